This design comes from an exercise in tuning for small area, a short achievable clock period and few clock cycles per item on the open sky130 flow, not from production work. The RTL was checked by simulation tests, not by an equivalence proof against the original design. The runs stand in the order in which they began. Some may have run side by side, so a run need not build on the results above it, and the first need not be the original design. Not every run is shown, and edits may drop behaviour that the tests do not exercise. The clock port is modelled as an ideal driver; clocking choices that lean on that would not hold on a real chip.

**design/flow/run.sh**
```bash
#!/bin/bash
# synth_recipe.tcl (not shown) runs the flow's synth.tcl, then flattens the netlist and writes it again
# the make line also repeats each setting of config.mk as NAME=value (left out here)
make -C /OpenROAD-flow-scripts/flow DESIGN_CONFIG=/design/flow/config.mk WORK_HOME=/design/flow/orfs CLKGATE_MAP_FILE= SYNTH_SCRIPT=/design/flow/synth_recipe.tcl finish
```
**design/flow/config.mk**
```make
export PLATFORM = sky130hd
export DESIGN_NAME = idct8x8
export DESIGN_NICKNAME = idct8x8
export VERILOG_FILES = /design/flow/design.v
export SDC_FILE = /design/flow/constraint.sdc
export NUM_CORES = 8
export LEC_CHECK = 0
export CAP_MARGIN = 20
export CORE_MARGIN = 2
export CORE_UTILIZATION = 40
export SLEW_MARGIN = 20
```
**design/flow/constraint.sdc**
```tcl
create_clock -name core_clock -period 10.0 [get_ports {clk}]
set_input_delay 2.0000 -clock core_clock [delete_from_list [all_inputs] [get_ports {clk}]]
set_output_delay 2.0000 -clock core_clock [all_outputs]
set_load 0.01 [all_outputs]
```
**design/flow/design.v**
```verilog
`timescale 1ns/1ps
module idct1d_mac #(
    parameter IN_W   = 16,
    parameter SCALE  = 14,
    parameter ACC_W  = 38,
    parameter OUT_W  = 20
)(
    input  wire                   clk,
    input  wire                   rst,
    input  wire                   start,
    input  wire signed [8*IN_W-1:0] vec_in_flat,
    output reg                     done,
    output reg signed [8*OUT_W-1:0] vec_out_flat
);
    wire signed [IN_W-1:0] x [0:7];
    generate
      genvar gi; 
      for (gi = 0; gi < 8; gi = gi + 1) begin : UNFLAT_IN
        assign x[gi] = vec_in_flat[gi*IN_W +: IN_W];
      end
    endgenerate
    reg signed [IN_W-1:0] x_s0 [0:7];
    reg signed [IN_W+1:0] x_s1 [0:7];
    reg signed [IN_W+2:0] x_s2 [0:7];
    reg signed [IN_W+3:0] x_s3 [0:7];
    reg signed [OUT_W-1:0] y [0:7];
    reg [2:0] state;
    localparam S_IDLE = 3'd0;
    localparam S_S0_LOAD = 3'd1;
    localparam S_S1_BUTTERFLY = 3'd2;
    localparam S_S2_BUTTERFLY = 3'd3;
    localparam S_S3_BUTTERFLY = 3'd4;
    localparam S_S4_OUT = 3'd5;
    localparam S_FINISHED = 3'd6;  
    reg busy;
    integer oi; 
    integer li;
    always @(*) begin
      for (oi = 0; oi < 8; oi = oi + 1) begin
        vec_out_flat[oi*OUT_W +: OUT_W] = y[oi];
      end
    end
    function signed [IN_W+1:0] a_mul (input signed [IN_W+1:0] val);
        begin
            a_mul = (val <<< 1) + (val);  
        end
    endfunction
    function signed [IN_W+2:0] b_mul (input signed [IN_W+2:0] val);
        begin
            b_mul = (val <<< 2) - (val <<< 1) - (val);  
        end
    endfunction
    always @(posedge clk or posedge rst) begin
        if (rst) begin
            state <= S_IDLE;
            done <= 1'b0;
            busy <= 1'b0;
            for (li = 0; li < 8; li = li + 1) begin
                x_s0[li] <= 0;
            end
        end else begin
            done <= 1'b0;
            case (state)
                S_IDLE: begin
                    if (start && !busy) begin
                        busy <= 1'b1;
                        for (li = 0; li < 8; li = li + 1) begin
                            x_s0[li] <= x[li];
                        end
                        state <= S_S1_BUTTERFLY;
                    end
                end
                S_S1_BUTTERFLY: begin
                    x_s1[0] <= x_s0[0] + x_s0[4];
                    x_s1[1] <= x_s0[1] + x_s0[5];
                    x_s1[2] <= x_s0[2] + x_s0[6];
                    x_s1[3] <= x_s0[3] + x_s0[7];
                    x_s1[4] <= x_s0[0] - x_s0[4];
                    x_s1[5] <= x_s0[1] - x_s0[5];
                    x_s1[6] <= x_s0[2] - x_s0[6];
                    x_s1[7] <= x_s0[3] - x_s0[7];
                    state <= S_S2_BUTTERFLY;
                end
                S_S2_BUTTERFLY: begin
                    x_s2[0] <= x_s1[0] + x_s1[2];
                    x_s2[1] <= x_s1[1] + x_s1[3];
                    x_s2[2] <= x_s1[0] - x_s1[2];
                    x_s2[3] <= x_s1[1] - x_s1[3];
                    x_s2[4] <= a_mul(x_s1[4]) + b_mul(x_s1[5]);
                    x_s2[5] <= b_mul(x_s1[4]) - a_mul(x_s1[5]);
                    x_s2[6] <= a_mul(x_s1[6]) + b_mul(x_s1[7]);
                    x_s2[7] <= b_mul(x_s1[6]) - a_mul(x_s1[7]);
                    state <= S_S3_BUTTERFLY;
                end
                S_S3_BUTTERFLY: begin
                    x_s3[0] <= x_s2[0] + x_s2[1];
                    x_s3[1] <= x_s2[0] - x_s2[1];
                    x_s3[2] <= x_s2[2] + x_s2[3];
                    x_s3[3] <= x_s2[2] - x_s2[3];
                    x_s3[4] <= x_s2[4] + x_s2[5];
                    x_s3[5] <= x_s2[4] - x_s2[5];
                    x_s3[6] <= x_s2[6] + x_s2[7];
                    x_s3[7] <= x_s2[6] - x_s2[7];
                    state <= S_S4_OUT;
                end
                S_S4_OUT: begin
                    y[0] <= x_s3[0];
                    y[1] <= x_s3[1];
                    y[2] <= x_s3[2];
                    y[3] <= x_s3[3];
                    y[4] <= x_s3[4];
                    y[5] <= x_s3[5];
                    y[6] <= x_s3[6];
                    y[7] <= x_s3[7];
                    state <= S_FINISHED;
                end
                S_FINISHED: begin
                    busy <= 1'b0;
                    done <= 1'b1;
                    state <= S_IDLE;
                end
            endcase
        end
    end
endmodule
module idct8x8 (
    input  wire clk,
    input  wire rst,
    input  wire in_we,
    input  wire [5:0] in_addr,
    input  wire signed [15:0] in_data,
    input  wire start,
    output reg  done,
    input  wire [5:0] out_addr,
    output wire [7:0] out_data
);
    reg signed [15:0] in_ram [0:63];
    reg signed [19:0] mid_ram [0:63];
    reg [7:0] out_ram [0:63];
    always @(posedge clk) if (in_we) in_ram[in_addr] <= in_data;
    assign out_data = out_ram[out_addr];
    reg signed [8*16-1:0] vec_row_flat;
    wire signed [8*20-1:0] row_vec_out_flat;
    reg row_start;
    wire row_done;
    idct1d_mac #(.IN_W(16), .SCALE(14), .ACC_W(38), .OUT_W(20)) U_ROW (
      .clk(clk), .rst(rst), .start(row_start),
      .vec_in_flat(vec_row_flat),
      .done(row_done),
      .vec_out_flat(row_vec_out_flat)
    );
    reg signed [8*20-1:0] vec_col_flat_in;
    wire signed [8*24-1:0] col_vec_out_flat;
    reg col_start;
    wire col_done;
    idct1d_mac #(.IN_W(20), .SCALE(14), .ACC_W(42), .OUT_W(24)) U_COL (
      .clk(clk), .rst(rst), .start(col_start),
      .vec_in_flat(vec_col_flat_in),
      .done(col_done),
      .vec_out_flat(col_vec_out_flat)
    );
    reg [2:0] state;
    reg [2:0] row, col;
    localparam S_IDLE=0, S_ROW_IN=1, S_ROW_RUN=2, S_COL_IN=3, S_COL_RUN=4, S_DONE=5;
    task pack_row;
      input [2:0] r;
      integer u, addr;
      begin
        for (u=0; u<8; u=u+1) begin
          addr = r*8 + u;
          vec_row_flat[u*16 +: 16] = in_ram[addr];
        end
      end
    endtask
    task unpack_row_to_mid;
      input [2:0] r;
      integer u, addr;
      reg signed [19:0] tmp;
      begin
        for (u=0; u<8; u=u+1) begin
          tmp = row_vec_out_flat[u*20 +: 20];
          addr = r*8 + u;
          mid_ram[addr] = tmp;
        end
      end
    endtask
    task pack_col_from_mid;
      input [2:0] c;
      integer r2, addr;
      begin
        for (r2=0; r2<8; r2=r2+1) begin
          addr = r2*8 + c;
          vec_col_flat_in[r2*20 +: 20] = mid_ram[addr];
        end
      end
    endtask
    function [7:0] clamp8;
      input signed [23:0] v;
      begin
        if (v < 0) clamp8 = 0;
        else if (v > 255) clamp8 = 255;
        else clamp8 = v[7:0];
      end
    endfunction
    task store_col_to_out;
      input [2:0] c;
      integer r2, addr;
      reg signed [23:0] yval, scaled;
      begin
        for (r2=0; r2<8; r2=r2+1) begin
          yval = col_vec_out_flat[r2*24 +: 24];
             scaled = (yval + 4) >>> 3;
          addr = r2*8 + c;
          out_ram[addr] = clamp8(scaled + 128);  
        end
      end
    endtask
    always @(posedge clk or posedge rst) begin
      if (rst) begin
        state <= S_IDLE;
        done <= 0;
        row_start <= 0;
        col_start <= 0;
        row <= 0;
        col <= 0;
        vec_row_flat <= 0;
        vec_col_flat_in <= 0;
      end else begin
        row_start <= 0;
        col_start <= 0;
        done <= 0;
        case (state)
          S_IDLE: if (start) begin row<=0; state<=S_ROW_IN; end
          S_ROW_IN: begin pack_row(row); row_start<=1; state<=S_ROW_RUN; end
          S_ROW_RUN: if (row_done) begin
              unpack_row_to_mid(row);
              if (row!=7) begin row<=row+1; state<=S_ROW_IN; end
              else begin col<=0; state<=S_COL_IN; end
            end
          S_COL_IN: begin pack_col_from_mid(col); col_start<=1; state<=S_COL_RUN; end
          S_COL_RUN: if (col_done) begin
              store_col_to_out(col);
              if (col!=7) begin col<=col+1; state<=S_COL_IN; end
              else state<=S_DONE;
            end
          S_DONE: begin done<=1; state<=S_IDLE; end
        endcase
      end
    end
endmodule
```
==> results of run 1 <==
cells by family (layout without fill, tap and decap cells):
group / count (synthesis) / count (layout) / share of synthesized area
xor+xnor: 1007 / 1007 / 0.0368
buf+inv: 2449 / 2645 / 0.0390
flops: 4674 / 4674 / 0.571
simple gates: 5030 / 5030 / 0.0951
compound gates: 4646 / 4646 / 0.125
mux: 644 / 644 / 0.0410
fa+ha+maj: 1576 / 1576 / 0.0923
other cells: 1 / 44 / 0.0000156
how the worst max path moves through the flow:
stage           startpoint          end  cells past startpoint
2_1_floorplan          rst     register                      5
3_3_place_gp   out_addr[5]  out_data[5]                     10
3_5_place_dp   out_addr[4]  out_data[5]                      9
4_1_cts        out_addr[5]  out_data[5]                     10
5_1_grt        out_addr[5]  out_data[1]                      9
6_report       out_addr[3]  out_data[7]                     10
layer usage:
layer  wire length, um  vias up  global-route usage
met3             52600     1349              0.0323
met2            362000     6465               0.405
met1            293000    79700               0.302
met5               238        -                   0
met4             41300       12               0.114
li1                  -    73000                   -
registers in the layout, summed over array words and instances (netlist names), 128 cells and up, named ones only:
register,flops
U_ROW.x_s2,148
mid_ram,1244
U_COL.x_s0,160
U_COL.y,176
U_ROW.x_s1,132
vec_col_flat_in,160
U_COL.x_s2,180
U_ROW.x_s0,128
U_ROW.y,153
U_ROW.x_s3,153
out_ram,512
U_COL.x_s3,176
vec_row_flat,128
in_ram,1024
U_COL.x_s1,164
synthesized netlist by cell type, drive strengths merged, types with 200 or more instances:
| master | number |
|---|---|
| a21o | 200 |
| inv | 1370 |
| mux2i | 206 |
| xnor2 | 739 |
| ha | 1244 |
| nor3 | 320 |
| o21ai | 826 |
| nand3 | 270 |
| mux4 | 256 |
| dfrtp | 598 |
| nand2 | 2280 |
| clkbuf | 864 |
| fa | 332 |
| a21oi | 1698 |
| a31oi | 249 |
| a222oi | 293 |
| xor2 | 265 |
| nor2 | 1055 |
| edfxtp | 4076 |
| buf | 214 |
| a22oi | 235 |
final cells by class:
class,count,share of cell area
Inverter,1371,0.0193
Tap cell,8008,0.0376
Antenna cell,42,0.000394
Multi-Input combinational cell,12900,0.356
Sequential cell,4674,0.515
Timing Repair Buffer,372,0.0117
Clock inverter,296,0.0116
Clock buffer,606,0.0484
metrics by stage:
stage / util / cells / setup slack [ns] / cell area, um2
floorplan: - / 20000 / -5.54 / 241000
global placement: 0.418 / 27300 / 2.01 / 250000
detailed placement: 0.418 / 27300 / 2.06 / 250000
CTS: 0.445 / 28200 / 2.06 / 266000
global route: 0.445 / 28300 / 1.94 / 267000
finish: 0.445 / 28300 / 1.99 / 267000
==> reports/metrics.yaml, run 1 <==
clk_pin_slew_ns: 0.06
h-tree-depth: 5
rsz0062_at_grt: "no"
crit_slowest_cell: "nor2_1"
grt_pass1_vias: 156000
ctsLongestPathBuffers: 4
outcome: "timing/DRC/antenna clean"
ys_seq_area_frac: 0.571
die_h_um: 780
gp_congestion: 0.943
r2r_end: "U_COL.x_s2[5][22]$_DFFE_PP_"
fill_cells: 54400
path_class: "input port to output pin"
grt_max_degree: 169
ys_types: 116
min_period_ns: 8.01
hold_path.class: "register to register"
wl_per_cell_um: 26.5
multi_input_area_um2: 94900
root_buffer: "clkbuf_16"
numClockSinks: 4674
tightest_slew_ns: 1.29
cpPeakStageDelay_ns: 1.03
rr_worst_depth: 19
start_util: 0.402
port_buffers: 40
layout_worst_path_cycle_share: 0.801
grt_pass1_wl_um: 1080000
syn_to_final_growth_pct: 10.8
path_max_fanout: 8
grt_util_all_layers: 0.238
regArea_um2: 137000
crit_top_cell: "clkdlybuf4s50_1"
num_rows: 284
cts_tree: "done"
final_nets: 21400
slew_headroom: 0.129
synth.avg_cell_area_um2: 12.0
worst_setup_path_end_kind: "output pin"
fmax_ghz: 0.125
drv_cap: 0
routed_via_density: 5.68
start_kind: "input port"
layout_commonest_cell: "edfxtp_1"
finalClockSkew_ns: 0.141
critPathBufInv: 3
cts_setup_buffers: 0
synth_top_area_frac: 0.509
grt_overflow: 0
crit_path_cell_trace: "clkdlybuf4s50_1, nor2b_1, nand3_1, nor2_1, a22oi_1, nand4_1, nor4_1, buf_4, a21oi_1, clkdlybuf4s50_1"
hold_path_end: "U_ROW.y[2][11]$_DFFE_PP_"
setup-tns-final_ns: 0
drc: 0
whs_ns: 0.348
clk_latency_ns: 1.11
crit_family: "simple AND/OR/NAND/NOR gates"
dr.pass1.iters: 12
ant_nets: 0
io_pins: 41
crit_arrival_ns: 6.01
wirelength_um: 749000
slew_violations: 0
cts_buffers: 480
synthTopCellsByArea: "edfxtp_1 (51%), ha_1 (6.5%), dfrtp_1 (6.2%)"
antenna_found_initial: 53
cts_hold_buf: 0
regToRegSetupSlack_ns: 3.24
die_w_um: 780
cts_resized: 0
core_area_um2: 599000
setup_viol_count_final: 0
ys_warn_count: 15
hold_violations: 0
synth-seq-cells: 4674
yosys.area.top_type: "edfxtp_1"
final_cell_mix: "edfxtp_1 (4,076), nand2_1 (2,252), a21oi_1 (1,677)"
async_flop_share: 0.128
holdPathStages: 0
cp_data_required_time_ns: 8.00
synth_cells: 20000
worstReg2RegStart: "U_COL.x_s1[5][0]$_DFFE_PP_"
synth_area_um2: 241000
hp-start: "U_ROW.x_s3[2][11]$_DFFE_PP_"
place_hpwl_um: 521000
synthFlopType: "edfxtp_1"
drive_above_1_share: 0.0938
num_vias: 160000
dr.first_iter.drc_count: 18000
synth_edf_count: 4076
die_area_um2: 608000
Testbench counts, summed over its fixed seeds: cycles 33,024, blocks 128.
Power of run 1 is not shown: the default activity estimate is doubtful for this run.
==> inputs of run 2 (changes only) <==
==> design/flow/design.v (replaced) <==
`timescale 1ns/1ps
module idct8x8 (
    input  wire clk,
    input  wire rst,
    input  wire in_we,
    input  wire [5:0] in_addr,
    input  wire signed [15:0] in_data,
    input  wire start,
    output reg  done,
    input  wire [5:0] out_addr,
    output wire [7:0] out_data
);
    localparam WW = 19;                
    reg [64*WW-1:0] w;                 
    reg rowph, colph;
    reg [3:0] cnt;
    wire idle = ~rowph & ~colph;
    wire dov  = rowph | (start & idle);
    wire doh  = colph;
    reg s_row, s_odd, s_even;
    always @(posedge clk or posedge rst) begin
        if (rst) begin
            s_row <= 1'b1; s_odd <= 1'b0; s_even <= 1'b0;
        end else begin
            s_row  <= ~(colph | (dov & cnt == 4'd8)) | (colph & cnt == 4'd8);
            s_odd  <= (dov & cnt == 4'd8) | (colph & cnt <= 4'd2);
            s_even <= colph & cnt >= 4'd3 & cnt <= 4'd7;
        end
    end
    reg [159:0] v;
    integer i;
    always @(*) begin
        for (i = 0; i < 8; i = i + 1)
            v[i*20 +: 20] = ({20{s_row}}  & {{4{w[((i+4)%8)*WW+15]}}, w[((i+4)%8)*WW +: 16]})
                          | ({20{s_odd}}  & {w[(i*8)*WW +: WW], 1'b0})
                          | ({20{s_even}} & {w[(i*8)*WW+WW-1], w[(i*8)*WW +: WW]});
    end
    reg [87:0] g;
    reg [83:0] d;
    reg [7:0] f;
    function signed [1:0] wrapf;
        input signed [20:0] dd;
        input rm;
        begin
            if (rm) wrapf = (dd >= 21'sd43691) ? 2'sd1 : (dd <= -21'sd43691) ? -2'sd1 : 2'sd0;
            else    wrapf = (dd >= 21'sd699051) ? 2'sd1 : (dd <= -21'sd699051) ? -2'sd1 : 2'sd0;
        end
    endfunction
    function [21:0] add4;
        input signed [19:0] a0, b0, c0, d0;
        input neg;
        reg [21:0] a, b, c, dd, s1, c1, s2, c2;
        begin
            a = {{2{a0[19]}}, a0};
            b = {{2{b0[19]}}, b0};
            c = {{2{c0[19]}}, c0} ^ {22{neg}};
            dd = {{2{d0[19]}}, d0} ^ {22{neg}};
            s1 = a ^ b ^ c;
            c1 = {(a[20:0] & b[20:0]) | (a[20:0] & c[20:0]) | (b[20:0] & c[20:0]), neg};
            s2 = s1 ^ c1 ^ dd;
            c2 = {(s1[20:0] & c1[20:0]) | (s1[20:0] & dd[20:0]) | (c1[20:0] & dd[20:0]), neg};
            add4 = s2 + c2;
        end
    endfunction
    wire signed [19:0] x0 = v[0 +: 20], x1 = v[20 +: 20], x2 = v[40 +: 20], x3 = v[60 +: 20];
    wire signed [19:0] x4 = v[80 +: 20], x5 = v[100 +: 20], x6 = v[120 +: 20], x7 = v[140 +: 20];
    reg signed [20:0] dd [0:3];
    always @(*) begin
        g[0 +: 22]  = add4(x0, x4, x2, x6, 1'b0);
        g[22 +: 22] = add4(x1, x5, x3, x7, 1'b0);
        g[44 +: 22] = add4(x0, x4, x2, x6, 1'b1);
        g[66 +: 22] = add4(x1, x5, x3, x7, 1'b1);
        dd[0] = x0 - x4;
        dd[1] = x1 - x5;
        dd[2] = x2 - x6;
        dd[3] = x3 - x7;
        for (i = 0; i < 4; i = i + 1) begin
            d[i*21 +: 21] = dd[i];
            f[i*2 +: 2] = wrapf(dd[i], ~colph);
        end
    end
    reg [87:0] pg;
    reg [83:0] pd;
    reg [7:0] pf;
    reg rm2;
    always @(posedge clk) begin
        pg <= g;
        pd <= d;
        pf <= f;
        rm2 <= ~colph;
    end
    reg [91:0] y;
    reg [91:0] h;
    reg [63:0] px;
    function [7:0] pixel;
        input [23:0] yy;
        reg same, hi;
        reg [7:0] q;
        begin
            same = (yy[23:10] == 14'd0) | (yy[23:10] == 14'h3fff);
            q = yy[10:3] + {7'd0, yy[2]};
            hi = ~yy[23] & yy[2] & (yy[9:3] == 7'h7f);
            pixel = (~same | hi) ? {8{~yy[23]}} : {~q[7], q[6:0]};
        end
    endfunction
    function [22:0] addcorr;
        input [22:0] b;
        input signed [2:0] t;
        input rm;
        reg [5:0] a;
        begin
            a = rm ? {{3{t[2]}}, t} : {t[1:0], 4'd0};
            addcorr = {b[22:17] + a, b[16:0]};
        end
    endfunction
    wire signed [21:0] g0 = pg[0 +: 22], g1 = pg[22 +: 22], g2 = pg[44 +: 22], g3 = pg[66 +: 22];
    wire signed [20:0] d0 = pd[0 +: 21], d1 = pd[21 +: 21], d2 = pd[42 +: 21], d3 = pd[63 +: 21];
    wire signed [1:0] f0 = pf[0 +: 2], f1 = pf[2 +: 2], f2 = pf[4 +: 2], f3 = pf[6 +: 2];
    function [22:0] addbk;
        input [22:0] a, b;
        input ci;
        reg [22:0] p, g, p0;
        integer ii, jj;
        begin
            p = a ^ b; g = a & b; p0 = p;
            g[0] = g[0] | (p[0] & ci);
            for (ii = 1; ii <= 5; ii = ii + 1)
                for (jj = 2**ii - 1; jj < 23; jj = jj + 2**ii) begin
                    g[jj] = g[jj] | p[jj] & g[jj - 2**(ii-1)];
                    p[jj] = p[jj] & p[jj - 2**(ii-1)];
                end
            for (ii = 5; ii > 0; ii = ii - 1)
                for (jj = 2**ii + 2**(ii-1) - 1; jj < 23; jj = jj + 2**ii) begin
                    g[jj] = g[jj] | p[jj] & g[jj - 2**(ii-1)];
                    p[jj] = p[jj] & p[jj - 2**(ii-1)];
                end
            addbk = p0 ^ {g[21:0], ci};
        end
    endfunction
    reg signed [22:0] yy [0:3];
    reg signed [22:0] hh [0:3];
    always @(*) begin
        yy[0] = addbk({g0[21], g0}, {g1[21], g1}, 1'b0);
        yy[1] = addbk({g0[21], g0}, ~{g1[21], g1}, 1'b1);
        yy[2] = addbk({g2[21], g2}, {g3[21], g3}, 1'b0);
        yy[3] = addbk({g2[21], g2}, ~{g3[21], g3}, 1'b1);
        hh[0] = addcorr(addbk({d0[20], d0, 1'b0}, ~{{2{d1[20]}}, d1}, 1'b1), f1 - f0, rm2);
        hh[1] = addcorr(addbk({{2{d0[20]}}, d0}, {d1[20], d1, 1'b0}, 1'b0), -f0 - f1, rm2);
        hh[2] = addcorr(addbk({d2[20], d2, 1'b0}, ~{{2{d3[20]}}, d3}, 1'b1), f3 - f2, rm2);
        hh[3] = addcorr(addbk({{2{d2[20]}}, d2}, {d3[20], d3, 1'b0}, 1'b0), -f2 - f3, rm2);
        for (i = 0; i < 4; i = i + 1) begin
            y[i*23 +: 23] = yy[i];
            h[i*23 +: 23] = hh[i];
            px[i*8 +: 8] = pixel({yy[i][22], yy[i]});
            px[(i+4)*8 +: 8] = pixel({hh[i], 1'b0});
        end
    end
    function [5:0] phys;
        input [5:0] a;
        phys = {a[5:3], a[2:0] + 3'd4};
    endfunction
    wire [5:0] pin = phys(in_addr);
    reg [63:0] wsel, hsel;
    always @(*) begin
        for (i = 0; i < 64; i = i + 1) begin
            wsel[i] = ~dov & ~doh & in_we & (pin == i);
            hsel[i] = ~dov & ~doh & ~(in_we & (pin == i));
        end
    end
    wire [64*WW-1:0] wn;
    genvar gr, gc;
    generate
        for (gr = 0; gr < 8; gr = gr + 1) begin : R
            for (gc = 0; gc < 8; gc = gc + 1) begin : C
                localparam integer K = (gr*8 + gc)*WW;
                wire [WW-1:0] vs, hs;
                if (gr == 7) begin
                    if (gc >= 4) assign vs = y[(gc-4)*23 +: WW];
                    else         assign vs = h[gc*23 +: WW];
                end else         assign vs = w[K+8*WW +: WW];
                if (gc == 7) assign hs = {w[K+8 +: WW-8], px[gr*8 +: 8]};
                else         assign hs = w[K+WW +: WW];
                assign wn[K +: 16] = ({16{dov}} & vs[15:0]) | ({16{doh}} & hs[15:0])
                                   | ({16{wsel[gr*8+gc]}} & in_data) | ({16{hsel[gr*8+gc]}} & w[K +: 16]);
                assign wn[K+16 +: WW-16] = dov ? vs[WW-1:16] : hs[WW-1:16];
            end
        end
    endgenerate
    always @(posedge clk) w <= wn;
    always @(posedge clk or posedge rst) begin
        if (rst) begin
            rowph <= 1'b0;
            colph <= 1'b0;
            cnt <= 4'd0;
            done <= 1'b0;
        end else begin
            done <= 1'b0;
            if (dov) begin
                if (cnt == 4'd8) begin rowph <= 1'b0; colph <= 1'b1; cnt <= 4'd0; end
                else begin rowph <= 1'b1; cnt <= cnt + 4'd1; end
            end else if (doh) begin
                if (cnt == 4'd8) begin colph <= 1'b0; done <= 1'b1; cnt <= 4'd0; end
                else cnt <= cnt + 4'd1;
            end
        end
    end
    wire [511:0] pix;
    generate
        for (gr = 0; gr < 64; gr = gr + 1) begin : P
            assign pix[gr*8 +: 8] = w[phys(gr)*WW +: 8];
        end
    endgenerate
    idct_rdmux u_rd (.d(pix), .a(out_addr), .q(out_data));
endmodule
module idct_rdmux (
    input  wire [511:0] d,
    input  wire [5:0] a,
    output reg  [7:0] q
);
    reg [7:0] lo, hi;
    reg [7:0] part [0:7];
    integer i, j;
    always @(*) begin
        for (i = 0; i < 8; i = i + 1) begin
            lo[i] = (a[2:0] == i);
            hi[i] = (a[5:3] == i);
        end
        for (j = 0; j < 8; j = j + 1) begin
            part[j] = 8'd0;
            for (i = 0; i < 8; i = i + 1) part[j] = part[j] | ({8{lo[i]}} & d[(j*8+i)*8 +: 8]);
        end
        q = 8'd0;
        for (j = 0; j < 8; j = j + 1) q = q | ({8{hi[j]}} & part[j]);
    end
endmodule
--- a/design/flow/config.mk
+++ b/design/flow/config.mk
@@ -6,6 +6,12 @@
 export NUM_CORES = 8
 export LEC_CHECK = 0
 export CAP_MARGIN = 20
+export CELL_PAD_IN_SITES_DETAIL_PLACEMENT = 1
 export CORE_MARGIN = 2
-export CORE_UTILIZATION = 40
+export CORE_UTILIZATION = 35
+export CTS_CLUSTER_DIAMETER = 80
+export CTS_CLUSTER_SIZE = 24
+export PLACE_DENSITY = 0.5
+export SETUP_SLACK_MARGIN = 4.2
 export SLEW_MARGIN = 20
+export SYNTH_HIERARCHICAL = 1
==> reports/metrics.yaml, run 2 <==
synth_xor_area_frac: 0.0310
synth_edf_count: 24
layout_commonest_cell: "nand2_1"
synth-seq-cells: 1407
cts_tree: "done"
synth-compound-area-share: 0.245
drc: 0
synth.avg_cell_area_um2: 8.61
port_buffers: 40
die_w_um: 482
ys_types: 97
grt_max_degree: 190
hold_path.class: "register to register"
crit_arrival_ns: 4.21
setup-tns-final_ns: 0
final_nets: 9967
ys_seq_area_frac: 0.356
fill_cells: 26000
dr.first_iter.drc_count: 18300
gp_congestion: 1.04
cp_data_required_time_ns: 8.00
finalClockSkew_ns: 0.0350
async_flop_share: 0.00711
die_area_um2: 232000
io_pins: 41
wl_per_cell_um: 39.5
place_hpwl_um: 369000
grt_util_all_layers: 0.405
wirelength_um: 490000
grt_overflow: 0
h-tree-depth: 3
synth_top_area_frac: 0.344
yosys.area_share.adder: 0.131
grt_pass1_wl_um: 660000
hold_violations: 0
worst_setup_path_end_kind: "output pin"
synth_top_family_by_area: "compound AO/OA/AOI/OAI gates"
syn_to_final_growth_pct: 15.4
start_util: 0.352
ys_top_cells_by_count: "nand2_1 (2,398), dfxtp_1 (1,373), a222oi_1 (1,077)"
yosys.area.top_type: "dfxtp_1"
ant_nets: 0
ctsLongestPathBuffers: 3
synth.area.mux_share: 0.00732
ys_warn_count: 12
core_area_um2: 227000
synth_area_um2: 80000
min_period_ns: 6.21
largest_register_ffs: 1216
yosys.cell_count.top_type: "nand2_1"
cts_buffers: 109
final_cell_mix: "nand2_1 (2,390), dfxtp_1 (1,369), a222oi_1 (1,077)"
slew_headroom: 0.0904
rsz0062_at_grt: "yes"
start_kind: "input port"
synth_cells: 9289
num_vias: 83400
outcome: "timing/DRC/antenna clean"
num_rows: 175
tightest_slew_ns: 1.36
die_h_um: 482
synthFlopType: "dfxtp_1"
grt_pass1_vias: 79200
clk_pin_slew_ns: 0.09
layout_worst_path_cycle_share: 0.621
synth-simple-area-share: 0.168
setup_viol_count_final: 0
synthTopCellsByArea: "dfxtp_1 (34%), a222oi_1 (13%), nand2_1 (11%)"
drive_above_1_share: 0.116
slew_violations: 0
cts_hold_buf: 0
routed_via_density: 6.72
fmax_ghz: 0.161
root_buffer: "clkbuf_16"
drv_cap: 0
dr.pass1.iters: 17
path_class: "input port to output pin"
clk_latency_ns: 0.84
numClockSinks: 1407
antenna_found_initial: 79
path_max_fanout: 8
==> run 2: layer usage <==
metal / vias up / global-route usage / share of wire
met4: 38 / 0.195 / 0.055
met1: 42500 / 0.539 / 0.40
li1: 34300 / - / -
met2: 5513 / 0.577 / 0.41
met3: 1056 / 0.145 / 0.13
met5: - / 0 / 0.00092
==> run 2: cells by family after synthesis <==
| kind of cell | Yosys count |
|---|---|
| xor gates and xnor gates | 283 |
| muxes | 44 |
| adders and majority gates | 678 |
| buffers and inverters | 1301 |
| DFF | 1407 |
| AOI/OAI and AO/OA | 2333 |
| and+or+nand+nor | 3243 |
==> run 2: final cells by class <==
type	count	area, um2	share of cell area
well taps	3009	3760	0.0408
multi-input cells	6581	48400	0.525
flip-flops and latches	1407	28500	0.308
repair buffers	516	5080	0.0550
inverters	642	2430	0.0264
diodes	48	120	0.00130
clock inverters	82	1200	0.0130
clock buffers	121	2820	0.0306
==> run 2: what timing repair did <==
action                                  4_1_cts  5_1_grt
buffers inserted                             90       25
cloned                                       23        6
pin swaps                                    90       74
endpoints found under the setup margin      257      241
resized for setup                           323       99
==> run 2: worst max-delay path: stages <==
cell	delay, ns
buf_16	0.13
buf_16	0.16
nor2b_4	0.16
bufbuf_16	0.29
a221oi_1	0.31
o22ai_1	0.15
o211ai_1	0.46
nand4_1	0.29
buf_2	0.22
==> run 2: path summary, 6_finish.rpt <==
kind	from	to	slack, ns	cells after the start
max	out_addr[1]	out_data[4]	3.79	9
min	w[73]$_DFF_P_	w[54]$_DFF_P_	0.42	2
max reg2reg	pd[21]$_DFF_P_	w[747]$_DFF_P_	4.16	27
min reg2reg	w[73]$_DFF_P_	w[54]$_DFF_P_	0.42	2
max in group asynchronous	rst	s_odd$_DFF_PP0_	8.01	2
min in group asynchronous	rst	rowph$_DFFE_PP0N_	1.53	2
==> run 2: per-module statistics from Yosys, one instance, submodules excluded <==
module | flops+latches | cells | area (um2)
idct_rdmux | 0 | 577 | 4240
idct8x8 | 1407 | 8712 | 75800
==> run 2: metrics by stage <==
| stage | utilization | hold slack, ns | setup slack, ns | std cells | cell area, um2 |
|---|---|---|---|---|---|
| after floorplan | - | 0.392 | 4.36 | 9289 | 80000 |
| after global placement | 0.371 | 0.401 | 2.42 | 12000 | 84400 |
| after detailed placement | 0.371 | 0.407 | 2.58 | 12000 | 84400 |
| after CTS | 0.402 | 0.426 | 3.99 | 12300 | 91300 |
| after global routing | 0.406 | 0.445 | 3.95 | 12400 | 92300 |
| final | 0.406 | 0.421 | 3.79 | 12400 | 92300 |
Testbench counts for the RTL of run 2, summed over its fixed seeds: cycles 18,688, blocks 128.
Power of run 2 is not shown: default switching activity piles up to over one toggle a cycle in this logic, so the estimate is an artifact.
==> inputs of run 3 (changes only) <==
--- a/design/flow/design.v
+++ b/design/flow/design.v
@@ -17,105 +17,25 @@
     wire idle = ~rowph & ~colph;
     wire dov  = rowph | (start & idle);
     wire doh  = colph;
-    reg s_row, s_odd, s_even;
+    reg s_row, s_odd;
     always @(posedge clk or posedge rst) begin
         if (rst) begin
-            s_row <= 1'b1; s_odd <= 1'b0; s_even <= 1'b0;
+            s_row <= 1'b1; s_odd <= 1'b0;
         end else begin
             s_row  <= ~(colph | (dov & cnt == 4'd8)) | (colph & cnt == 4'd8);
             s_odd  <= (dov & cnt == 4'd8) | (colph & cnt <= 4'd2);
-            s_even <= colph & cnt >= 4'd3 & cnt <= 4'd7;
         end
     end
     reg [159:0] v;
     integer i;
     always @(*) begin
         for (i = 0; i < 8; i = i + 1)
-            v[i*20 +: 20] = ({20{s_row}}  & {{4{w[((i+4)%8)*WW+15]}}, w[((i+4)%8)*WW +: 16]})
-                          | ({20{s_odd}}  & {w[(i*8)*WW +: WW], 1'b0})
-                          | ({20{s_even}} & {w[(i*8)*WW+WW-1], w[(i*8)*WW +: WW]});
+            v[i*20 +: 20] = s_row ? {{4{w[((i+4)%8)*WW+15]}}, w[((i+4)%8)*WW +: 16]}
+                          : s_odd ? {w[(i*8)*WW +: WW], 1'b0}
+                          : {w[(i*8)*WW+WW-1], w[(i*8)*WW +: WW]};
     end
     reg [87:0] g;
     reg [83:0] d;
-    reg [7:0] f;
-    function signed [1:0] wrapf;
-        input signed [20:0] dd;
-        input rm;
-        begin
-            if (rm) wrapf = (dd >= 21'sd43691) ? 2'sd1 : (dd <= -21'sd43691) ? -2'sd1 : 2'sd0;
-            else    wrapf = (dd >= 21'sd699051) ? 2'sd1 : (dd <= -21'sd699051) ? -2'sd1 : 2'sd0;
-        end
-    endfunction
-    function [21:0] add4;
-        input signed [19:0] a0, b0, c0, d0;
-        input neg;
-        reg [21:0] a, b, c, dd, s1, c1, s2, c2;
-        begin
-            a = {{2{a0[19]}}, a0};
-            b = {{2{b0[19]}}, b0};
-            c = {{2{c0[19]}}, c0} ^ {22{neg}};
-            dd = {{2{d0[19]}}, d0} ^ {22{neg}};
-            s1 = a ^ b ^ c;
-            c1 = {(a[20:0] & b[20:0]) | (a[20:0] & c[20:0]) | (b[20:0] & c[20:0]), neg};
-            s2 = s1 ^ c1 ^ dd;
-            c2 = {(s1[20:0] & c1[20:0]) | (s1[20:0] & dd[20:0]) | (c1[20:0] & dd[20:0]), neg};
-            add4 = s2 + c2;
-        end
-    endfunction
-    wire signed [19:0] x0 = v[0 +: 20], x1 = v[20 +: 20], x2 = v[40 +: 20], x3 = v[60 +: 20];
-    wire signed [19:0] x4 = v[80 +: 20], x5 = v[100 +: 20], x6 = v[120 +: 20], x7 = v[140 +: 20];
-    reg signed [20:0] dd [0:3];
-    always @(*) begin
-        g[0 +: 22]  = add4(x0, x4, x2, x6, 1'b0);
-        g[22 +: 22] = add4(x1, x5, x3, x7, 1'b0);
-        g[44 +: 22] = add4(x0, x4, x2, x6, 1'b1);
-        g[66 +: 22] = add4(x1, x5, x3, x7, 1'b1);
-        dd[0] = x0 - x4;
-        dd[1] = x1 - x5;
-        dd[2] = x2 - x6;
-        dd[3] = x3 - x7;
-        for (i = 0; i < 4; i = i + 1) begin
-            d[i*21 +: 21] = dd[i];
-            f[i*2 +: 2] = wrapf(dd[i], ~colph);
-        end
-    end
-    reg [87:0] pg;
-    reg [83:0] pd;
-    reg [7:0] pf;
-    reg rm2;
-    always @(posedge clk) begin
-        pg <= g;
-        pd <= d;
-        pf <= f;
-        rm2 <= ~colph;
-    end
-    reg [91:0] y;
-    reg [91:0] h;
-    reg [63:0] px;
-    function [7:0] pixel;
-        input [23:0] yy;
-        reg same, hi;
-        reg [7:0] q;
-        begin
-            same = (yy[23:10] == 14'd0) | (yy[23:10] == 14'h3fff);
-            q = yy[10:3] + {7'd0, yy[2]};
-            hi = ~yy[23] & yy[2] & (yy[9:3] == 7'h7f);
-            pixel = (~same | hi) ? {8{~yy[23]}} : {~q[7], q[6:0]};
-        end
-    endfunction
-    function [22:0] addcorr;
-        input [22:0] b;
-        input signed [2:0] t;
-        input rm;
-        reg [5:0] a;
-        begin
-            a = rm ? {{3{t[2]}}, t} : {t[1:0], 4'd0};
-            addcorr = {b[22:17] + a, b[16:0]};
-        end
-    endfunction
-    wire signed [21:0] g0 = pg[0 +: 22], g1 = pg[22 +: 22], g2 = pg[44 +: 22], g3 = pg[66 +: 22];
-    wire signed [20:0] d0 = pd[0 +: 21], d1 = pd[21 +: 21], d2 = pd[42 +: 21], d3 = pd[63 +: 21];
-    wire signed [1:0] f0 = pf[0 +: 2], f1 = pf[2 +: 2], f2 = pf[4 +: 2], f3 = pf[6 +: 2];
     function [22:0] addbk;
         input [22:0] a, b;
         input ci;
@@ -137,6 +57,81 @@
             addbk = p0 ^ {g[21:0], ci};
         end
     endfunction
+    function [21:0] add4;
+        input signed [19:0] a0, b0, c0, d0;
+        input neg;
+        reg [21:0] a, b, c, dd, s1, c1, s2, c2;
+        begin
+            a = {{2{a0[19]}}, a0};
+            b = {{2{b0[19]}}, b0};
+            c = {{2{c0[19]}}, c0} ^ {22{neg}};
+            dd = {{2{d0[19]}}, d0} ^ {22{neg}};
+            s1 = a ^ b ^ c;
+            c1 = {(a[20:0] & b[20:0]) | (a[20:0] & c[20:0]) | (b[20:0] & c[20:0]), neg};
+            s2 = s1 ^ c1 ^ dd;
+            c2 = {(s1[20:0] & c1[20:0]) | (s1[20:0] & dd[20:0]) | (c1[20:0] & dd[20:0]), neg};
+            add4 = addbk({s2[21], s2}, {c2[21], c2}, 1'b0);
+        end
+    endfunction
+    wire signed [19:0] x0 = v[0 +: 20], x1 = v[20 +: 20], x2 = v[40 +: 20], x3 = v[60 +: 20];
+    wire signed [19:0] x4 = v[80 +: 20], x5 = v[100 +: 20], x6 = v[120 +: 20], x7 = v[140 +: 20];
+    reg signed [20:0] dd [0:3];
+    always @(*) begin
+        g[0 +: 22]  = add4(x0, x4, x2, x6, 1'b0);
+        g[22 +: 22] = add4(x1, x5, x3, x7, 1'b0);
+        g[44 +: 22] = add4(x0, x4, x2, x6, 1'b1);
+        g[66 +: 22] = add4(x1, x5, x3, x7, 1'b1);
+        dd[0] = addbk({{3{x0[19]}}, x0}, ~{{3{x4[19]}}, x4}, 1'b1);
+        dd[1] = addbk({{3{x1[19]}}, x1}, ~{{3{x5[19]}}, x5}, 1'b1);
+        dd[2] = addbk({{3{x2[19]}}, x2}, ~{{3{x6[19]}}, x6}, 1'b1);
+        dd[3] = addbk({{3{x3[19]}}, x3}, ~{{3{x7[19]}}, x7}, 1'b1);
+        for (i = 0; i < 4; i = i + 1) begin
+            d[i*21 +: 21] = dd[i];
+        end
+    end
+    reg [87:0] pg;
+    reg [83:0] pd;
+    reg rm2;
+    always @(posedge clk) begin
+        pg <= g;
+        pd <= d;
+        rm2 <= ~colph;
+    end
+    reg [91:0] y;
+    reg [91:0] h;
+    reg [63:0] px;
+    function [7:0] pixel;
+        input [23:0] yy;
+        reg same, hi;
+        reg [7:0] q;
+        begin
+            same = (yy[23:10] == 14'd0) | (yy[23:10] == 14'h3fff);
+            q = yy[10:3] + {7'd0, yy[2]};
+            hi = ~yy[23] & yy[2] & (yy[9:3] == 7'h7f);
+            pixel = (~same | hi) ? {8{~yy[23]}} : {~q[7], q[6:0]};
+        end
+    endfunction
+    function [22:0] addcorr;
+        input [22:0] b;
+        input signed [2:0] t;
+        input rm;
+        reg [5:0] a;
+        begin
+            a = rm ? {{3{t[2]}}, t} : {t[1:0], 4'd0};
+            addcorr = {b[22:17] + a, b[16:0]};
+        end
+    endfunction
+    wire signed [21:0] g0 = pg[0 +: 22], g1 = pg[22 +: 22], g2 = pg[44 +: 22], g3 = pg[66 +: 22];
+    wire signed [20:0] d0 = pd[0 +: 21], d1 = pd[21 +: 21], d2 = pd[42 +: 21], d3 = pd[63 +: 21];
+    function signed [1:0] wrapf;
+        input signed [20:0] dd;
+        input rm;
+        begin
+            if (rm) wrapf = (dd >= 21'sd43691) ? 2'sd1 : (dd <= -21'sd43691) ? -2'sd1 : 2'sd0;
+            else    wrapf = (dd >= 21'sd699051) ? 2'sd1 : (dd <= -21'sd699051) ? -2'sd1 : 2'sd0;
+        end
+    endfunction
+    wire signed [1:0] f0 = wrapf(d0, rm2), f1 = wrapf(d1, rm2), f2 = wrapf(d2, rm2), f3 = wrapf(d3, rm2);
     reg signed [22:0] yy [0:3];
     reg signed [22:0] hh [0:3];
     always @(*) begin
==> design/flow/config.mk (replaced) <==
export PLATFORM = sky130hd
export DESIGN_NAME = idct8x8
export DESIGN_NICKNAME = idct8x8
export VERILOG_FILES = /design/flow/design.v
export SDC_FILE = /design/flow/constraint.sdc
export NUM_CORES = 8
export LEC_CHECK = 0
export CAP_MARGIN = 20
export CORE_MARGIN = 2
export CORE_UTILIZATION = 45
export CTS_BUF_LIST = sky130_fd_sc_hd__clkbuf_8
export CTS_CLUSTER_DIAMETER = 60
export CTS_CLUSTER_SIZE = 16
export MIN_ROUTING_LAYER = met2
export SETUP_SLACK_MARGIN = 4.0
export SLEW_MARGIN = 20
export SYNTH_HIERARCHICAL = 1
==> reports/metrics.yaml, run 3 <==
outcome: "did not finish"
failing_step: "global routing"
error: "[ERROR GRT-0116] Global routing finished with congestion. Check the congestion regions in the DRC Viewer."
synth.area.mux_share: 0.0264
place_hpwl_um: 336000
synth_top_family_by_area: "compound AO/OA/AOI/OAI gates"
synthFlopType: "dfxtp_1"
synth.avg_cell_area_um2: 8.77
root_buffer: "clkbuf_8"
cts_buffers: 141
grt_overflow: 3547
grt_pass1_wl_um: 799000
pre_cts_ws_ns: 2.41
port_buffers: 40
synth_xor_area_frac: 0.0254
grt_max_degree: 231
start_util: 0.453
async_flop_share: 0.00644
io_pins: 41
die_h_um: 425
yosys.area_share.adder: 0.142
synth-seq-cells: 1398
synth_area_um2: 79900
numClockSinks: 1398
h-tree-depth: 4
synth_top_area_frac: 0.342
ys_top_cells_by_count: "nand2_1 (2,459), dfxtp_1 (1,365), a222oi_1 (980)"
die_w_um: 425
synth-simple-area-share: 0.163
synth-compound-area-share: 0.230
ys_seq_area_frac: 0.354
gp_congestion: 1.31
synth_edf_count: 24
synth_cells: 9112
synthTopCellsByArea: "dfxtp_1 (34%), a222oi_1 (12%), nand2_1 (12%)"
grt_pass1_vias: 126000
ys_warn_count: 12
yosys.cell_count.top_type: "nand2_1"
yosys.area.top_type: "dfxtp_1"
num_rows: 154
ctsLongestPathBuffers: 3
grt_util_all_layers: 0.899
ys_types: 110
run 3: worst max-delay path by stage:
stage               startpoint              to  slack, ns  depth (start not counted)
2_1_floorplan  s_odd$_DFF_PP0_  pg[65]$_DFF_P_       4.15                         22
3_3_place_gp       out_addr[4]     out_data[6]       2.39                          8
3_5_place_dp       out_addr[4]     out_data[6]       2.41                          8
4_1_cts            out_addr[1]     out_data[3]       3.92                         11
run 3: repair_timing:
item	CTS
buffers inserted	56
pin swaps	37
hold buffers	0
cloned	18
endpoints found under the hold margin	0
setup endpoints to repair	36
resized for setup	166
run 3: cell families after synthesis:
family | count (synthesis)
AO/OA/AOI/OAI | 2201
AND/OR/NAND/NOR | 3179
XOR/XNOR | 229
adder cells (fa/ha/maj) | 703
flip-flops | 1398
buffers and inverters | 1208
multiplexers | 194
run 3: per-layer routing:
metal / overflow / global-route usage
met1: - / -
met2: 189 / 0.890
met3: 2884 / 1.03
met4: 154 / 0.713
met5: 320 / 0.874
run 3: stage by stage:
stage | hold slack [ns] | cell area [um2] | cells
after CTS | 0.426 | 87400 | 11400
after detailed placement | 0.397 | 82600 | 11100
after global placement | 0.404 | 82600 | 11100
after floorplan | 0.392 | 79900 | 9112
run 3: per-module statistics from Yosys (local to each module, per instance):
module	cell area, um2	flops+latches	copies in the design	cells
idct_rdmux	4240	0	1	577
idct8x8	75600	1398	1	8535
Testbench counts for the RTL of run 3, summed over its fixed seeds: cycles 18,688, blocks 128.
==> inputs of run 4 (changes only) <==
--- a/design/flow/config.mk
+++ b/design/flow/config.mk
@@ -11,7 +11,6 @@
 export CTS_BUF_LIST = sky130_fd_sc_hd__clkbuf_8
 export CTS_CLUSTER_DIAMETER = 60
 export CTS_CLUSTER_SIZE = 16
-export MIN_ROUTING_LAYER = met2
 export SETUP_SLACK_MARGIN = 4.0
 export SLEW_MARGIN = 20
 export SYNTH_HIERARCHICAL = 1
==> reports/metrics.yaml, run 4 <==
synth_area_um2: 79900
ys_types: 110
start_util: 0.453
start_kind: "input port"
root_buffer: "clkbuf_8"
die_w_um: 425
ys_seq_area_frac: 0.354
ys_warn_count: 12
cts_buffers: 143
synth.avg_cell_area_um2: 8.77
grt_pass1_wl_um: 594000
grt_max_degree: 194
die_h_um: 425
outcome: "timing/DRC/antenna clean"
hold_path.class: "register to register"
yosys.area.top_type: "dfxtp_1"
whs_ns: 0.425
wirelength_um: 441000
async_flop_share: 0.00644
layout_commonest_cell: "nand2_1"
h-tree-depth: 4
slew_violations: 0
drc: 0
synth_top_area_frac: 0.342
path_class: "input port to output pin"
syn_to_final_growth_pct: 9.58
dr.first_iter.drc_count: 21300
ctsLongestPathBuffers: 3
setup_viol_count_final: 0
clk_pin_slew_ns: 0.10
final_nets: 9657
yosys.cell_count.top_type: "nand2_1"
num_vias: 79900
gp_congestion: 1.09
cts_hold_buf: 0
crit_arrival_ns: 4.14
grt_util_all_layers: 0.469
drv_cap: 0
dp.cells: 11100
rr_worst_depth: 19
numClockSinks: 1398
hold_violations: 0
worst_setup_path_end_kind: "output pin"
rsz0062_at_grt: "yes"
drive_above_1_share: 0.101
pre_cts_ws_ns: 2.32
cts_tree: "done"
setup-tns-final_ns: 0
port_buffers: 40
io_pins: 41
tightest_slew_ns: 1.30
routed_via_density: 7.01
synth_edf_count: 24
grt_overflow: 0
num_rows: 154
layout_worst_path_cycle_share: 0.614
final_cell_mix: "nand2_1 (2,451), dfxtp_1 (1,355), a222oi_1 (980)"
core_area_um2: 176000
path_max_fanout: 19
finalClockSkew_ns: 0.0715
fin_cells: 11400
fin_ws_ns: 3.86
place_hpwl_um: 331000
wl_per_cell_um: 38.7
ant_nets: 0
grt_pass1_vias: 71400
holdPathStages: 2
largest_register_ffs: 1216
synth-seq-cells: 1398
regArea_um2: 28300
synthFlopType: "dfxtp_1"
clk_latency_ns: 1.04
synthTopCellsByArea: "dfxtp_1 (34%), a222oi_1 (12%), nand2_1 (12%)"
fill_cells: 16800
antenna_found_initial: 52
die_area_um2: 181000
multi_input_area_um2: 47800
ys_top_cells_by_count: "nand2_1 (2,459), dfxtp_1 (1,365), a222oi_1 (980)"
cp_data_required_time_ns: 8.00
min_period_ns: 6.14
synth_cells: 9112
fmax_ghz: 0.163
slew_headroom: 0.131
dr.pass1.iters: 17
==> run 4: worst max-delay path, cell delays in order <==
cell and delay (ns):
buf_12 0.19, and2_2 0.63, a221oi_1 0.20, nor2_1 0.42, a32oi_2 0.26, nand4_1 0.24
buf_2 0.17
==> run 4: path summary, 6_finish.rpt <==
path / from / endpoint / slack, ns
setup / recovery: out_addr[1] / out_data[4] / 3.86
hold / removal: w[113]$_DFF_P_ / w[94]$_DFF_P_ / 0.42
setup reg to reg: s_row$_DFF_PP1_ / pg[21]$_DFF_P_ / 4.07
hold reg to reg: w[113]$_DFF_P_ / w[94]$_DFF_P_ / 0.42
max in group asynchronous: rst / s_odd$_DFF_PP0_ / 8.29
min in group asynchronous: rst / colph$_DFFE_PP0P_ / 1.28
==> run 4: stage by stage <==
stage | util | cell area, um2
6_report | 0.496 | 87500
5_1_grt | 0.496 | 87500
2_1_floorplan | - | 79900
3_3_place_gp | 0.468 | 82500
3_5_place_dp | 0.468 | 82600
4_1_cts | 0.493 | 86900
==> run 4: what timing repair did <==
item,4_1_cts,5_1_grt
buffers inserted,24,14
gates resized for setup,165,81
gates cloned,15,5
endpoints found under the setup margin,43,38
pin swaps,35,26
==> run 4: Yosys stat by module (local to each module, per instance) <==
| module | cell area (um2) | flops+latches | times used |
|---|---|---|---|
| idct8x8 | 75600 | 1398 | 1 |
| idct_rdmux | 4240 | 0 | 1 |
==> run 4: per-layer routing <==
layer	part of all wire	track usage	vias to the layer above
met3	0.17	0.219	974
met4	0.047	0.182	28
li1	-	-	33000
met5	0.00076	0	-
met1	0.40	0.656	39100
met2	0.38	0.614	6771
==> run 4: logic make-up after synthesis <==
group,Yosys count,synth area share
AOI/OAI and AO/OA,2201,0.230
xor gates and xnor gates,229,0.0254
adders and majority gates,703,0.142
buffers and inverters,1208,0.0591
DFF,1398,0.354
muxes,194,0.0264
and+or+nand+nor,3179,0.163
==> run 4: layout make-up <==
class / instances / area share
antenna: 23 / 0.000658
clock buffer: 154 / 0.0242
clock inverter: 101 / 0.0125
inverter: 543 / 0.0236
multi-input combinational: 6510 / 0.547
sequential: 1398 / 0.323
tap: 2340 / 0.0335
timing repair buffer: 326 / 0.0357
Power of run 4 is left out for the same reason.
==> inputs of run 5 (changes only) <==
--- a/design/flow/design.v
+++ b/design/flow/design.v
@@ -15,22 +15,24 @@
     reg rowph, colph;
     reg [3:0] cnt;
     wire idle = ~rowph & ~colph;
-    wire dov  = rowph | (start & idle);
+    wire dov  = rowph;                 
     wire doh  = colph;
-    reg s_row, s_odd;
+    reg s_row0, s_row1, s_odd;
     always @(posedge clk or posedge rst) begin
         if (rst) begin
-            s_row <= 1'b1; s_odd <= 1'b0;
+            s_row0 <= 1'b1; s_row1 <= 1'b0; s_odd <= 1'b0;
         end else begin
-            s_row  <= ~(colph | (dov & cnt == 4'd8)) | (colph & cnt == 4'd8);
-            s_odd  <= (dov & cnt == 4'd8) | (colph & cnt <= 4'd2);
+            s_row0 <= (idle & ~start) | (colph & cnt == 4'd8);
+            s_row1 <= (idle & start) | (rowph & cnt != 4'd7);
+            s_odd  <= (rowph & cnt == 4'd7) | (colph & cnt <= 4'd2);
         end
     end
     reg [159:0] v;
     integer i;
     always @(*) begin
         for (i = 0; i < 8; i = i + 1)
-            v[i*20 +: 20] = s_row ? {{4{w[((i+4)%8)*WW+15]}}, w[((i+4)%8)*WW +: 16]}
+            v[i*20 +: 20] = s_row0 ? {{4{w[((i+4)%8)*WW+15]}}, w[((i+4)%8)*WW +: 16]}
+                          : s_row1 ? {{4{w[(8+(i+4)%8)*WW+15]}}, w[(8+(i+4)%8)*WW +: 16]}
                           : s_odd ? {w[(i*8)*WW +: WW], 1'b0}
                           : {w[(i*8)*WW+WW-1], w[(i*8)*WW +: WW]};
     end
@@ -190,9 +192,11 @@
             done <= 1'b0;
         end else begin
             done <= 1'b0;
-            if (dov) begin
-                if (cnt == 4'd8) begin rowph <= 1'b0; colph <= 1'b1; cnt <= 4'd0; end
-                else begin rowph <= 1'b1; cnt <= cnt + 4'd1; end
+            if (idle) begin
+                if (start) begin rowph <= 1'b1; cnt <= 4'd0; end
+            end else if (dov) begin
+                if (cnt == 4'd7) begin rowph <= 1'b0; colph <= 1'b1; cnt <= 4'd0; end
+                else cnt <= cnt + 4'd1;
             end else if (doh) begin
                 if (cnt == 4'd8) begin colph <= 1'b0; done <= 1'b1; cnt <= 4'd0; end
                 else cnt <= cnt + 4'd1;
==> design/flow/flow/run.sh (new file) <==
#!/bin/bash
# The standard layout, with an extra gate-sizing pass after clock tree synthesis:
# flow/size.tcl upsizes cells on near-critical paths (their footprint may change)
# and legalizes the placement; the standard flow then routes and finishes.
set -eo pipefail
R="$PWD/orfs/results/sky130hd/idct8x8/base"
bash standard.sh cts 2>&1 | tee flow_make_cts.log
ODB_IN="$R/4_cts.odb" ODB_OUT="$R/4_cts_sized.odb" SDC="$R/4_cts.sdc" \
  SIZE_WINDOW=0.15 SIZE_PASSES=4 SIZE_PATHS=60 \
  openroad -no_init -exit flow/size.tcl 2>&1 | tee flow_size.log
cp "$R/4_cts_sized.odb" "$R/4_cts.odb"
touch "$R/4_cts.odb" "$R/4_cts.sdc"
bash standard.sh finish 2>&1 | tee flow_make_finish.log
==> design/flow/flow/size.tcl (new file) <==
# Upsizes combinational cells on near-critical paths after clock tree synthesis, one
# cell at a time, keeping a change only when its path gets faster and the worst slack does not drop.
read_liberty /OpenROAD-flow-scripts/flow/platforms/sky130hd/lib/sky130_fd_sc_hd__tt_025C_1v80.lib
read_db $::env(ODB_IN)
read_sdc $::env(SDC)
source /OpenROAD-flow-scripts/flow/platforms/sky130hd/setRC.tcl
set_propagated_clock [all_clocks]
estimate_parasitics -placement
set block [ord::get_db_block]
proc wns {} { return [expr {[sta::worst_slack_cmd max]*1e9}] }
proc eslack {vtx} { return [expr {[sta::vertex_worst_slack $vtx max]*1e9}] }
proc bigger {m} {
  if {![regexp {^(sky130_fd_sc_hd__[a-z0-9]+)_([0-9]+)$} $m -> base n]} { return "" }
  set best ""; set bk 1000
  foreach lib [[ord::get_db] getLibs] { foreach mm [$lib getMasters] { set nm [$mm getName]; if {[regexp "^${base}_(\[0-9\]+)\$" $nm -> k] && $k > $n && $k < $bk} { set best $nm; set bk $k } } }
  return $best
}
set t0 [clock seconds]
puts "start wns [format %.4f [wns]]"
set tried {}
for {set pass 0} {$pass < $::env(SIZE_PASSES)} {incr pass} {
  set w0 [wns]
  set kept 0; set trials 0
  set work {}
  foreach pe [find_timing_paths -path_group core_clock -sort_by_slack -group_path_count $::env(SIZE_PATHS) -endpoint_path_count 1] {
    set ps [expr {[$pe slack]*1e9}]
    if {$ps > $w0 + $::env(SIZE_WINDOW)} break
    set en [get_full_name [$pe pin]]
    set insts {}
    foreach pin [[$pe path] pins] {
      set pn [get_full_name $pin]
      set k [string last "/" $pn]
      if {$k < 0} continue
      set port [string range $pn [expr {$k+1}] end]
      if {$port ni {X Y}} continue
      lappend insts [string range $pn 0 [expr {$k-1}]]
    }
    lappend work [list $en $insts]
  }
  foreach wk $work {
    lassign $wk en insts
    if {[string first / $en] >= 0} { set endpin [get_pins [string map {[ \\[ ] \\]} $en]] } else { set endpin [get_ports $en] }
    foreach iname $insts {
      set inst [$block findInst $iname]
      if {$inst eq "NULL"} continue
      set m [[$inst getMaster] getName]
      if {[string match "*clkbuf*" $m] || [string match "*dly*" $m]} continue
      set b [bigger $m]
      if {$b eq ""} continue
      if {[dict exists $tried "$iname $b"]} continue
      dict set tried "$iname $b" 1
      set wb [wns]
      set sb [get_property $endpin slack_max]
      replace_cell $iname $b
      estimate_parasitics -placement
      incr trials
      set sa [get_property $endpin slack_max]
      if {[wns] >= $wb - 0.0005 && $sa > $sb + 0.003} { incr kept } else { replace_cell $iname $m; estimate_parasitics -placement }
    }
  }
  puts "pass $pass: trials $trials kept $kept wns [format %.4f [wns]] ([expr {[clock seconds]-$t0}] s)"
  if {$kept == 0} break
}
if {[info exists ::env(ODB_OUT)]} {
  detailed_placement
  estimate_parasitics -placement
  puts "after dpl wns [format %.4f [wns]]"
  write_db $::env(ODB_OUT)
}
==> design/flow/standard.sh (new file) <==
#!/bin/bash
# synth_recipe.tcl (not shown) runs the flow's synth.tcl, then flattens the netlist and writes it again
# the make line also repeats each setting of config.mk as NAME=value (left out here)
make -C /OpenROAD-flow-scripts/flow DESIGN_CONFIG=/design/flow/config.mk WORK_HOME=/design/flow/orfs CLKGATE_MAP_FILE= SYNTH_SCRIPT=/design/flow/synth_recipe.tcl "${@:-finish}"
removed: design/flow/run.sh
==> reports/metrics.yaml, run 5 <==
clk_latency_ns: 1.05
async_flop_share: 0.00715
start_util: 0.452
setup_viol_count_final: 0
routed-wl-met2_um: 166000
synthFlopType: "dfxtp_1"
synth_edf_count: 24
final_util: 0.501
place_hpwl_um: 325000
yosys.area.top_type: "dfxtp_1"
outcome: "timing/DRC/antenna clean"
core_area_um2: 180000
antenna_found_initial: 81
routed_via_density: 7.08
synth_top_area_frac: 0.336
crit_arrival_ns: 4.07
synth_area_um2: 81400
final_nets: 9702
root_buffer: "clkbuf_8"
cp_data_required_time_ns: 8.00
die_w_um: 429
layout_worst_path_cycle_share: 0.607
drv_cap: 0
synth-seq-cells: 1399
largest_register_ffs: 1216
dr.first_iter.drc_count: 20800
crit_path_cell_trace: "buf_8, buf_12, and2_4, buf_12, a221oi_4, o22ai_2, o211ai_1, nand4_2, buf_2"
h-tree-depth: 4
dr.pass1.iters: 17
ys_top_cells_by_count: "nand2_1 (2,032), dfxtp_1 (1,365), a222oi_1 (1,002)"
crit_top_cell: "buf_12"
io_pins: 41
fill_cells: 17000
min_period_ns: 6.07
grt_util_all_layers: 0.458
port_buffers: 40
syn_to_final_growth_pct: 10.9
cts_buffers: 148
finalClockSkew_ns: 0.0737
synth_cells: 9158
setup-tns-final_ns: 0
ys_warn_count: 12
crit_family: "compound AO/OA/AOI/OAI gates"
path_max_fanout: 23
clk_pin_slew_ns: 0.10
drt-met1-wl_um: 174000
grt_pass1_vias: 73700
num_vias: 81500
slew_headroom: 0.0786
cts_hold_buf: 0
synthTopCellsByArea: "dfxtp_1 (34%), a222oi_1 (12%), nand2_1 (9.4%)"
regArea_um2: 28400
die_area_um2: 184000
final_cell_mix: "nand2_1 (2,024), dfxtp_1 (1,346), a222oi_1 (1,002)"
slew_violations: 0
wirelength_um: 442000
rsz0062_at_grt: "yes"
hold_violations: 0
gp_congestion: 1.07
multi_input_area_um2: 50100
die_h_um: 429
worst_setup_path_end_kind: "output pin"
grt_overflow: 0
ys_types: 103
cpPeakStageDelay_ns: 0.55
wl_per_cell_um: 38.4
start_kind: "input port"
crit_slowest_cell: "o211ai_1"
path_class: "input port to output pin"
num_rows: 156
fmax_ghz: 0.165
numClockSinks: 1399
ys_seq_area_frac: 0.347
drc: 0
hold_path.class: "register to register"
critPathBufInv: 4
ant_nets: 0
drive_above_1_share: 0.123
wl_met3_um: 75300
layout_commonest_cell: "nand2_1"
cts_tree: "done"
ctsLongestPathBuffers: 3
top_layer_used: "met5"
synth.avg_cell_area_um2: 8.89
grt_max_degree: 216
tightest_slew_ns: 1.37
grt_pass1_wl_um: 596000
yosys.cell_count.top_type: "nand2_1"
-- run 5: cell types whose count changed after synthesis, sizes merged, moves of 71 or more --
| cell | before | now |
|---|---|---|
| nor2b | 38 | 209 |
| o31a | 7 | 78 |
| mux2 | 56 | 184 |
| a211oi | 15 | 110 |
| nand2 | 2460 | 2033 |
| clkbuf | 517 | 591 |
| mux2i | 130 | 58 |
-- run 5: layout make-up --
class / instances / share of cell area
Multi-Input combinational cell: 6527 / 0.555
Inverter: 548 / 0.0229
Sequential cell: 1399 / 0.314
Antenna cell: 55 / 0.00152
Tap cell: 2370 / 0.0328
Clock inverter: 108 / 0.0114
Clock buffer: 156 / 0.0238
Timing Repair Buffer: 343 / 0.0387
-- run 5: final timing paths --
| check | slack, ns | cells past startpoint | to | start |
|---|---|---|---|---|
| min reg2reg | 0.45 | 0 | w[455]$_DFFE_PP_ | w[607]$_DFFE_PP_ |
| max | 3.93 | 9 | out_data[2] | out_addr[1] |
| min | 0.45 | 0 | w[455]$_DFFE_PP_ | w[607]$_DFFE_PP_ |
| max reg2reg | 4.07 | 19 | w[900]$_DFF_P_ | pd[30]$_DFF_P_ |
| max in group asynchronous | 7.85 | 2 | s_odd$_DFF_PP0_ | rst |
| min in group asynchronous | 1.48 | 2 | done$_DFF_PP0_ | rst |
-- run 5: logic make-up (layout without fill, tap and decap cells) --
kind of cell    after synthesis  count (layout)  share of synthesized area
compound gates             2331            2331                      0.237
xor+xnor                    228             228                     0.0246
fa+ha+maj                   703             703                      0.139
buf+inv                    1235            1155                     0.0582
flops                      1399            1399                      0.347
mux                         250             250                     0.0348
other cells                   0              55                          0
simple gates               3012            3015                      0.159
-- run 5: through the flow --
stage | setup slack (ns) | hold WS [ns] | std cells | instance area, um2
after floorplan | 4.05 | 0.422 | 9158 | 81400
after global placement | 2.51 | 0.425 | 11100 | 84100
after detailed placement | 2.44 | 0.430 | 11100 | 84200
after CTS | 3.94 | 0.445 | 11400 | 89100
after global routing | 3.99 | 0.461 | 11500 | 90200
final | 3.93 | 0.451 | 11500 | 90300
-- run 5: per-layer routing --
metal,GRT usage,up-vias
met1,0.624,39800
met3,0.219,1266
met5,0.00546,-
met4,0.224,58
met2,0.595,6808
li1,-,33600
-- run 5: timing repair --
| item | in CTS | in global routing |
|---|---|---|
| endpoints found under the hold margin | 0 | 0 |
| setup endpoints to repair | 71 | 50 |
| gates cloned | 18 | 3 |
| pin swaps | 37 | 36 |
| gates resized for setup | 214 | 79 |
| setup buffers | 37 | 26 |
-- run 5: Yosys stat by module (local to each module, per instance) --
module,area (um2),times used,cells inside,flip-flops and latches
idct8x8,77200,1,8581,1399
idct_rdmux,4240,1,577,0
Testbench counts for the RTL of run 5, summed over its fixed seeds: cycles 18,688, blocks 128.
Power of run 5 is left out for the same reason.
==> inputs of run 6 (changes only) <==
--- a/design/flow/design.v
+++ b/design/flow/design.v
@@ -15,24 +15,22 @@
     reg rowph, colph;
     reg [3:0] cnt;
     wire idle = ~rowph & ~colph;
-    wire dov  = rowph;                 
+    wire dov  = rowph | (start & idle);
     wire doh  = colph;
-    reg s_row0, s_row1, s_odd;
+    reg s_row, s_odd;
     always @(posedge clk or posedge rst) begin
         if (rst) begin
-            s_row0 <= 1'b1; s_row1 <= 1'b0; s_odd <= 1'b0;
+            s_row <= 1'b1; s_odd <= 1'b0;
         end else begin
-            s_row0 <= (idle & ~start) | (colph & cnt == 4'd8);
-            s_row1 <= (idle & start) | (rowph & cnt != 4'd7);
-            s_odd  <= (rowph & cnt == 4'd7) | (colph & cnt <= 4'd2);
+            s_row  <= ~(colph | (dov & cnt == 4'd8)) | (colph & cnt == 4'd8);
+            s_odd  <= (dov & cnt == 4'd8) | (colph & cnt <= 4'd2);
         end
     end
     reg [159:0] v;
     integer i;
     always @(*) begin
         for (i = 0; i < 8; i = i + 1)
-            v[i*20 +: 20] = s_row0 ? {{4{w[((i+4)%8)*WW+15]}}, w[((i+4)%8)*WW +: 16]}
-                          : s_row1 ? {{4{w[(8+(i+4)%8)*WW+15]}}, w[(8+(i+4)%8)*WW +: 16]}
+            v[i*20 +: 20] = s_row ? {{4{w[((i+4)%8)*WW+15]}}, w[((i+4)%8)*WW +: 16]}
                           : s_odd ? {w[(i*8)*WW +: WW], 1'b0}
                           : {w[(i*8)*WW+WW-1], w[(i*8)*WW +: WW]};
     end
@@ -192,11 +190,9 @@
             done <= 1'b0;
         end else begin
             done <= 1'b0;
-            if (idle) begin
-                if (start) begin rowph <= 1'b1; cnt <= 4'd0; end
-            end else if (dov) begin
-                if (cnt == 4'd7) begin rowph <= 1'b0; colph <= 1'b1; cnt <= 4'd0; end
-                else cnt <= cnt + 4'd1;
+            if (dov) begin
+                if (cnt == 4'd8) begin rowph <= 1'b0; colph <= 1'b1; cnt <= 4'd0; end
+                else begin rowph <= 1'b1; cnt <= cnt + 4'd1; end
             end else if (doh) begin
                 if (cnt == 4'd8) begin colph <= 1'b0; done <= 1'b1; cnt <= 4'd0; end
                 else cnt <= cnt + 4'd1;
==> reports/metrics.yaml, run 6 <==
grt_util_all_layers: 0.469
num_vias: 79900
min_period_ns: 6.12
worstReg2RegStart: "s_row$_DFF_PP1_"
crit_arrival_ns: 7.09
final_util: 0.497
fill_cells: 16800
ys_warn_count: 12
routed_via_density: 7.01
yosys.cell_count.top_type: "nand2_1"
ctsLongestPathBuffers: 3
slew_headroom: 0.148
drive_above_1_share: 0.102
cp_data_required_time_ns: 10.96
synth_edf_count: 24
path_class: "input port to register"
pre_cts_ws_ns: 2.32
numClockSinks: 1398
slew_violations: 0
path_max_fanout: 82
place_hpwl_um: 331000
holdPathStages: 2
crit_start: "start"
hp-start: "w[131]$_DFF_P_"
setup_viol_count_final: 0
layout_worst_path_cycle_share: 0.612
finalClockSkew_ns: 0.0652
drv_cap: 0
ys_top_cells_by_count: "nand2_1 (2,459), dfxtp_1 (1,365), a222oi_1 (980)"
die_h_um: 425
worst_setup_path_end_kind: "register"
fin_ws_ns: 3.88
grt_overflow: 0
syn_to_final_growth_pct: 9.81
cts_tree: "done"
setup-tns-final_ns: 0
dr.first_iter.drc_count: 21200
cts_buffers: 143
synth_cells: 9112
final_nets: 9648
synth.avg_cell_area_um2: 8.77
hold_violations: 0
synth_area_um2: 79900
antenna_found_initial: 61
drc: 0
num_rows: 154
yosys.area.top_type: "dfxtp_1"
ant_nets: 0
synth_top_area_frac: 0.342
final_cell_mix: "nand2_1 (2,451), dfxtp_1 (1,355), a222oi_1 (980)"
port_buffers: 40
start_util: 0.453
wirelength_um: 441000
fmax_ghz: 0.163
synthTopCellsByArea: "dfxtp_1 (34%), a222oi_1 (12%), nand2_1 (12%)"
tightest_slew_ns: 1.28
synth-seq-cells: 1398
rsz0062_at_grt: "yes"
ys_seq_area_frac: 0.354
clk_latency_ns: 1.04
largest_register_ffs: 1216
io_pins: 41
grt_pass1_wl_um: 594000
core_area_um2: 176000
gp_congestion: 1.09
start_kind: "input port"
clk_pin_slew_ns: 0.10
root_buffer: "clkbuf_8"
outcome: "timing/DRC/antenna clean"
ys_types: 110
synthFlopType: "dfxtp_1"
grt_pass1_vias: 71500
die_area_um2: 181000
hold_path.class: "register to register"
rr_worst_depth: 19
wl_per_cell_um: 38.7
async_flop_share: 0.00644
h-tree-depth: 4
layout_commonest_cell: "nand2_1"
grt_max_degree: 194
dr.pass1.iters: 17
die_w_um: 425
==> run 6: cell types whose count changed after synthesis, sizes merged, moves of 71 or more <==
cell | previous run | this run
nand2 | 2033 | 2460
nor2b | 209 | 38
mux2 | 184 | 56
a211oi | 110 | 15
clkbuf | 591 | 517
mux2i | 58 | 130
o31a | 78 | 7
==> run 6: final cells by class <==
| class | count | area (um2) | share of cell area |
|---|---|---|---|
| Timing Repair Buffer | 317 | 3060 | 0.0349 |
| Antenna cell | 37 | 92.6 | 0.00106 |
| Tap cell | 2340 | 2930 | 0.0334 |
| Clock buffer | 154 | 2120 | 0.0242 |
| Clock inverter | 101 | 1100 | 0.0125 |
| Sequential cell | 1398 | 28300 | 0.323 |
| Multi-Input combinational cell | 6510 | 48000 | 0.548 |
| Inverter | 543 | 2060 | 0.0235 |
==> run 6: path summary, 6_finish.rpt <==
kind                                endpoint  slack [ns]
setup / recovery              w[146]$_DFF_P_        3.88
setup reg to reg              pg[65]$_DFF_P_        4.11
hold reg to reg               w[112]$_DFF_P_        0.42
max in group asynchronous    s_odd$_DFF_PP0_        8.30
min in group asynchronous  colph$_DFFE_PP0P_        1.29
hold / removal                w[112]$_DFF_P_        0.42
==> run 6: cell families after synthesis <==
kind of cell               count (synthesis)  share of synthesized area
muxes                                    194                     0.0264
and+or+nand+nor                         3179                      0.163
DFF                                     1398                      0.354
AOI/OAI and AO/OA                       2201                      0.230
adders and majority gates                703                      0.142
buffers and inverters                   1208                     0.0591
xor gates and xnor gates                 229                     0.0254
==> run 6: through the flow <==
stage / hold WS [ns] / cells / area [um2]
2_1_floorplan: 0.392 / 9112 / 79900
3_3_place_gp: 0.401 / 11100 / 82500
3_5_place_dp: 0.399 / 11100 / 82600
4_1_cts: 0.425 / 11400 / 86900
5_1_grt: 0.453 / 11400 / 87600
6_report: 0.425 / 11400 / 87700
==> run 6: Yosys stat by module, one instance, submodules excluded <==
module / flip-flops and latches / area, um2 / cells inside / copies in the design
idct8x8: 1398 / 75600 / 8535 / 1
idct_rdmux: 0 / 4240 / 577 / 1
==> run 6: critical path, stage by stage <==
cell and delay (ns):
clkdlybuf4s50_1 0.46, a21oi_4 0.51, inv_8 0.33, nor2_2 0.98, nand2_1 0.89, nor2_1 1.20
buf_4 0.42, a222oi_1 0.11, inv_1 0.10
==> run 6: repair_timing <==
item	in CTS	in global routing
buffers inserted	24	4
hold buffers	0	0
gates cloned	15	4
endpoints found under the setup margin	43	37
pin swaps	35	16
gates resized for setup	165	86
==> run 6: per-layer routing <==
layer | track usage | vias to the layer above | part of all wire
met2 | 0.612 | 6788 | 0.38
met3 | 0.220 | 1079 | 0.17
met5 | 0 | - | 0.00070
li1 | - | 33000 | -
met4 | 0.186 | 38 | 0.049
met1 | 0.656 | 39000 | 0.40
Testbench counts for the RTL of run 6, summed over its fixed seeds: cycles 18,688, blocks 128.
Power of run 6 is left out for the same reason.
==> inputs of run 7 (changes only) <==
--- a/design/flow/config.mk
+++ b/design/flow/config.mk
@@ -11,6 +11,6 @@
 export CTS_BUF_LIST = sky130_fd_sc_hd__clkbuf_8
 export CTS_CLUSTER_DIAMETER = 60
 export CTS_CLUSTER_SIZE = 16
-export SETUP_SLACK_MARGIN = 4.0
+export SETUP_SLACK_MARGIN = 4.2
 export SLEW_MARGIN = 20
 export SYNTH_HIERARCHICAL = 1
==> reports/metrics.yaml, run 7 <==
tightest_slew_ns: 1.34
cp_data_required_time_ns: 10.89
layout_commonest_cell: "nand2_1"
setup_viol_count_final: 0
numClockSinks: 1398
hold_violations: 0
cts_hold_buf: 0
syn_to_final_growth_pct: 11.6
path_class: "register to register"
num_vias: 80500
grt_pass1_wl_um: 589000
cts_buffers: 144
synthTopCellsByArea: "dfxtp_1 (34%), a222oi_1 (12%), nand2_1 (12%)"
final_nets: 9700
synth-seq-cells: 1398
fmax_ghz: 0.167
clk_latency_ns: 1.03
rsz0062_at_grt: "yes"
drc: 0
grt_max_degree: 226
ys_warn_count: 12
synth-simple-area-share: 0.163
clk_pin_slew_ns: 0.09
synth_cells: 9112
port_buffers: 40
drv_cap: 0
io_pins: 41
worst_setup_path_end_kind: "register"
synth_edf_count: 24
crit_arrival_ns: 6.89
outcome: "timing/DRC/antenna clean"
cts_tree: "done"
synth.area.mux_share: 0.0264
place_hpwl_um: 327000
antenna_found_initial: 47
place_area_um2: 82500
grt_util_all_layers: 0.462
synthFlopType: "dfxtp_1"
synth.avg_cell_area_um2: 8.77
dr.first_iter.drc_count: 20000
crit_start: "s_odd$_DFF_PP0_"
finalClockSkew_ns: 0.0587
yosys.area.top_type: "dfxtp_1"
grt_pass1_vias: 72600
wl_per_cell_um: 38.2
wirelength_um: 436000
hold_path.class: "register to register"
ys_seq_area_frac: 0.354
h-tree-depth: 4
path_max_fanout: 14
dr.pass1.iters: 15
drive_above_1_share: 0.118
synth_area_um2: 79900
num_rows: 154
ant_nets: 0
grt_overflow: 0
largest_register_ffs: 1216
routed_via_density: 7.04
async_flop_share: 0.00644
slew_violations: 0
root_buffer: "clkbuf_8"
slew_headroom: 0.109
synth_xor_area_frac: 0.0254
synth_top_area_frac: 0.342
ys_top_cells_by_count: "nand2_1 (2,459), dfxtp_1 (1,365), a222oi_1 (980)"
core_area_um2: 176000
setup-tns-final_ns: 0
gp_congestion: 1.07
synth_top_family_by_area: "compound AO/OA/AOI/OAI gates"
die_h_um: 425
worstReg2RegStart: "s_odd$_DFF_PP0_"
ctsLongestPathBuffers: 3
ys_types: 110
final_cell_mix: "nand2_1 (2,448), dfxtp_1 (1,349), a222oi_1 (980)"
regToRegSetupSlack_ns: 4.00
die_w_um: 425
layout_worst_path_cycle_share: 0.600
yosys.area_share.adder: 0.142
yosys.cell_count.top_type: "nand2_1"
min_period_ns: 6.00
post-route-cell-area_um2: 89100
synth-compound-area-share: 0.230
start_util: 0.453
die_area_um2: 181000
start_kind: "register"
hp-start: "w[111]$_DFF_P_"
==> run 7: cell counts after synthesis <==
No cell type changed its count.
==> run 7: timing repair <==
action	4_1_cts	5_1_grt
setup buffers	49	29
pin swaps	50	56
gates cloned	23	7
gates resized for setup	253	139
setup endpoints to repair	85	28
==> run 7: final cells by class <==
class | count | area [um2]
antenna | 24 | 60.1
clock buffer | 155 | 2130
clock inverter | 95 | 983
fill | 16600 | 87200
inverter | 543 | 2070
multi-input combinational | 6511 | 48800
sequential | 1398 | 28300
tap | 2340 | 2930
timing repair buffer | 367 | 3880
==> run 7: cells by family (layout without fill, tap and decap cells) <==
family | Yosys count | count (layout)
fa+ha+maj | 703 | 703
buf+inv | 1208 | 1160
flops | 1398 | 1398
other cells | 0 | 24
simple gates | 3179 | 3184
xor+xnor | 229 | 229
mux | 194 | 194
compound gates | 2201 | 2201
==> run 7: layer usage <==
layer / vias to the layer above / part of all wire / global-route usage
li1: 33100 / - / -
met1: 39700 / 0.40 / 0.639
met2: 6668 / 0.39 / 0.627
met3: 1072 / 0.17 / 0.206
met4: 18 / 0.045 / 0.170
met5: - / 0.00032 / 0
==> run 7: worst paths after layout <==
check	end	cells after the start
worst max-delay path	pg[65]$_DFF_P_	18
worst min-delay path	w[92]$_DFF_P_	2
worst max register to register	pg[65]$_DFF_P_	18
worst min register to register	w[92]$_DFF_P_	2
max in group asynchronous	s_odd$_DFF_PP0_	2
min in group asynchronous	cnt[1]$_DFFE_PP0P_	2
==> run 7: through the flow <==
step	cells	hold slack (ns)	setup slack, ns	util
floorplan	9112	0.392	4.20	-
global route	11400	0.438	3.97	0.505
finish	11400	0.420	4.00	0.506
CTS	11400	0.421	4.05	0.497
global placement	11000	0.400	2.46	0.468
detailed placement	11100	0.399	2.42	0.468
==> run 7: critical path, stage by stage (launching register included) <==
cell and delay [ns]:
dfrtp_4 0.62, buf_6 0.22, buf_16 0.20, mux2i_1 0.24
nor2_1 0.06, a21oi_1 0.79, fa_1 0.56, ha_1 0.46
o21ai_0 0.25, nand2b_1 0.10, a31o_4 0.29, o31a_4 0.40
o41ai_4 0.42, o211a_1 0.29, a21oi_4 0.08, a31o_1 0.24
fa_2 0.37, xnor2_2 0.14, xnor2_1 0.12
==> run 7: Yosys stat by module, one instance, submodules excluded <==
module	cells inside	area [um2]	copies in the design	flip-flops and latches
idct8x8	8535	75600	1	1398
idct_rdmux	577	4240	1	0
Power of run 7 is left out for the same reason.

-- port drivers added, routing unchanged --
How much do the figures lean on ideal ports? The routed layouts below were timed once more, with nothing changed but the port constraints.
Step 1: set_driving_cell puts a clkbuf_16 on clk and a buf_2 on each other input, an assumption about the parent block.
Step 2 adds t to the input delays and takes it off the output delays; t is the mean of the earliest and latest rising clock arrival at the registers after step 1. Input paths then give back, and output paths get back, about the clock's delay inside the block.
a / b / c = ideal / step 1 / step 2; a / b = the first two.
run	t, ns	setup slack, ns	worst slew at a driven data input, ns	pins driven straight from the clock port
run 1	1.173	1.992 / 1.957 / 1.957	0.28	1
run 2	0.924	3.794 / 3.611 / 3.419	0.29	1
run 4	1.091	3.859 / 3.642 / 2.952	0.25	1
run 5	1.096	3.931 / 3.827 / 3.781	0.20	1
run 6	1.092	3.876 / 3.796 / 2.847	0.26	1
run 7	1.091	3.998 / 3.781 / 3.641	0.29	1
After both steps every run listed still meets setup and hold. The setup slack of run 6, which loses most, moves by -0.080 ns with the drivers and by -1.029 ns with both steps.
